Background: an optimization exercise with open tools, aiming at small area. Do not read the settings as production practice.
At most, simulation tests tie the RTL to the original design; equivalence was not proved.
Order is by start time. A run may have started before the one above it ended, and the first run may already hold edits.
The series may have gaps, and a smaller design here may also do less where the tests do not look.
The RTL of runs 3 and 4 was laid out without a check of its function.

===== flow/design.v =====
module mmult(
    input clk,
    input reset_n,
    input enable,
    input [0:9*8-1] A_mat,
    input [0:9*8-1] B_mat,
    output reg valid,
    output reg [0:9*18-1] C_mat
);
    reg [1:0] cycle;
    reg [53:0] r0, r1, r2;
    wire [0:23] a_row = cycle[1] ? A_mat[48:71] : (cycle[0] ? A_mat[24:47] : A_mat[0:23]);
    wire [7:0] a0 = a_row[0:7];
    wire [7:0] a1 = a_row[8:15];
    wire [7:0] a2 = a_row[16:23];
    wire [17:0] c0 = a0 * B_mat[0:7]   + a1 * B_mat[24:31] + a2 * B_mat[48:55];
    wire [17:0] c1 = a0 * B_mat[8:15]  + a1 * B_mat[32:39] + a2 * B_mat[56:63];
    wire [17:0] c2 = a0 * B_mat[16:23] + a1 * B_mat[40:47] + a2 * B_mat[64:71];
    always @(posedge clk) begin
        if (enable) begin
            r0 <= r1;
            r1 <= r2;
            r2 <= {c0, c1, c2};
        end
    end
    always @(posedge clk or negedge reset_n) begin
        if (!reset_n) begin
            valid <= 1'b0;
            cycle <= 2'd0;
            C_mat <= 162'd0;
        end else if (enable) begin
            cycle <= cycle + 2'd1;
            if (cycle == 2'd3) begin
                C_mat <= {r0, r1, r2};
                valid <= 1'b1;
            end
        end else begin
            valid <= 1'b0;
        end
    end
endmodule

===== flow/run.sh =====
#!/bin/bash
# synth_recipe.tcl (not shown) runs the flow's synth.tcl, then flattens the netlist and writes it again
# the make line also repeats each setting of config.mk as NAME=value (left out here)
make -C /OpenROAD-flow-scripts/flow DESIGN_CONFIG=/design/flow/config.mk WORK_HOME=/design/flow/orfs CLKGATE_MAP_FILE= SYNTH_SCRIPT=/design/flow/synth_recipe.tcl finish

===== flow/config.mk =====
export PLATFORM = sky130hd
export DESIGN_NAME = mmult
export DESIGN_NICKNAME = mmult
export VERILOG_FILES = /design/flow/design.v
export SDC_FILE = /design/flow/constraint.sdc
export NUM_CORES = 4
export LEC_CHECK = 0
export CAP_MARGIN = 20
export CORE_MARGIN = 2
export CORE_UTILIZATION = 40
export SLEW_MARGIN = 20

===== flow/constraint.sdc =====
create_clock -name core_clock -period 10.0 [get_ports {clk}]
set_input_delay 2.0000 -clock core_clock [delete_from_list [all_inputs] [get_ports {clk}]]
set_output_delay 2.0000 -clock core_clock [all_outputs]
set_load 0.01 [all_outputs]

==> metrics.yaml, run 1 <==
cts_tree: "yes"
r2r_end: "r2[49]$_DFFE_PP_"
rsz0062_at_grt: "no"
htreeDepth: 2
synth_top_area_cell: "fa_1"
start_util: 0.4022
fin_tns_setup_ns: 0
clk_pin_slew_worst_paths_ns: 0.07
area_growth_pct: 17.39
crit_start: "A_mat[35]"
wire_per_inst_um: 17.72
drc: 0
grt_first_pass_wirelength_um: 122500
dr.pass1.iters: 5
dieHeight_um: 287.9
ys.flop_type: "dfrtp_1"
hold_buffers: 0
dieArea_mm2: 0.08288
finClkSkew_ns: 0.03057
synth_edf_count: 162
yosys-top-cells-area: "fa_1 30%, edfxtp_1 15%, dfrtp_1 13%, ha_1 12%, inv_1 8.1%"
status: "finished clean"
grtUsageMet1: 0.2601
synthTopCellsByCount: "692 x inv_1, 483 x fa_1, 319 x and2_1, 298 x ha_1, 221 x nand2_1"
final_max_slew_viol_count: 0
grt.total_usage: 0.1917
seq_area_frac_synth: 0.2790
drive_above_1_share: 0.09316
yosys_warnings: 1
num-fill-cells: 7543
period_needed_ns: 8.351
vias: 20270
clk_latency_ns: 0.56
slew_headroom: 0.3605
async_flop_share: 0.5046
fmaxAchievable_mhz: 119.7
core_area_mm2: 0.08016
drv_cap: 0
synth_area_mm2: 0.03224
overflow: 0
nets: 4133
finalNonFillerCells: 4296
die_w_um: 287.9
viasPerCell: 4.718
worst_slew_pin_slew_ns: 0.9593
cts-buffers-inserted: 35
cts_buffer_depth: 3
crit_type: "primary input to flop"
grt_pass1_vias: 21660
num_rows: 104
multi_input_area_mm2: 0.02032
cts_resized: 0
synth_top_cell_area_share: 0.3000
cp-endpoint: "r2[15]$_DFFE_PP_"
synthCells: 2897
seqCellArea_mm2: 0.008996
reg2reg_from: "cycle[1]$_DFFE_PN0P_"
r2r_setup_slack_ns: 2.26
synth-seq-cells: 327
cts_setup_buffers: 0
antenna_found_initial: 12
boundaryPins: 310
end_kind: "flop"
top_usage_layer: "met2"
ant_nets: 0
routabilityCongestion: 0.8466
hold_viol_final: 0
use_met2: 0.3233
setup_violations: 0
yosysMostFrequentCell: "inv_1"
drtIter0Drc: 943
grt_use_met3: 0.03384
min_path_type: "flop to flop"
worstPathMaxFanout: 10
hpwl_um: 61130
port_buffers: 309
min_period_over_period: 0.8351
dpl.cell_count: 4228
grt_max_degree: 104
r2r_cells: 22
required_ns: 10.28
synth_cell_types: 58
clock-root-buffer: "clkbuf_16"
cts.sinks: 327
finalWirelength_um: 76130
critPathLaunchType: "primary input"
syn_area_per_cell_um2: 11.13
critical_path_arrival_ns: 8.64
-- registers in the layout, summed over array words and instances, names as in the netlist --
register  flops
r2           54
valid         1
r1           54
r0           54
C_mat       162
cycle         2
-- stage by stage --
step	util	setup WS [ns]	hold slack [ns]	area, um2
3_5_place_dp	0.4574	1.094	0.4303	36670
3_3_place_gp	0.4574	1.192	0.4287	36670
4_1_cts	0.4719	1.706	0.4408	37830
2_1_floorplan	-	1.996	0.4222	32240
5_1_grt	0.4719	1.305	0.4530	37830
6_report	0.4721	1.649	0.4386	37840
-- cell usage in the layout, fill, tap and decap left out, types with 3 or more instances in the layout --
cell type / instances
clkdlybuf4s50_1: 307
a21oi_1: 25
and2b_1: 17
o21ai_1: 3
o21ai_2: 22
edfxtp_1: 162
buf_4: 40
nand3_1: 6
a21o_1: 14
fa_1: 483
inv_1: 692
o21a_1: 5
nand2b_1: 13
bufinv_16: 4
clkinv_1: 4
nor3_1: 7
diode_2: 5
a211oi_1: 3
and2_1: 319
clkbuf_8: 3
dfrtp_1: 163
nor2b_1: 51
a21oi_2: 4
o21bai_1: 3
clkbuf_16: 36
nor2_1: 28
xor2_1: 10
inv_6: 4
o21ai_0: 16
mux2_2: 163
mux2i_1: 26
ha_1: 298
clkinv_2: 4
nand2_1: 220
clkbuf_1: 7
o211ai_1: 3
xnor2_1: 25
-- metal layers --
layer	vias to the layer above	wire length [um]	part of all wire
li1	9471	-	-
met1	10320	33940	0.45
met5	-	57	0.00075
met4	10	1246	0.016
met2	403	36660	0.48
met3	67	4221	0.055
-- worst min-delay path by stage --
| stage | from | to | depth (start not counted) |
|---|---|---|---|
| detailed placement | r1[44]$_DFFE_PP_ | r0[44]$_DFFE_PP_ | 0 |
| global placement | r1[48]$_DFFE_PP_ | r0[48]$_DFFE_PP_ | 0 |
| floorplan | r1[0]$_DFFE_PP_ | r0[0]$_DFFE_PP_ | 0 |
| finish | r1[9]$_DFFE_PP_ | r0[9]$_DFFE_PP_ | 0 |
| global route | r1[26]$_DFFE_PP_ | r0[26]$_DFFE_PP_ | 0 |
| CTS | r1[9]$_DFFE_PP_ | r0[9]$_DFFE_PP_ | 0 |
-- area by class of cell --
cell class | count | area share
Timing Repair Buffer | 350 | 0.09040
Tap cell | 1060 | 0.03505
Clock inverter | 19 | 0.005885
Antenna cell | 5 | 0.0003306
Multi-Input combinational cell | 1799 | 0.5371
Inverter | 692 | 0.06864
Sequential cell | 327 | 0.2377
Clock buffer | 44 | 0.02486
-- logic make-up after synthesis --
family          after synthesis  share of synthesized area
flops                       327                     0.2790
mux                         189                    0.06501
compound gates              119                    0.02632
simple gates                675                     0.1126
buf+inv                     771                    0.09191
xor+xnor                     35                   0.009509
fa+ha+maj                   781                     0.4156
-- critical path, cell delays in order --
cell and delay (ns):
clkdlybuf4s50_1 0.39, mux2i_1 0.17, nor2_1 0.07, a21oi_2 0.57
buf_4 0.28, nor2b_1 0.07, fa_1 0.50, inv_1 0.05
fa_1 0.53, inv_1 0.05, fa_1 0.45, fa_1 0.51
fa_1 0.46, fa_1 0.50, inv_1 0.05, fa_1 0.49
inv_1 0.05, ha_1 0.33, o21a_1 0.14, o31a_1 0.16
nor2_1 0.09, o31ai_2 0.40, o22ai_1 0.17, xnor2_1 0.15
Power of run 1 is not shown: default switching activity piles up to over one toggle a cycle in this logic, so the estimate is an artifact.
==> run 2: too many edits to list; what changed since run 1 <==
flow/design.v: 41 -> 1746 lines; modules unchanged: 0
  mmult: edited, 41 -> 1728 lines, shown in part
  mmult_sel: new, 8 lines
  mmult_fa: new, 10 lines
==> module mmult, changes in run 2, first 41 of 1733 lines <==
@@ -5,34 +5,1721 @@
     input [0:9*8-1] A_mat,
     input [0:9*8-1] B_mat,
     output reg valid,
-    output reg [0:9*18-1] C_mat
+    output [0:9*18-1] C_mat
 );
     reg [1:0] cycle;
-    reg [53:0] r0, r1, r2;
-    wire [0:23] a_row = cycle[1] ? A_mat[48:71] : (cycle[0] ? A_mat[24:47] : A_mat[0:23]);
+    reg pub;
+    reg [53:0] rn0, rn1, rn2;
+    reg [0:161] cmn;
+    assign C_mat = ~cmn & {162{pub}};
+    wire [0:23] a_row;
+    wire [2:0] row_sel = {cycle[1], ~cycle[1] & cycle[0], ~cycle[1] & ~cycle[0]};
+    mmult_sel sel (.row_sel(row_sel), .A_mat(A_mat), .a_row(a_row));
     wire [7:0] a0 = a_row[0:7];
     wire [7:0] a1 = a_row[8:15];
     wire [7:0] a2 = a_row[16:23];
-    wire [17:0] c0 = a0 * B_mat[0:7]   + a1 * B_mat[24:31] + a2 * B_mat[48:55];
-    wire [17:0] c1 = a0 * B_mat[8:15]  + a1 * B_mat[32:39] + a2 * B_mat[56:63];
-    wire [17:0] c2 = a0 * B_mat[16:23] + a1 * B_mat[40:47] + a2 * B_mat[64:71];
+    wire [7:0] b00 = B_mat[0:7],   b01 = B_mat[8:15],  b02 = B_mat[16:23];
+    wire [7:0] b10 = B_mat[24:31], b11 = B_mat[32:39], b12 = B_mat[40:47];
+    wire [7:0] b20 = B_mat[48:55], b21 = B_mat[56:63], b22 = B_mat[64:71];
+    wire [17:0] cn0, cn1, cn2;
+    wire d0_p0_0_0 = ~(a0[0] & b00[0]);
+    wire d0_p0_0_1 = ~(a0[0] & b00[1]);
+    wire d0_p0_0_2 = ~(a0[0] & b00[2]);
+    wire d0_p0_0_3 = ~(a0[0] & b00[3]);
+    wire d0_p0_0_4 = ~(a0[0] & b00[4]);
+    wire d0_p0_0_5 = ~(a0[0] & b00[5]);
+    wire d0_p0_0_6 = ~(a0[0] & b00[6]);
+    wire d0_p0_0_7 = ~(a0[0] & b00[7]);
+    wire d0_p0_1_0 = ~(a0[1] & b00[0]);
+    wire d0_p0_1_1 = ~(a0[1] & b00[1]);
+    wire d0_p0_1_2 = ~(a0[1] & b00[2]);
+    wire d0_p0_1_3 = ~(a0[1] & b00[3]);
+    wire d0_p0_1_4 = ~(a0[1] & b00[4]);
+    wire d0_p0_1_5 = ~(a0[1] & b00[5]);
==> module mmult_sel as of run 2 <==
module mmult_sel(
    input [2:0] row_sel,
    input [0:71] A_mat,
    output [0:23] a_row
);
    assign a_row = ({24{row_sel[0]}} & A_mat[0:23]) | ({24{row_sel[1]}} & A_mat[24:47]) |
                   ({24{row_sel[2]}} & A_mat[48:71]);
endmodule
==> module mmult_fa as of run 2 <==
module mmult_fa(
    input a,
    input b,
    input c,
    output s,
    output co
);
    assign s = a ^ b ^ c;
    assign co = (a & b) | (c & (a ^ b));
endmodule
--- a/flow/config.mk
+++ b/flow/config.mk
@@ -5,7 +5,9 @@
 export SDC_FILE = /design/flow/constraint.sdc
 export NUM_CORES = 4
 export LEC_CHECK = 0
+export ABC_AREA = 1
 export CAP_MARGIN = 20
 export CORE_MARGIN = 2
 export CORE_UTILIZATION = 40
 export SLEW_MARGIN = 20
+export SYNTH_HIERARCHICAL = 1
==> run 2 against run 1 <==
Against the previous run: still clean on timing, DRC and antenna; cell count is 27% lower; synthesized cell count fell by 35%; sequential share of layout area grew 7.0 points.
==> metrics.yaml, run 2 <==
status: "finished clean"
r2r_cells: 26
synth_edf_count: 324
fmaxAchievable_mhz: 101.9
async_flop_share: 0.01220
viasPerCell: 5.023
worst_slew_pin_slew_ns: 0.8609
critPathMostFrequentCell: "fa_2"
cp_top_family: "adder cells"
synth_cell_types: 16
dr.pass1.iters: 6
start_util: 0.4032
final_cell_mix: "657 x nand2_1, 469 x fa_1, 324 x edfxtp_1"
required_ns: 10.29
antenna_found_initial: 4
finClkSkew_ns: 0.01222
slew_headroom: 0.4261
grt.total_usage: 0.2169
holdPathStages: 0
synth_top_area_cell: "fa_1"
utilization: 0.5203
synth-seq-cells: 328
synthTopCellsByCount: "658 x nand2_1, 549 x fa_1, 324 x edfxtp_1, 162 x nor2_1, 61 x buf_2"
vias: 15820
drive_above_1_share: 0.1615
cts_tree: "yes"
dieHeight_um: 252.9
synthCells: 1873
htreeDepth: 1
seq_area_frac_synth: 0.3965
critical_path_arrival_ns: 10.11
ys.flop_type: "edfxtp_1"
cts_buffer_depth: 3
path_cells: "clkdlybuf4s50_1, nand2_1, nand3_2, buf_12, buf_12, buf_4, nand2_1, fa_2, fa_1, fa_1, fa_1, fa_1, fa_2, fa_1, fa_2, fa_2, fa_2, fa_2, fa_2, fa_2, fa_2, fa_2, fa_2, fa_1"
boundaryPins: 310
fin_tns_setup_ns: 0
drtIter0Drc: 1185
regMostFlops: "cmn"
routabilityCongestion: 0.9219
cp_num_cells: 24
port_buffers: 309
yosysMostFrequentCell: "nand2_1"
wire_per_inst_um: 21.33
yosys_warnings: 7
hp-start: "rn0[45]$_DFFE_PP_"
grt_max_degree: 89
setup_violations: 0
drc: 0
final_max_slew_viol_count: 0
grt_pass1_vias: 17770
cts-buffers-inserted: 30
min_period_over_period: 0.9815
overflow: 0
critPathSlowestCell: "fa_1"
clk_latency_ns: 0.55
ant_nets: 0
num-fill-cells: 5241
period_needed_ns: 9.815
layout_commonest_cell: "nand2_1"
num_rows: 91
crit_type: "primary input to flop"
synth_top_cell_area_share: 0.4434
dieArea_mm2: 0.06398
min_path_type: "flop to flop"
clock-root-buffer: "clkbuf_16"
whs_ns: 0.4135
die_w_um: 252.9
critPathLaunchType: "primary input"
finalWirelength_um: 67200
hold_viol_final: 0
area_growth_pct: 29.06
end_kind: "flop"
max_stage_delay_ns: 0.54
worstPathMaxFanout: 8
crit_start: "A_mat[45]"
synth_area_mm2: 0.02479
grt_first_pass_wirelength_um: 103000
cts.sinks: 328
largest_reg_flops: 162
drv_cap: 0
nets: 3035
cp_num_buf_inv: 4
reg2reg_from: "cycle[0]$_DFFE_PN0P_"
hpwl_um: 56560
core_area_mm2: 0.06148
syn_area_per_cell_um2: 13.23
yosys-top-cells-area: "fa_1 44%, edfxtp_1 39%, nand2_1 10%, nor2_1 2.5%, buf_2 1.2%"
clk_pin_slew_worst_paths_ns: 0.06
## run 2: cell count changes after synthesis, sizes merged, moves of 134 or more
cell    delta
and2     -319
dfrtp    -161
edfxtp   +162
ha       -295
inv      -687
mux2     -163
nand2    +437
nor2     +134
## run 2: cells by family (layout without fill, tap and decap cells)
family | count (synthesis) | count (layout) | synth area share
DFF | 328 | 328 | 0.3965
buffers and inverters | 148 | 608 | 0.02837
and+or+nand+nor | 844 | 844 | 0.1300
adders and majority gates | 552 | 552 | 0.4449
other | 1 | 28 | 0.0001513
## run 2: per-module statistics from Yosys, one instance, submodules excluded
| module | cells inside | flip-flops and latches |
|---|---|---|
| mmult | 1222 | 328 |
| mmult_fa | 1 | 0 |
| mmult_sel | 102 | 0 |
## run 2: layout make-up
type | instances | area (um2) | area share
Multi-Input combinational cell | 1423 | 14610 | 0.4566
Sequential cell | 328 | 9829 | 0.3073
Timing Repair Buffer | 548 | 5585 | 0.1746
Tap cell | 790 | 988.4 | 0.03090
Clock buffer | 35 | 790.8 | 0.02472
Clock inverter | 20 | 160.2 | 0.005006
Inverter | 5 | 26.28 | 0.0008213
Antenna cell | 1 | 2.502 | 0.00007822
## run 2: per-stage QoR
step | cell area, um2 | std cells | setup WS [ns]
6_report | 31990 | 3150 | 0.1845
5_1_grt | 31990 | 3150 | -0.01936
4_1_cts | 31890 | 3149 | 0.002672
3_5_place_dp | 30840 | 3093 | -0.8660
3_3_place_gp | 30840 | 3093 | -0.7795
2_1_floorplan | 25040 | 1899 | 0.0003801
## run 2: per-layer routing
metal | track usage | routed length, um
met5 | 0 | 41
met4 | 0.06340 | 1913
met3 | 0.05942 | 6787
met2 | 0.3407 | 31100
met1 | 0.2972 | 27360
## run 2: worst register-to-register path, delay by kind of cell (launching register included)
kind                     cells  cell delay (ns)
adder cells (fa/ha/maj)     18             7.14
buffers and inverters        5             0.82
flip-flops                   1             0.42
AND/OR/NAND/NOR              3             0.33
## run 2: final timing paths
check | end | slack [ns]
max | rn2[16]$_DFFE_PP_ | 0.18
min | cmn[8]$_DFFE_PP_ | 0.41
max reg2reg | rn2[16]$_DFFE_PP_ | 1.04
min reg2reg | cmn[8]$_DFFE_PP_ | 0.41
max in group asynchronous | cycle[0]$_DFFE_PN0P_ | 8.09
min in group asynchronous | pub$_DFFE_PN0P_ | 1.69
## run 2: repair_timing
action	4_1_cts	5_1_grt
setup buffers	1	0
hold buffers	0	0
endpoints found under the hold margin	0	0
gates resized for setup	29	34
pin swaps	17	30
setup endpoints to repair	6	6
Power of run 2 is left out for the same reason.
==> run 3: too many edits to list; what changed since run 2 <==
flow/design.v: 1746 -> 1579 lines; modules unchanged: 2
  mmult: edited, 1728 -> 1519 lines, shown in part
  mmult_digit: new, 8 lines
  mmult_pick3: new, 7 lines
  mmult_pick2: new, 7 lines
  mmult_x3: new, 6 lines
  mmult_xnor: new, 7 lines
  mmult_or: new, 7 lines
==> module mmult, changes in run 3, first 45 of 2849 lines <==
@@ -8,10 +8,10 @@
     output [0:9*18-1] C_mat
 );
     reg [1:0] cycle;
-    reg pub;
+    reg pubn;
     reg [53:0] rn0, rn1, rn2;
     reg [0:161] cmn;
-    assign C_mat = ~cmn & {162{pub}};
+    assign C_mat = ~(cmn | {162{pubn}});
     wire [0:23] a_row;
     wire [2:0] row_sel = {cycle[1], ~cycle[1] & cycle[0], ~cycle[1] & ~cycle[0]};
     mmult_sel sel (.row_sel(row_sel), .A_mat(A_mat), .a_row(a_row));
@@ -21,1684 +21,1475 @@
     wire [7:0] b00 = B_mat[0:7],   b01 = B_mat[8:15],  b02 = B_mat[16:23];
     wire [7:0] b10 = B_mat[24:31], b11 = B_mat[32:39], b12 = B_mat[40:47];
     wire [7:0] b20 = B_mat[48:55], b21 = B_mat[56:63], b22 = B_mat[64:71];
+    wire [9:0] t0, t1, t2;
+    mmult_x3 x3_0 (.a(a0), .t(t0));
+    mmult_x3 x3_1 (.a(a1), .t(t1));
+    mmult_x3 x3_2 (.a(a2), .t(t2));
     wire [17:0] cn0, cn1, cn2;
-    wire d0_p0_0_0 = ~(a0[0] & b00[0]);
-    wire d0_p0_0_1 = ~(a0[0] & b00[1]);
-    wire d0_p0_0_2 = ~(a0[0] & b00[2]);
-    wire d0_p0_0_3 = ~(a0[0] & b00[3]);
-    wire d0_p0_0_4 = ~(a0[0] & b00[4]);
-    wire d0_p0_0_5 = ~(a0[0] & b00[5]);
-    wire d0_p0_0_6 = ~(a0[0] & b00[6]);
-    wire d0_p0_0_7 = ~(a0[0] & b00[7]);
-    wire d0_p0_1_0 = ~(a0[1] & b00[0]);
-    wire d0_p0_1_1 = ~(a0[1] & b00[1]);
-    wire d0_p0_1_2 = ~(a0[1] & b00[2]);
-    wire d0_p0_1_3 = ~(a0[1] & b00[3]);
-    wire d0_p0_1_4 = ~(a0[1] & b00[4]);
-    wire d0_p0_1_5 = ~(a0[1] & b00[5]);
-    wire d0_p0_1_6 = ~(a0[1] & b00[6]);
-    wire d0_p0_1_7 = ~(a0[1] & b00[7]);
-    wire d0_p0_2_0 = ~(a0[2] & b00[0]);
-    wire d0_p0_2_1 = ~(a0[2] & b00[1]);
-    wire d0_p0_2_2 = ~(a0[2] & b00[2]);
-    wire d0_p0_2_3 = ~(a0[2] & b00[3]);
-    wire d0_p0_2_4 = ~(a0[2] & b00[4]);
-    wire d0_p0_2_5 = ~(a0[2] & b00[5]);
-    wire d0_p0_2_6 = ~(a0[2] & b00[6]);
==> module mmult_digit as of run 3 <==
module mmult_digit(
    input [1:0] b,
    output [3:1] d
);
    assign d[1] = b[0] & ~b[1];
    assign d[2] = ~b[0] & b[1];
    assign d[3] = b[0] & b[1];
endmodule
==> module mmult_pick3 as of run 3 <==
module mmult_pick3(
    input [3:1] d,
    input [3:1] x,
    output y_n
);
    assign y_n = ~((d[1] & x[1]) | (d[2] & x[2]) | (d[3] & x[3]));
endmodule
==> module mmult_pick2 as of run 3 <==
module mmult_pick2(
    input [3:2] d,
    input [3:2] x,
    output y_n
);
    assign y_n = ~((d[2] & x[2]) | (d[3] & x[3]));
endmodule
==> module mmult_x3 as of run 3 <==
module mmult_x3(
    input [7:0] a,
    output [9:0] t
);
    assign t = {1'b0, a, 1'b0} + {2'b0, a};
endmodule
==> module mmult_xnor as of run 3 <==
module mmult_xnor(
    input a,
    input b,
    output y
);
    assign y = ~(a ^ b);
endmodule
==> module mmult_or as of run 3 <==
module mmult_or(
    input a,
    input b,
    output y
);
    assign y = a | b;
endmodule
removed: flow/run.sh
==> flow/flow/run.sh (new file) <==
#!/bin/bash
# The standard layout (standard.sh, unchanged synthesis), with:
#  - the port buffers made of the smallest buffer (buf_1) instead of clkdlybuf4s50_1,
#  - power recovery after global routing (downsizes gates on paths with slack to spare).
set -euo pipefail
export BUFFER_PORTS_ARGS="-buffer_cell sky130_fd_sc_hd__buf_1"
bash standard.sh RECOVER_POWER=100 finish > standard.log 2>&1
==> flow/standard.sh (new file) <==
#!/bin/bash
# synth_recipe.tcl (not shown) runs the flow's synth.tcl, then flattens the netlist and writes it again
# the make line also repeats each setting of config.mk as NAME=value (left out here)
make -C /OpenROAD-flow-scripts/flow DESIGN_CONFIG=/design/flow/config.mk WORK_HOME=/design/flow/orfs CLKGATE_MAP_FILE= SYNTH_SCRIPT=/design/flow/synth_recipe.tcl "${@:-finish}"
--- a/flow/config.mk
+++ b/flow/config.mk
@@ -5,7 +5,6 @@
 export SDC_FILE = /design/flow/constraint.sdc
 export NUM_CORES = 4
 export LEC_CHECK = 0
-export ABC_AREA = 1
 export CAP_MARGIN = 20
 export CORE_MARGIN = 2
 export CORE_UTILIZATION = 40
==> run 3 against run 2 <==
Against the previous run: now fails the layout checks on capacitance limit, slew limit; via count up 9.2%; clock skew up 0.011 ns; synthesized cell count down 16%; global-route usage up 3.4 points; maximum frequency up 2.7%; cell area down 16%.
==> metrics.yaml, run 3 <==
rsz0062_at_grt: "no"
cts_resized: 0
critPathLaunchType: "primary input"
hold_viol_final: 0
hpwl_um: 55310
ant_nets: 0
min_path_type: "flop to flop"
r2r_cells: 25
cts_buffer_depth: 3
setup_violations: 0
regMostFlops: "cmn"
area_growth_pct: 17.33
drive_above_1_share: 0.1386
grt_max_degree: 87
start_util: 0.4052
max_stage_delay_ns: 0.82
clk_latency_ns: 0.53
clk_pin_slew_worst_paths_ns: 0.06
crit_type: "primary input to flop"
dieArea_mm2: 0.05905
grt_first_pass_wirelength_um: 110900
port_buffers: 309
critPathSlowestCell: "xor2_1"
placed_area_mm2: 0.02579
r2r_end: "rn2[53]$_DFFE_PP_"
die_w_um: 243.0
num-fill-cells: 5187
viasPerCell: 6.192
grt.total_usage: 0.2504
min_period_over_period: 0.9557
antenna_found_initial: 3
overflow: 0
whs_ns: 0.4046
nets: 2497
yosys_warnings: 7
cts_setup_buffers: 0
layout_commonest_cell: "edfxtp_1"
final_max_slew_viol_count: 506
routabilityCongestion: 0.9376
reg2reg_from: "cycle[1]$_DFFE_PN0P_"
status: "failed layout checks"
drtIter0Drc: 3621
so_faults: "capacitance limit, slew limit"
drc: 0
crit_start: "A_mat[7]"
slew_headroom: -1.568
boundaryPins: 310
vias: 17290
critical_path_arrival_ns: 9.82
cp-endpoint: "rn2[53]$_DFFE_PP_"
clock-root-buffer: "clkbuf_16"
required_ns: 10.26
wire_per_inst_um: 26.74
htreeDepth: 2
cts_tree: "yes"
synth_area_mm2: 0.02285
synthCells: 1570
final_cell_area_mm2: 0.02681
fmaxAchievable_mhz: 104.6
worst_slew_pin_slew_ns: 3.853
end_kind: "flop"
final_cell_mix: "324 x edfxtp_1, 307 x buf_1, 306 x fa_1"
path_cells: "buf_1, a222oi_1, inv_1, ha_1, fa_1, a21oi_1, o21bai_1, xor2_1, a222oi_1, fa_1, fa_1, fa_1, fa_1, fa_1, fa_1, or2_0, fa_1, fa_1, or2_0, fa_1, or4_1, nor3_1, xor2_1"
num_rows: 87
r2r_setup_slack_ns: 0.70
hold_buffers: 0
period_needed_ns: 9.557
cts-buffers-inserted: 34
finalWirelength_um: 74650
largest_reg_flops: 162
core_area_mm2: 0.05639
critPathMostFrequentCell: "fa_1"
syn_area_per_cell_um2: 14.55
grt_pass1_vias: 17830
drv_cap: 8
cts.sinks: 328
worstPathMaxFanout: 8
dr.pass1.iters: 13
dieHeight_um: 243.0
finClkSkew_ns: 0.02297
[run 3: worst min-delay path by stage]
| stage | startpoint | depth (start not counted) | to |
|---|---|---|---|
| floorplan | rn0[53]$_DFFE_PP_ | 0 | cmn[0]$_DFFE_PP_ |
| global placement | rn0[6]$_DFFE_PP_ | 0 | cmn[47]$_DFFE_PP_ |
| detailed placement | rn0[30]$_DFFE_PP_ | 0 | cmn[23]$_DFFE_PP_ |
| CTS | rn0[46]$_DFFE_PP_ | 0 | cmn[7]$_DFFE_PP_ |
| global route | rn0[1]$_DFFE_PP_ | 0 | cmn[52]$_DFFE_PP_ |
| finish | rn0[46]$_DFFE_PP_ | 0 | cmn[7]$_DFFE_PP_ |
[run 3: layer usage]
layer	routed length, um	track usage	vias to the layer above
met5	0	0	-
met4	2712	0.08860	0
met3	8930	0.06579	203
met2	33740	0.3913	1247
met1	29270	0.3387	8640
li1	-	-	7197
[run 3: area by class of cell]
| type | count | area, um2 | area share |
|---|---|---|---|
| multi-input combinational | 1162 | 12670 | 0.4727 |
| tap | 756 | 945.9 | 0.03528 |
| inverter | 50 | 187.7 | 0.007001 |
| clock inverter | 14 | 148.9 | 0.005554 |
| antenna | 2 | 5.005 | 0.0001867 |
| timing repair buffer | 435 | 2106 | 0.07855 |
| clock buffer | 45 | 913.4 | 0.03407 |
| sequential | 328 | 9831 | 0.3667 |
[run 3: critical path: cells and delay by family]
family,cells,cell delay (ns)
compound gates,4,0.94
xor+xnor,2,0.91
fa+ha+maj,11,4.58
buf+inv,2,0.17
simple gates,4,1.21
[run 3: stage by stage]
stage,setup slack [ns],std cells,setup TNS (ns),utilization
2_1_floorplan,0.4090,1570,0,-
3_3_place_gp,-0.2041,2730,-0.9101,0.4571
3_5_place_dp,0.004717,2731,0,0.4574
4_1_cts,0.5530,2790,0,0.4763
5_1_grt,0.06280,2790,0,0.4754
6_report,0.4431,2792,0,0.4755
Power of run 3 is left out for the same reason.
==> run 4, diff against run 3 <==
==> flow/flow/run.sh (replaced) <==
#!/bin/bash
# The standard layout (standard.sh, unchanged synthesis), with:
#  - the port buffers made of the smallest buffer (buf_1) instead of clkdlybuf4s50_1,
#  - power recovery after global routing (downsizes gates on paths with slack to spare),
#  - a clock tree of smaller buffers and without dummy loads.
set -euo pipefail
export BUFFER_PORTS_ARGS="-buffer_cell sky130_fd_sc_hd__buf_1"
export CTS_ARGS="-sink_clustering_enable -repair_clock_nets -buf_list {sky130_fd_sc_hd__clkbuf_4 sky130_fd_sc_hd__clkbuf_8} -dont_use_dummy_load"
bash standard.sh RECOVER_POWER=100 finish > standard.log 2>&1
==> run 4 against run 3 <==
Against the previous run: still fails the layout checks on capacitance limit, slew limit; die area did not move; cell count decreased by 0.11%; via count decreased by 0.51%; largest cell class unchanged.
==> metrics.yaml, run 4 <==
htreeDepth: 2
finClkSkew_ns: 0.07408
grt.total_usage: 0.2505
status: "failed layout checks"
r2r_cells: 25
placed_area_mm2: 0.02579
nets: 2514
layout_commonest_cell: "edfxtp_1"
clk_pin_slew_worst_paths_ns: 0.05
clock-root-buffer: "clkbuf_8"
antenna_found_initial: 6
worstPathMaxFanout: 8
critical_path_arrival_ns: 9.85
port_buffers: 309
grt_first_pass_wirelength_um: 110900
regMostFlops: "cmn"
cts_resized: 0
cts_setup_buffers: 0
hpwl_um: 55310
cts_tree: "yes"
fmaxAchievable_mhz: 104.9
yosys_warnings: 7
utilization: 0.4692
holdPathStages: 0
num-fill-cells: 5217
rsz0062_at_grt: "no"
crit_type: "primary input to flop"
seqCellArea_mm2: 0.009831
dieHeight_um: 243.0
min_path_type: "flop to flop"
synth_area_mm2: 0.02285
critPathLaunchType: "primary input"
dieArea_mm2: 0.05905
drv_cap: 8
boundaryPins: 310
finalWirelength_um: 74880
num_rows: 87
cts_buffer_depth: 3
start_util: 0.4052
ant_nets: 0
min_period_over_period: 0.9533
grt_max_degree: 87
setup_violations: 0
overflow: 0
grt_pass1_vias: 17940
final_max_slew_viol_count: 506
syn_area_per_cell_um2: 14.55
dr.pass1.iters: 14
slew_headroom: -1.587
core_area_mm2: 0.05639
fin_tns_setup_ns: 0
routabilityCongestion: 0.9376
cts-buffers-inserted: 51
wire_per_inst_um: 26.85
synthCells: 1570
area_growth_pct: 15.79
period_needed_ns: 9.533
hold_viol_final: 0
clk_latency_ns: 0.61
hold_buffers: 0
largest_reg_flops: 162
drive_above_1_share: 0.1422
multi_input_area_mm2: 0.01267
final_cell_area_mm2: 0.02646
drc: 0
dpl.cell_count: 2731
cts.sinks: 328
die_w_um: 243.0
finalNonFillerCells: 2789
drtIter0Drc: 3632
vias: 17200
so_faults: "capacitance limit, slew limit"
required_ns: 10.32
worst_slew_pin_slew_ns: 3.881
viasPerCell: 6.167
end_kind: "flop"
final_cell_mix: "324 x edfxtp_1, 307 x buf_1, 306 x fa_1"
## run 4: metal layers
metal  vias to the layer above  track usage  wire (um)
met5                         -            0          0
met3                       186      0.07054       8828
met1                      8602       0.3339      29520
met2                      1198       0.3888      33880
met4                         0      0.09798       2647
li1                       7213            -          -
## run 4: per-stage QoR
stage | hold WS, ns | setup slack, ns
floorplan | 0.4003 | 0.4090
global placement | 0.4006 | -0.2041
detailed placement | 0.4045 | 0.004717
CTS | 0.3641 | 0.6185
global route | 0.3824 | 0.08786
finish | 0.3706 | 0.4673
## run 4: final cells by class
cell class | count | area share
clock buffers | 51 | 0.02653
flip-flops and latches | 328 | 0.3716
multi-input cells | 1162 | 0.4788
well taps | 756 | 0.03575
repair buffers | 435 | 0.07959
inverters | 50 | 0.007094
diodes | 7 | 0.0006621
## run 4: final timing paths
check	from	endpoint	slack, ns
max	A_mat[6]	rn2[17]$_DFFE_PP_	0.47
min	rn0[46]$_DFFE_PP_	cmn[7]$_DFFE_PP_	0.37
min reg2reg	rn0[46]$_DFFE_PP_	cmn[7]$_DFFE_PP_	0.37
max in group asynchronous	reset_n	pubn$_DFFE_PN1P_	8.48
min in group asynchronous	reset_n	valid$_DFFE_PN0P_	1.29
max reg2reg	cycle[1]$_DFFE_PN0P_	rn2[17]$_DFFE_PP_	0.69
## run 4: worst max-delay path: stages
cell and delay [ns]:
buf_1 0.07, a222oi_1 0.34, inv_1 0.10, ha_1 0.23
fa_1 0.41, a21oi_1 0.23, o21bai_1 0.11, xor2_1 0.80
a222oi_1 0.26, fa_1 0.58, fa_1 0.44, fa_1 0.47
fa_1 0.43, fa_1 0.40, fa_1 0.45, or2_0 0.23
fa_1 0.41, fa_1 0.39, or2_0 0.24, fa_1 0.39
or4_4 0.58, nor3_1 0.19, xor2_1 0.09
Power of run 4 is left out for the same reason.
==> run 5, diff against run 4 <==
--- a/flow/design.v
+++ b/flow/design.v
@@ -1551,7 +1551,66 @@
     input [7:0] a,
     output [9:0] t
 );
-    assign t = {1'b0, a, 1'b0} + {2'b0, a};
+    wire [7:1] g, p;
+    genvar i;
+    generate
+        for (i = 1; i <= 7; i = i + 1) begin : gp
+            mmult_ha h (.a(a[i]), .b(a[i-1]), .s(p[i]), .co(g[i]));
+        end
+    endgenerate
+    wire g21, g43, g65, g75, g41, g31, g51, g61, g71, p43, p65, p75;
+    mmult_ao21 c21 (.a(g[2]), .b(p[2]), .c(g[1]), .y(g21));
+    mmult_ao21 c43 (.a(g[4]), .b(p[4]), .c(g[3]), .y(g43));
+    mmult_ao21 c65 (.a(g[6]), .b(p[6]), .c(g[5]), .y(g65));
+    mmult_ao21 c75 (.a(g[7]), .b(p[7]), .c(g65), .y(g75));
+    mmult_ao21 c41 (.a(g43), .b(p43), .c(g21), .y(g41));
+    mmult_ao21 c31 (.a(g[3]), .b(p[3]), .c(g21), .y(g31));
+    mmult_ao21 c51 (.a(g[5]), .b(p[5]), .c(g41), .y(g51));
+    mmult_ao21 c61 (.a(g65), .b(p65), .c(g41), .y(g61));
+    mmult_ao21 c71 (.a(g75), .b(p75), .c(g41), .y(g71));
+    mmult_and2 q43 (.a(p[4]), .b(p[3]), .y(p43));
+    mmult_and2 q65 (.a(p[6]), .b(p[5]), .y(p65));
+    mmult_and2 q75 (.a(p[7]), .b(p65), .y(p75));
+    wire [8:2] c = {g71, g61, g51, g41, g31, g21, g[1]};
+    assign t[0] = a[0];
+    assign t[1] = p[1];
+    mmult_ha s8 (.a(a[7]), .b(c[8]), .s(t[8]), .co(t[9]));
+    generate
+        for (i = 2; i <= 7; i = i + 1) begin : sum
+            mmult_xor2 x (.a(p[i]), .b(c[i]), .y(t[i]));
+        end
+    endgenerate
+endmodule
+module mmult_ao21(
+    input a,
+    input b,
+    input c,
+    output y
+);
+    assign y = a | (b & c);
+endmodule
+module mmult_and2(
+    input a,
+    input b,
+    output y
+);
+    assign y = a & b;
+endmodule
+module mmult_xor2(
+    input a,
+    input b,
+    output y
+);
+    assign y = a ^ b;
+endmodule
+module mmult_ha(
+    input a,
+    input b,
+    output s,
+    output co
+);
+    assign s = a ^ b;
+    assign co = a & b;
 endmodule
 module mmult_xnor(
     input a,
==> flow/flow/run.sh (replaced) <==
#!/bin/bash
# The standard layout (standard.sh, unchanged synthesis), with:
#  - the port buffers made of the smallest buffer (buf_1) instead of clkdlybuf4s50_1,
#  - a clock tree of smaller buffers (clkbuf_4/clkbuf_8) and without dummy loads.
set -euo pipefail
export BUFFER_PORTS_ARGS="-buffer_cell sky130_fd_sc_hd__buf_1"
export CTS_ARGS="-sink_clustering_enable -repair_clock_nets -buf_list {sky130_fd_sc_hd__clkbuf_4 sky130_fd_sc_hd__clkbuf_8} -dont_use_dummy_load"
bash standard.sh finish > standard.log 2>&1
==> run 5 against run 4 <==
Against the previous run: now clean on timing, DRC and antenna; die area decreased by 1.3%; setup slack better by 0.35 ns; count of clock-buffer cells in the layout grew 1; clock skew decreased by 0.011 ns; global-route usage is 0.067 points lower; cell count decreased by 3.0%; non-clock buffer count fell by 35; synthesized cell count shrank 2.9%; register-to-register slack better by 0.39 ns; maximum frequency rose by 3.8%; sequential cell count is the same; synthesized area shrank 1.3%; largest cell class unchanged.
==> metrics.yaml, run 5 <==
cts_tree: "yes"
cts-buffers-inserted: 52
status: "finished clean"
cts_setup_buffers: 0
worst_slew_pin_slew_ns: 1.069
critical_path_arrival_ns: 9.54
grt_max_degree: 90
synth_area_mm2: 0.02255
hold_viol_final: 0
layout_commonest_cell: "edfxtp_1"
final_max_slew_viol_count: 0
grt_first_pass_wirelength_um: 106300
synthCells: 1525
clk_pin_slew_worst_paths_ns: 0.06
critPathMostFrequentCell: "fa_1"
die_w_um: 241.5
num_rows: 87
drc: 0
critPathSlowestCell: "xor2_1"
area_growth_pct: 15.18
port_buffers: 309
period_needed_ns: 9.185
min_path_type: "flop to flop"
yosys_warnings: 7
max_stage_delay_ns: 0.77
required_ns: 10.35
finClkSkew_ns: 0.06322
clock-root-buffer: "clkbuf_8"
vias: 16630
hold_buffers: 0
dieArea_mm2: 0.05830
ant_nets: 0
htreeDepth: 2
fmaxAchievable_mhz: 108.9
overflow: 0
viasPerCell: 6.151
critPathLaunchType: "primary input"
grt_pass1_vias: 17110
r2r_setup_slack_ns: 1.08
finalNonFillerCells: 2704
num-fill-cells: 5149
rsz0062_at_grt: "no"
drive_above_1_share: 0.1327
dieHeight_um: 241.5
cts_buffer_depth: 3
setup_violations: 0
largest_reg_flops: 162
final_cell_mix: "324 x edfxtp_1, 308 x buf_1, 303 x fa_1"
drtIter0Drc: 3439
antenna_found_initial: 4
nets: 2426
boundaryPins: 310
path_cells: "buf_1, a222oi_1, inv_1, ha_1, a21o_1, a21o_1, a21o_1, xor2_1, buf_4, a222oi_1, fa_1, fa_1, fa_1, fa_1, fa_1, or2_1, fa_1, fa_1, or2_1, fa_1, nor4_1, nand2_1, xnor2_1, buf_4"
worstPathMaxFanout: 7
dr.pass1.iters: 17
finalWirelength_um: 73020
end_kind: "flop"
regMostFlops: "cmn"
drv_cap: 0
min_period_over_period: 0.9185
cts.sinks: 328
routabilityCongestion: 0.9147
core_area_mm2: 0.05606
syn_area_per_cell_um2: 14.79
slew_headroom: 0.2847
start_util: 0.4023
clk_latency_ns: 0.62
wire_per_inst_um: 27.01
crit_type: "primary input to flop"
fin_tns_setup_ns: 0
hpwl_um: 52490
cts_resized: 0
grt.total_usage: 0.2498
dpl.cell_count: 2648
run 5: path summary, 6_finish.rpt:
kind,start,endpoint,depth (start not counted)
max in group asynchronous,reset_n,pubn$_DFFE_PN1P_,1
hold reg to reg,rn0[7]$_DFFE_PP_,cmn[46]$_DFFE_PP_,0
hold / removal,rn0[7]$_DFFE_PP_,cmn[46]$_DFFE_PP_,0
min in group asynchronous,reset_n,valid$_DFFE_PN0P_,1
setup reg to reg,cycle[1]$_DFFE_PN0P_,rn2[53]$_DFFE_PP_,23
setup / recovery,A_mat[5],rn2[35]$_DFFE_PP_,24
run 5: stage by stage:
step                area, um2  worst slack (ns)  hold slack, ns    util
global route            25970            0.4274          0.3905  0.4633
detailed placement      25250            0.2313          0.4045  0.4504
global placement        25250            0.2738          0.4004  0.4504
floorplan               22550            0.5989          0.4003       -
CTS                     25970            0.8654          0.3828  0.4632
finish                  25980            0.8152          0.3822  0.4634
run 5: area by class of cell:
cell class / instances / area, um2 / area share
antenna: 4 / 10.01 / 0.0003853
clock buffer: 52 / 715.7 / 0.02755
inverter: 35 / 131.4 / 0.005058
multi-input combinational: 1129 / 12420 / 0.4780
sequential: 328 / 9834 / 0.3786
tap: 756 / 945.9 / 0.03641
timing repair buffer: 400 / 1922 / 0.07398
run 5: metal layers:
| metal | wire [um] | share of wire | GRT usage |
|---|---|---|---|
| met5 | 23 | 0.00031 | 0 |
| met4 | 2633 | 0.036 | 0.09371 |
| met3 | 8320 | 0.11 | 0.06518 |
| met2 | 33130 | 0.45 | 0.3862 |
| met1 | 28910 | 0.40 | 0.3399 |
run 5: worst max-delay path, delay by kind of cell:
kind | cells | cell delay, ns
fa+ha+maj | 9 | 3.93
compound gates | 5 | 1.08
simple gates | 4 | 0.98
xor+xnor | 2 | 0.93
buf+inv | 4 | 0.62
Power of run 5 is left out for the same reason.
## Run 6: large edit since run 5, in outline
flow/design.v: 1638 -> 1598 lines; modules unchanged: 6
  mmult: edited, 1519 -> 1510 lines, shown in part
  mmult_digit: edited, 8 -> 11 lines
  mmult_inv: new, 6 lines
  mmult_nor2: new, 7 lines
  mmult_x3: edited, 34 -> 16 lines
  removed: mmult_pick2, mmult_ao21, mmult_and2, mmult_xor2
==> module mmult, changes in run 6, first 35 of 1251 lines <==
@@ -44,7 +44,7 @@
     wire d0_p0_0_7;
     mmult_pick3 d0_p0_0_7_s (.d(d0_d0_0), .x({t0[7], a0[6], a0[7]}), .y_n(d0_p0_0_7));
     wire d0_p0_0_8;
-    mmult_pick2 d0_p0_0_8_s (.d(d0_d0_0[3:2]), .x({t0[8], a0[7]}), .y_n(d0_p0_0_8));
+    mmult_pick3 d0_p0_0_8_s (.d({d0_d0_0[3:2], 1'b0}), .x({t0[8], a0[7], 1'b0}), .y_n(d0_p0_0_8));
     wire d0_p0_0_9 = ~(d0_d0_0[3] & t0[9]);
     wire [3:1] d0_d0_1;
     mmult_digit d0_d0_1_dec (.b(b00[3:2]), .d(d0_d0_1));
@@ -64,7 +64,7 @@
     wire d0_p0_1_7;
     mmult_pick3 d0_p0_1_7_s (.d(d0_d0_1), .x({t0[7], a0[6], a0[7]}), .y_n(d0_p0_1_7));
     wire d0_p0_1_8;
-    mmult_pick2 d0_p0_1_8_s (.d(d0_d0_1[3:2]), .x({t0[8], a0[7]}), .y_n(d0_p0_1_8));
+    mmult_pick3 d0_p0_1_8_s (.d({d0_d0_1[3:2], 1'b0}), .x({t0[8], a0[7], 1'b0}), .y_n(d0_p0_1_8));
     wire d0_p0_1_9 = ~(d0_d0_1[3] & t0[9]);
     wire [3:1] d0_d0_2;
     mmult_digit d0_d0_2_dec (.b(b00[5:4]), .d(d0_d0_2));
@@ -84,7 +84,7 @@
     wire d0_p0_2_7;
     mmult_pick3 d0_p0_2_7_s (.d(d0_d0_2), .x({t0[7], a0[6], a0[7]}), .y_n(d0_p0_2_7));
     wire d0_p0_2_8;
-    mmult_pick2 d0_p0_2_8_s (.d(d0_d0_2[3:2]), .x({t0[8], a0[7]}), .y_n(d0_p0_2_8));
+    mmult_pick3 d0_p0_2_8_s (.d({d0_d0_2[3:2], 1'b0}), .x({t0[8], a0[7], 1'b0}), .y_n(d0_p0_2_8));
     wire d0_p0_2_9 = ~(d0_d0_2[3] & t0[9]);
     wire [3:1] d0_d0_3;
     mmult_digit d0_d0_3_dec (.b(b00[7:6]), .d(d0_d0_3));
@@ -104,7 +104,7 @@
     wire d0_p0_3_7;
     mmult_pick3 d0_p0_3_7_s (.d(d0_d0_3), .x({t0[7], a0[6], a0[7]}), .y_n(d0_p0_3_7));
     wire d0_p0_3_8;
-    mmult_pick2 d0_p0_3_8_s (.d(d0_d0_3[3:2]), .x({t0[8], a0[7]}), .y_n(d0_p0_3_8));
+    mmult_pick3 d0_p0_3_8_s (.d({d0_d0_3[3:2], 1'b0}), .x({t0[8], a0[7], 1'b0}), .y_n(d0_p0_3_8));
     wire d0_p0_3_9 = ~(d0_d0_3[3] & t0[9]);
     wire [3:1] d0_d1_0;
==> module mmult_digit as of run 6 <==
module mmult_digit(
    input [1:0] b,
    output [3:1] d
);
    wire [1:0] b_n;
    mmult_inv i0 (.a(b[0]), .y(b_n[0]));
    mmult_inv i1 (.a(b[1]), .y(b_n[1]));
    mmult_nor2 g1 (.a(b_n[0]), .b(b[1]), .y(d[1]));
    mmult_nor2 g2 (.a(b[0]), .b(b_n[1]), .y(d[2]));
    mmult_nor2 g3 (.a(b_n[0]), .b(b_n[1]), .y(d[3]));
endmodule
==> module mmult_inv as of run 6 <==
module mmult_inv(
    input a,
    output y
);
    assign y = ~a;
endmodule
==> module mmult_nor2 as of run 6 <==
module mmult_nor2(
    input a,
    input b,
    output y
);
    assign y = ~(a | b);
endmodule
==> module mmult_x3 as of run 6 <==
module mmult_x3(
    input [7:0] a,
    output [9:0] t
);
    wire [8:1] c;
    assign t[0] = a[0];
    mmult_ha h1 (.a(a[1]), .b(a[0]), .s(t[1]), .co(c[1]));
    genvar i;
    generate
        for (i = 2; i <= 7; i = i + 1) begin : g
            mmult_fa f (.a(a[i]), .b(a[i-1]), .c(c[i-1]), .s(t[i]), .co(c[i]));
        end
    endgenerate
    mmult_ha h8 (.a(a[7]), .b(c[7]), .s(t[8]), .co(c[8]));
    assign t[9] = c[8];
endmodule
==> run 6 against run 5 <==
Against the previous run: global-route usage rose by 1.3 points; via count rose by 5.6%; die area fell by 2.2%.
==> metrics.yaml, run 6 <==
min_period_over_period: 0.9796
period_needed_ns: 9.796
dpl.cell_count: 2854
grt_max_degree: 134
largest_reg_flops: 162
clk_pin_slew_worst_paths_ns: 0.06
hpwl_um: 55500
status: "finished clean"
overflow: 0
crit_type: "primary input to flop"
port_buffers: 309
setup_violations: 0
drv_cap: 0
regMostFlops: "cmn"
clock-root-buffer: "clkbuf_8"
rsz0062_at_grt: "yes"
synthCells: 1540
slew_headroom: 0.2883
synth_area_mm2: 0.02205
num-fill-cells: 4879
clk_latency_ns: 0.62
worstPathMaxFanout: 8
final_max_slew_viol_count: 0
cts_buffer_depth: 3
drive_above_1_share: 0.1543
hold_buffers: 0
critPathLaunchType: "primary input"
critical_path_arrival_ns: 10.12
area_growth_pct: 22.61
antenna_found_initial: 2
end_kind: "flop"
drtIter0Drc: 4020
nets: 2685
drc: 0
wire_per_inst_um: 25.98
fmaxAchievable_mhz: 102.1
dr.pass1.iters: 14
syn_area_per_cell_um2: 14.32
core_area_mm2: 0.05477
worst_slew_pin_slew_ns: 1.068
min_path_type: "flop to flop"
dieArea_mm2: 0.05702
required_ns: 10.32
start_util: 0.4026
cts_tree: "yes"
r2r_setup_slack_ns: 0.61
grt.total_usage: 0.2624
die_w_um: 238.8
num_rows: 86
routabilityCongestion: 0.9638
finClkSkew_ns: 0.04761
boundaryPins: 310
vias: 17560
grt_first_pass_wirelength_um: 110300
cts.sinks: 328
viasPerCell: 6.036
finalWirelength_um: 75570
yosys_warnings: 7
htreeDepth: 2
finalNonFillerCells: 2909
cts-buffers-inserted: 52
grt_pass1_vias: 18070
layout_commonest_cell: "edfxtp_1"
dieHeight_um: 238.8
hold_viol_final: 0
final_cell_mix: "324 x edfxtp_1, 312 x a222oi_1, 310 x fa_1"
ant_nets: 0
-- run 6: layout make-up --
class / count / area [um2] / area share
multi-input cells: 1140 / 11940 / 0.4415
diodes: 2 / 5.005 / 0.0001851
well taps: 704 / 880.8 / 0.03258
clock buffers: 52 / 715.7 / 0.02647
flip-flops and latches: 328 / 9834 / 0.3638
inverters: 110 / 412.9 / 0.01527
repair buffers: 573 / 3249 / 0.1202
-- run 6: path summary, 6_finish.rpt --
| path | start | depth (start not counted) | to |
|---|---|---|---|
| setup / recovery | A_mat[14] | 24 | rn2[53]$_DFFE_PP_ |
| hold / removal | rn0[51]$_DFFE_PP_ | 0 | cmn[2]$_DFFE_PP_ |
| setup reg to reg | cycle[0]$_DFFE_PN0P_ | 25 | rn2[53]$_DFFE_PP_ |
| hold reg to reg | rn0[51]$_DFFE_PP_ | 0 | cmn[2]$_DFFE_PP_ |
| max in group asynchronous | reset_n | 1 | pubn$_DFFE_PN1P_ |
| min in group asynchronous | reset_n | 1 | cycle[0]$_DFFE_PN0P_ |
-- run 6: stage by stage --
stage	setup slack (ns)	hold WS, ns	cell area [um2]	setup TNS, ns	utilization
2_1_floorplan	0.03259	0.4003	22320	0	-
3_3_place_gp	-0.4446	0.4005	26230	-3.577	0.4790
6_report	0.2037	0.4053	27030	0	0.4936
3_5_place_dp	-0.5427	0.4045	26230	-4.829	0.4790
4_1_cts	0.1173	0.4021	26950	0	0.4921
5_1_grt	-0.04254	0.4102	27030	-0.04254	0.4936
-- run 6: critical path, stage by stage --
cell and delay (ns):
buf_1 0.07, a222oi_1 0.42, inv_2 0.11, ha_4 0.26, buf_12 0.15, buf_4 0.19, a222oi_1 0.60, fa_2 0.34
fa_1 0.42, fa_2 0.38, fa_1 0.58, fa_1 0.46, fa_1 0.56, fa_1 0.45, fa_2 0.40, fa_1 0.50
fa_2 0.36, fa_2 0.34, or2_1 0.25, fa_2 0.35, fa_2 0.44, nor4_4 0.25, nand2_1 0.11, xnor2_1 0.13
-- run 6: what timing repair did --
| item | in CTS | in global routing |
|---|---|---|
| resized for setup | 0 | 17 |
| endpoints found under the setup margin | 0 | 9 |
| hold endpoints to repair | 0 | 0 |
| buffers inserted | 0 | 2 |
-- run 6: metal layers --
metal  global-route usage  routed length [um]  up-vias
met1               0.3528               29100     8701
met3              0.07263                9512      208
met4               0.1034                2883        0
li1                     -                   -     7344
met5                    0                   0        -
met2               0.4050               34080     1306
Power of run 6 is left out for the same reason.
## Run 7: large edit since run 6, in outline
flow/design.v: 1598 -> 1654 lines; modules unchanged: 9
  mmult: edited, 1510 -> 1519 lines, shown in part
  mmult_pick2: new, 7 lines
  mmult_x3: edited, 16 -> 34 lines
  mmult_ao21: new, 8 lines
  mmult_and2: new, 7 lines
  mmult_xor2: new, 7 lines
==> module mmult, changes in run 7, first 35 of 1251 lines <==
@@ -44,7 +44,7 @@
     wire d0_p0_0_7;
     mmult_pick3 d0_p0_0_7_s (.d(d0_d0_0), .x({t0[7], a0[6], a0[7]}), .y_n(d0_p0_0_7));
     wire d0_p0_0_8;
-    mmult_pick3 d0_p0_0_8_s (.d({d0_d0_0[3:2], 1'b0}), .x({t0[8], a0[7], 1'b0}), .y_n(d0_p0_0_8));
+    mmult_pick2 d0_p0_0_8_s (.d(d0_d0_0[3:2]), .x({t0[8], a0[7]}), .y_n(d0_p0_0_8));
     wire d0_p0_0_9 = ~(d0_d0_0[3] & t0[9]);
     wire [3:1] d0_d0_1;
     mmult_digit d0_d0_1_dec (.b(b00[3:2]), .d(d0_d0_1));
@@ -64,7 +64,7 @@
     wire d0_p0_1_7;
     mmult_pick3 d0_p0_1_7_s (.d(d0_d0_1), .x({t0[7], a0[6], a0[7]}), .y_n(d0_p0_1_7));
     wire d0_p0_1_8;
-    mmult_pick3 d0_p0_1_8_s (.d({d0_d0_1[3:2], 1'b0}), .x({t0[8], a0[7], 1'b0}), .y_n(d0_p0_1_8));
+    mmult_pick2 d0_p0_1_8_s (.d(d0_d0_1[3:2]), .x({t0[8], a0[7]}), .y_n(d0_p0_1_8));
     wire d0_p0_1_9 = ~(d0_d0_1[3] & t0[9]);
     wire [3:1] d0_d0_2;
     mmult_digit d0_d0_2_dec (.b(b00[5:4]), .d(d0_d0_2));
@@ -84,7 +84,7 @@
     wire d0_p0_2_7;
     mmult_pick3 d0_p0_2_7_s (.d(d0_d0_2), .x({t0[7], a0[6], a0[7]}), .y_n(d0_p0_2_7));
     wire d0_p0_2_8;
-    mmult_pick3 d0_p0_2_8_s (.d({d0_d0_2[3:2], 1'b0}), .x({t0[8], a0[7], 1'b0}), .y_n(d0_p0_2_8));
+    mmult_pick2 d0_p0_2_8_s (.d(d0_d0_2[3:2]), .x({t0[8], a0[7]}), .y_n(d0_p0_2_8));
     wire d0_p0_2_9 = ~(d0_d0_2[3] & t0[9]);
     wire [3:1] d0_d0_3;
     mmult_digit d0_d0_3_dec (.b(b00[7:6]), .d(d0_d0_3));
@@ -104,7 +104,7 @@
     wire d0_p0_3_7;
     mmult_pick3 d0_p0_3_7_s (.d(d0_d0_3), .x({t0[7], a0[6], a0[7]}), .y_n(d0_p0_3_7));
     wire d0_p0_3_8;
-    mmult_pick3 d0_p0_3_8_s (.d({d0_d0_3[3:2], 1'b0}), .x({t0[8], a0[7], 1'b0}), .y_n(d0_p0_3_8));
+    mmult_pick2 d0_p0_3_8_s (.d(d0_d0_3[3:2]), .x({t0[8], a0[7]}), .y_n(d0_p0_3_8));
     wire d0_p0_3_9 = ~(d0_d0_3[3] & t0[9]);
     wire [3:1] d0_d1_0;
==> module mmult_pick2 as of run 7 <==
module mmult_pick2(
    input [3:2] d,
    input [3:2] x,
    output y_n
);
    assign y_n = ~((d[2] & x[2]) | (d[3] & x[3]));
endmodule
==> module mmult_x3 as of run 7 <==
module mmult_x3(
    input [7:0] a,
    output [9:0] t
);
    wire [7:1] g, p;
    genvar i;
    generate
        for (i = 1; i <= 7; i = i + 1) begin : gp
            mmult_ha h (.a(a[i]), .b(a[i-1]), .s(p[i]), .co(g[i]));
        end
    endgenerate
    wire g21, g43, g65, g75, g41, g31, g51, g61, g71, p43, p65, p75;
    mmult_ao21 c21 (.a(g[2]), .b(p[2]), .c(g[1]), .y(g21));
    mmult_ao21 c43 (.a(g[4]), .b(p[4]), .c(g[3]), .y(g43));
    mmult_ao21 c65 (.a(g[6]), .b(p[6]), .c(g[5]), .y(g65));
    mmult_ao21 c75 (.a(g[7]), .b(p[7]), .c(g65), .y(g75));
    mmult_ao21 c41 (.a(g43), .b(p43), .c(g21), .y(g41));
    mmult_ao21 c31 (.a(g[3]), .b(p[3]), .c(g21), .y(g31));
    mmult_ao21 c51 (.a(g[5]), .b(p[5]), .c(g41), .y(g51));
    mmult_ao21 c61 (.a(g65), .b(p65), .c(g41), .y(g61));
    mmult_ao21 c71 (.a(g75), .b(p75), .c(g41), .y(g71));
    mmult_and2 q43 (.a(p[4]), .b(p[3]), .y(p43));
    mmult_and2 q65 (.a(p[6]), .b(p[5]), .y(p65));
    mmult_and2 q75 (.a(p[7]), .b(p65), .y(p75));
    wire [8:2] c = {g71, g61, g51, g41, g31, g21, g[1]};
    assign t[0] = a[0];
    assign t[1] = p[1];
    mmult_ha s8 (.a(a[7]), .b(c[8]), .s(t[8]), .co(t[9]));
    generate
        for (i = 2; i <= 7; i = i + 1) begin : sum
            mmult_xor2 x (.a(p[i]), .b(c[i]), .y(t[i]));
        end
    endgenerate
endmodule
==> module mmult_ao21 as of run 7 <==
module mmult_ao21(
    input a,
    input b,
    input c,
    output y
);
    assign y = a | (b & c);
endmodule
==> module mmult_and2 as of run 7 <==
module mmult_and2(
    input a,
    input b,
    output y
);
    assign y = a & b;
endmodule
==> module mmult_xor2 as of run 7 <==
module mmult_xor2(
    input a,
    input b,
    output y
);
    assign y = a ^ b;
endmodule
==> flow/flow/run.sh (replaced) <==
#!/bin/bash
# The standard layout (standard.sh, unchanged synthesis), with:
#  - the port buffers made of the smallest buffer (buf_1) instead of clkdlybuf4s50_1,
#  - a clock tree of smaller buffers (clkbuf_4/clkbuf_8), sink clusters of up to 16
#    flip-flops, and no dummy loads.
set -euo pipefail
export BUFFER_PORTS_ARGS="-buffer_cell sky130_fd_sc_hd__buf_1"
export CTS_ARGS="-sink_clustering_enable -repair_clock_nets -buf_list {sky130_fd_sc_hd__clkbuf_4 sky130_fd_sc_hd__clkbuf_8} -sink_clustering_size 16 -sink_clustering_max_diameter 60 -dont_use_dummy_load"
bash standard.sh finish > standard.log 2>&1
==> run 7 against run 6 <==
Against the previous run: register-to-register slack better by 0.46 ns; first-iteration DRC count down 21%; still clean; hold slack worse by 0.016 ns; synthesized cell count up 3.7%; utilization down 2.3 points; critical path type unchanged; cell count down 3.8%.
==> metrics.yaml, run 7 <==
ant_nets: 0
nets: 2531
end_kind: "flop"
hpwl_um: 52980
clock-root-buffer: "clkbuf_8"
cts_buffer_depth: 3
finClkSkew_ns: 0.05571
clk_pin_slew_worst_paths_ns: 0.09
status: "finished clean"
hold_buffers: 0
regMostFlops: "cmn"
synth_area_mm2: 0.02242
period_needed_ns: 9.215
utilization: 0.4704
wire_per_inst_um: 26.33
port_buffers: 309
required_ns: 10.33
crit_start: "A_mat[6]"
routabilityCongestion: 0.9223
area_growth_pct: 15.82
critPathLaunchType: "primary input"
grt_max_degree: 87
crit_type: "primary input to flop"
grt_pass1_vias: 17160
htreeDepth: 1
cts.sinks: 328
worst_slew_pin_slew_ns: 1.088
dieArea_mm2: 0.05795
dpl_worst_slack_ns: 0.1656
boundaryPins: 310
drtIter0Drc: 3172
layout_commonest_cell: "edfxtp_1"
min_period_over_period: 0.9215
r2r_setup_slack_ns: 1.07
grt_first_pass_wirelength_um: 107100
min_path_type: "flop to flop"
cts-buffers-inserted: 28
use_met2: 0.3916
timing.final.ws_setup_ns: 0.7855
drv_cap: 0
core_area_mm2: 0.05520
grt.total_usage: 0.2504
drc: 0
grt_use_met3: 0.06142
clk_latency_ns: 0.60
antenna_found_initial: 6
top_usage_layer: "met2"
cp-endpoint: "rn2[53]$_DFFE_PP_"
start_util: 0.4061
fin_tns_setup_ns: 0
num_rows: 86
synthCells: 1597
hold_viol_final: 0
drive_above_1_share: 0.1079
r2r_end: "rn2[53]$_DFFE_PP_"
final_max_slew_viol_count: 0
finalWirelength_um: 73700
dr.pass1.iters: 12
worstPathMaxFanout: 5
yosys_warnings: 7
fmaxAchievable_mhz: 108.5
syn_area_per_cell_um2: 14.04
grtUsageMet1: 0.3440
critical_path_arrival_ns: 9.55
die_w_um: 240.7
reg2reg_from: "cycle[1]$_DFFE_PN0P_"
setup_violations: 0
slew_headroom: 0.2744
rsz0062_at_grt: "no"
viasPerCell: 6.065
final_cell_mix: "324 x edfxtp_1, 308 x buf_1, 303 x fa_1"
cts_setup_buffers: 0
cts_resized: 0
vias: 16980
dieHeight_um: 240.7
overflow: 0
largest_reg_flops: 162
r2r_cells: 23
cts_tree: "yes"
[run 7: cell count changes in the layout (fill, tap and decap cells not counted), sizes merged, moves of 9 or more]
cell | before | now
a21o | 0 | 27
xor2 | 7 | 28
a222oi | 312 | 276
clkbuf | 53 | 29
and2 | 1 | 10
ha | 12 | 30
a22oi | 0 | 36
fa | 321 | 303
conb | 72 | 0
buf | 572 | 456
[run 7: how the worst min path moves through the flow]
stage	to	slack (ns)	startpoint	cells after the start
after detailed placement	cmn[19]$_DFFE_PP_	0.40	rn0[34]$_DFFE_PP_	0
after floorplan	cmn[0]$_DFFE_PP_	0.40	rn0[53]$_DFFE_PP_	0
after global placement	cmn[46]$_DFFE_PP_	0.40	rn0[7]$_DFFE_PP_	0
after global routing	rn0[9]$_DFFE_PP_	0.40	rn1[9]$_DFFE_PP_	0
final	cmn[152]$_DFFE_PP_	0.39	rn2[9]$_DFFE_PP_	0
after CTS	cmn[152]$_DFFE_PP_	0.39	rn2[9]$_DFFE_PP_	0
[run 7: worst max-delay path, cell delays in order]
cell	delay [ns]
buf_1	0.08
a222oi_1	0.34
inv_1	0.15
ha_1	0.43
buf_4	0.21
a222oi_1	0.58
fa_1	0.55
fa_1	0.51
fa_1	0.57
fa_1	0.44
fa_1	0.41
fa_1	0.38
fa_1	0.47
or2_1	0.24
fa_1	0.38
fa_1	0.41
or2_1	0.26
fa_1	0.43
or4_4	0.47
nor3_2	0.14
xor2_1	0.10
[run 7: layout make-up]
class	count	area (um2)
Tap cell	748	935.9
Multi-Input combinational cell	1129	12030
Antenna cell	2	5.005
Sequential cell	328	9834
Inverter	107	401.6
Timing Repair Buffer	457	2375
Fill cell	4998	29240
Clock buffer	28	385.4
[run 7: layer usage]
metal / share of wire / wire [um]
met1: 0.40 / 29110
met2: 0.46 / 33730
met3: 0.11 / 8216
met4: 0.034 / 2536
met5: 0.0014 / 103
[run 7: stage by stage]
step	cell area [um2]	cells	hold WS [ns]
finish	25960	2799	0.3893
CTS	25960	2797	0.3883
global route	25960	2798	0.3951
detailed placement	25570	2769	0.4045
floorplan	22420	1597	0.4003
global placement	25560	2769	0.4001
Power of run 7 is left out for the same reason.
==> run 8, diff against run 7 <==
==> flow/flow/run.sh (replaced) <==
#!/bin/bash
# The standard layout (standard.sh, unchanged synthesis), with:
#  - the port buffers made of the smallest buffer (buf_1) instead of clkdlybuf4s50_1,
#  - a clock tree of smaller buffers (clkbuf_4/clkbuf_8), sink clusters of up to 20
#    flip-flops, and no dummy loads.
set -euo pipefail
export BUFFER_PORTS_ARGS="-buffer_cell sky130_fd_sc_hd__buf_1"
export CTS_ARGS="-sink_clustering_enable -repair_clock_nets -buf_list {sky130_fd_sc_hd__clkbuf_4 sky130_fd_sc_hd__clkbuf_8} -sink_clustering_size 20 -sink_clustering_max_diameter 80 -dont_use_dummy_load"
bash standard.sh finish > standard.log 2>&1
==> run 8 against run 7 <==
Against the previous run: utilization down 0.15 points; setup slack better by 0.024 ns; cell count down 0.21%; maximum frequency up 0.26%; register-to-register slack better by 0.04 ns; critical path type unchanged; sequential cell count unchanged; largest cell class unchanged; global-route usage about the same.
==> metrics.yaml, run 8 <==
status: "finished clean"
dr.pass1.iters: 13
clk_latency_ns: 0.61
clock-root-buffer: "clkbuf_8"
synth_area_mm2: 0.02242
cts_tree: "yes"
max_stage_delay_ns: 0.58
num_rows: 86
die_w_um: 240.7
dieArea_mm2: 0.05795
yosys_warnings: 7
routabilityCongestion: 0.9223
nets: 2525
htreeDepth: 1
finalNonFillerCells: 2793
cp_top_family: "adder cells"
wl_met1_um: 29380
overflow: 0
cts-buffers-inserted: 22
cp_num_buf_inv: 3
cts_setup_buffers: 0
critPathLaunchType: "primary input"
worst_slew_pin_slew_ns: 1.102
antenna_found_initial: 6
layout_commonest_cell: "edfxtp_1"
core_area_mm2: 0.05520
final_cell_mix: "324 x edfxtp_1, 308 x buf_1, 303 x fa_1"
drtIter0Drc: 3361
boundaryPins: 310
rsz0062_at_grt: "no"
regMostFlops: "cmn"
setup_violations: 0
drive_above_1_share: 0.1052
crit_type: "primary input to flop"
largest_reg_flops: 162
vias: 16920
hold_viol_final: 0
critical_path_arrival_ns: 9.55
worstPathMaxFanout: 5
dr.max_layer_used: "met5"
ant_nets: 0
finalWirelength_um: 73660
end_kind: "flop"
dieHeight_um: 240.7
final_max_slew_viol_count: 0
cts_buffer_depth: 3
min_path_type: "flop to flop"
area_growth_pct: 15.45
path_cells: "buf_1, a222oi_1, inv_1, ha_1, buf_4, a222oi_1, fa_1, fa_1, fa_1, fa_1, fa_1, fa_1, fa_1, or2_1, fa_1, fa_1, or2_1, fa_1, or4_4, nor3_2, xor2_1"
dpl.cell_count: 2769
required_ns: 10.36
wire_per_inst_um: 26.37
cts_resized: 0
drc: 0
cts.sinks: 328
grt.total_usage: 0.2505
port_buffers: 309
finClkSkew_ns: 0.07430
clk_pin_slew_worst_paths_ns: 0.11
met3WireLength_um: 7874
fmaxAchievable_mhz: 108.8
grt_pass1_vias: 17080
route.met2.wl_um: 33640
min_period_over_period: 0.9191
num-fill-cells: 5010
start_util: 0.4061
critPathMostFrequentCell: "fa_1"
critPathSlowestCell: "a222oi_1"
hpwl_um: 52980
hold_buffers: 0
grt_first_pass_wirelength_um: 107100
syn_area_per_cell_um2: 14.04
viasPerCell: 6.057
period_needed_ns: 9.191
grt_max_degree: 87
drv_cap: 0
slew_headroom: 0.2653
synthCells: 1597
## run 8: worst paths after layout
check                                           from                    to  slack [ns]  cells after the start
worst max-delay path                        A_mat[6]     rn2[53]$_DFFE_PP_        0.81                     21
worst min-delay path               rn0[46]$_DFFE_PP_      cmn[7]$_DFFE_PP_        0.41                      0
worst max register to register  cycle[1]$_DFFE_PN0P_     rn2[53]$_DFFE_PP_        1.11                     23
worst min register to register     rn0[46]$_DFFE_PP_      cmn[7]$_DFFE_PP_        0.41                      0
max in group asynchronous                    reset_n  cycle[1]$_DFFE_PN0P_        8.49                      1
min in group asynchronous                    reset_n     valid$_DFFE_PN0P_        1.31                      1
## run 8: layer usage
layer,vias to the layer above,GRT usage
met3,163,0.06142
met4,6,0.08156
met1,8512,0.3451
li1,7129,-
met5,-,0
met2,1106,0.3913
## run 8: cell type report
cell class,instances,area (um2),share of cell area
Antenna cell,2,5.005,0.0001934
Sequential cell,328,9834,0.3800
Timing Repair Buffer,457,2375,0.09176
Clock buffer,22,302.8,0.01170
Multi-Input combinational cell,1129,12030,0.4647
Tap cell,748,935.9,0.03616
Inverter,107,401.6,0.01552
## run 8: through the flow
step / setup TNS (ns) / cell area (um2) / setup slack, ns / utilization / hold slack, ns
2_1_floorplan: 0 / 22420 / 0.5989 / - / 0.4003
3_3_place_gp: -0.06791 / 25560 / -0.03469 / 0.4630 / 0.4001
3_5_place_dp: 0 / 25570 / 0.1656 / 0.4633 / 0.4045
4_1_cts: 0 / 25880 / 0.7996 / 0.4688 / 0.4035
5_1_grt: 0 / 25880 / 0.5789 / 0.4688 / 0.4031
6_report: 0 / 25880 / 0.8093 / 0.4689 / 0.4061
Power of run 8 is left out for the same reason.
==> run 9, diff against run 8 <==
--- a/flow/design.v
+++ b/flow/design.v
@@ -1529,25 +1529,9 @@
     input [1:0] b,
     output [3:1] d
 );
-    wire [1:0] b_n;
-    mmult_inv i0 (.a(b[0]), .y(b_n[0]));
-    mmult_inv i1 (.a(b[1]), .y(b_n[1]));
-    mmult_nor2 g1 (.a(b_n[0]), .b(b[1]), .y(d[1]));
-    mmult_nor2 g2 (.a(b[0]), .b(b_n[1]), .y(d[2]));
-    mmult_nor2 g3 (.a(b_n[0]), .b(b_n[1]), .y(d[3]));
-endmodule
-module mmult_inv(
-    input a,
-    output y
-);
-    assign y = ~a;
-endmodule
-module mmult_nor2(
-    input a,
-    input b,
-    output y
-);
-    assign y = ~(a | b);
+    assign d[1] = b[0] & ~b[1];
+    assign d[2] = ~b[0] & b[1];
+    assign d[3] = b[0] & b[1];
 endmodule
 module mmult_pick3(
     input [3:1] d,
==> flow/flow/run.sh (replaced) <==
#!/bin/bash
# The standard layout (standard.sh, unchanged synthesis), with:
#  - the port buffers made of the smallest buffer (buf_1) instead of clkdlybuf4s50_1,
#  - a clock tree of smaller buffers (clkbuf_4/clkbuf_8), sink clusters of up to 16
#    flip-flops, and no dummy loads.
set -euo pipefail
export BUFFER_PORTS_ARGS="-buffer_cell sky130_fd_sc_hd__buf_1"
export CTS_ARGS="-sink_clustering_enable -repair_clock_nets -buf_list {sky130_fd_sc_hd__clkbuf_4 sky130_fd_sc_hd__clkbuf_8} -sink_clustering_size 16 -sink_clustering_max_diameter 60 -dont_use_dummy_load"
bash standard.sh finish > standard.log 2>&1
==> run 9 against run 8 <==
Against the previous run: synthesized area increased by 0.60%; utilization down 1.1 points; clock skew decreased by 0.015 ns; register-to-register slack worse by 0.07 ns; setup slack worse by 0.030 ns; global-route usage fell by 0.32 points; synthesized cell count shrank 4.5%; non-clock buffer count fell by 57; critical path depth increased by 1; highest routed layer unchanged.
==> metrics.yaml, run 9 <==
cp_num_buf_inv: 2
min_path_type: "flop to flop"
cts.sinks: 328
seqCellArea_mm2: 0.009834
htreeDepth: 1
overflow: 0
fmaxAchievable_mhz: 108.5
cts_buffer_depth: 3
num-fill-cells: 5171
drtIter0Drc: 3445
regMostFlops: "cmn"
worstPathMaxFanout: 7
crit_start: "A_mat[5]"
start_util: 0.4023
finalWirelength_um: 72680
min_period_over_period: 0.9221
clk_latency_ns: 0.62
drv_cap: 0
dieHeight_um: 241.5
fin_tns_setup_ns: 0
clk_pin_slew_worst_paths_ns: 0.09
synth_area_mm2: 0.02255
hold_buffers: 0
hold_viol_final: 0
finClkSkew_ns: 0.05945
rsz0062_at_grt: "no"
critical_path_arrival_ns: 9.58
dr.pass1.iters: 15
period_needed_ns: 9.221
clock-root-buffer: "clkbuf_8"
num_rows: 87
required_ns: 10.36
critPathLaunchType: "primary input"
nets: 2403
multi_input_area_mm2: 0.01242
yosys_warnings: 7
routabilityCongestion: 0.9147
end_kind: "flop"
layout_commonest_cell: "edfxtp_1"
cts_tree: "yes"
cp_top_family: "adder cells"
critPathMostFrequentCell: "fa_1"
final_max_slew_viol_count: 0
drc: 0
area_growth_pct: 13.79
grt_first_pass_wirelength_um: 105700
drive_above_1_share: 0.1223
cts_resized: 0
dieArea_mm2: 0.05830
crit_type: "primary input to flop"
path_cells: "buf_1, a222oi_1, inv_1, ha_1, a21o_1, a21o_1, a21o_1, xor2_1, a222oi_1, fa_1, fa_1, fa_1, fa_1, fa_1, or2_1, fa_1, fa_1, or2_1, fa_1, or4_4, nor3_2, xor2_1"
port_buffers: 309
status: "finished clean"
core_area_mm2: 0.05606
antenna_found_initial: 6
die_w_um: 241.5
critPathSlowestCell: "xor2_1"
grt_max_degree: 90
cts_setup_buffers: 0
largest_reg_flops: 162
viasPerCell: 6.123
hp-start: "rn2[10]$_DFFE_PP_"
final_cell_mix: "324 x edfxtp_1, 308 x buf_1, 303 x fa_1"
syn_area_per_cell_um2: 14.79
hpwl_um: 52490
setup_violations: 0
slew_headroom: 0.2964
vias: 16420
reg2reg_from: "cycle[1]$_DFFE_PN0P_"
ant_nets: 0
synthCells: 1525
boundaryPins: 310
cts-buffers-inserted: 29
wire_per_inst_um: 27.10
worst_slew_pin_slew_ns: 1.052
grt_pass1_vias: 16900
grt.total_usage: 0.2473
max_stage_delay_ns: 0.83
-- run 9: per-layer routing --
metal	track usage	vias up	share of wire
met3	0.05982	163	0.11
li1	-	6896	-
met5	0	-	0.00039
met4	0.08717	4	0.035
met2	0.3844	1061	0.46
met1	0.3400	8297	0.40
-- run 9: worst register-to-register path: cells and delay by family, from the launching register on --
| family | cells | cell delay (ns) |
|---|---|---|
| AOI/OAI and AO/OA | 5 | 1.36 |
| buffers and inverters | 3 | 0.54 |
| DFF | 1 | 0.31 |
| adders and majority gates | 10 | 4.45 |
| and+or+nand+nor | 4 | 1.21 |
| xor gates and xnor gates | 2 | 0.91 |
-- run 9: path summary, 6_finish.rpt --
kind,slack (ns),cells after the start,endpoint
setup / recovery,0.78,22,rn2[17]$_DFFE_PP_
hold / removal,0.39,0,cmn[151]$_DFFE_PP_
setup reg to reg,1.04,24,rn2[17]$_DFFE_PP_
hold reg to reg,0.39,0,cmn[151]$_DFFE_PP_
max in group asynchronous,8.51,1,pubn$_DFFE_PN1P_
min in group asynchronous,1.23,1,valid$_DFFE_PN0P_
-- run 9: per-stage QoR --
step                      cell area, um2  instances  hold WS [ns]  setup WS, ns    util
after global routing               25650       2679        0.3922        0.4464  0.4576
after global placement             25250       2648        0.4004        0.2738  0.4504
final                              25660       2682        0.3857        0.7792  0.4578
after detailed placement           25250       2648        0.4045        0.2313  0.4504
after floorplan                    22550       1525        0.4003        0.5989       -
after CTS                          25650       2677        0.3884        0.8908  0.4575
-- run 9: final cells by class --
type	instances	share of cell area
sequential	328	0.3832
tap	756	0.03686
multi-input combinational	1129	0.4839
clock buffer	29	0.01555
inverter	35	0.005119
antenna	5	0.0004876
timing repair buffer	400	0.07489
Power of run 9 is left out for the same reason.
==> run 10, diff against run 9 <==
--- a/flow/config.mk
+++ b/flow/config.mk
@@ -7,6 +7,6 @@
 export LEC_CHECK = 0
 export CAP_MARGIN = 20
 export CORE_MARGIN = 2
-export CORE_UTILIZATION = 40
+export CORE_UTILIZATION = 50
 export SLEW_MARGIN = 20
 export SYNTH_HIERARCHICAL = 1
==> run 10 against run 9 <==
Against the previous run: via count increased by 1.3%; global-route usage increased by 5.2 points; register-to-register slack got worse by 0.10 ns; largest cell class unchanged.
==> metrics.yaml, run 10 <==
holdPathStages: 0
min_period_over_period: 0.9489
yosys_warnings: 7
synth_area_mm2: 0.02255
drtIter0Drc: 3261
cts-buffers-inserted: 25
min_path_type: "flop to flop"
dr.pass1.iters: 15
cts_tree: "yes"
critPathLaunchType: "primary input"
required_ns: 10.33
regMostFlops: "cmn"
die_w_um: 216.4
clk_pin_slew_worst_paths_ns: 0.10
cts_resized: 0
drive_above_1_share: 0.1351
seqCellArea_mm2: 0.009834
crit_type: "primary input to flop"
r2r_cells: 24
vias: 16630
final_max_slew_viol_count: 0
synthCells: 1525
dieArea_mm2: 0.04682
r2r_setup_slack_ns: 0.94
boundaryPins: 310
rsz0062_at_grt: "no"
multi_input_area_mm2: 0.01243
critical_path_arrival_ns: 9.82
syn_area_per_cell_um2: 14.79
grt_pass1_vias: 17430
drv_cap: 0
layout_commonest_cell: "edfxtp_1"
viasPerCell: 6.549
finClkSkew_ns: 0.02669
grt_first_pass_wirelength_um: 104500
fin_tns_setup_ns: 0
dpl.cell_count: 2514
start_util: 0.5078
hp-start: "rn0[50]$_DFFE_PP_"
core_area_mm2: 0.04441
fmaxAchievable_mhz: 105.4
grt_max_degree: 128
routabilityCongestion: 0.9659
worstPathMaxFanout: 8
slew_headroom: 0.2060
wire_per_inst_um: 27.79
cts_setup_buffers: 0
hpwl_um: 51500
final_cell_mix: "324 x edfxtp_1, 308 x buf_1, 303 x fa_1"
setup_violations: 0
grt.total_usage: 0.2990
port_buffers: 309
end_kind: "flop"
holdPathEnd: "cmn[3]$_DFFE_PP_"
hold_viol_final: 0
area_growth_pct: 13.65
ant_nets: 0
htreeDepth: 1
largest_reg_flops: 162
finalNonFillerCells: 2540
num-fill-cells: 3685
drc: 0
r2r_end: "rn2[35]$_DFFE_PP_"
num_rows: 77
worst_slew_pin_slew_ns: 1.187
final_cell_area_mm2: 0.02563
nets: 2429
cts_buffer_depth: 3
finalWirelength_um: 70590
placed_area_mm2: 0.02528
status: "finished clean"
clock-root-buffer: "clkbuf_8"
dieHeight_um: 216.4
cts.sinks: 328
antenna_found_initial: 1
overflow: 0
period_needed_ns: 9.489
clk_latency_ns: 0.58
hold_buffers: 0
reg2reg_from: "cycle[0]$_DFFE_PN0P_"
-- run 10: changes by cell type in the layout (fill, tap and decap cells not counted), sizes merged --
cell    change
buf        +30
clkbuf      -4
diode       -4
-- run 10: metal layers --
| layer | share of wire | vias to the layer above | global-route usage |
|---|---|---|---|
| li1 | - | 6943 | - |
| met1 | 0.38 | 8296 | 0.4071 |
| met2 | 0.46 | 1205 | 0.4754 |
| met3 | 0.12 | 190 | 0.06821 |
| met4 | 0.039 | 0 | 0.1071 |
| met5 | 0 | - | 0 |
-- run 10: cell type report --
class / count / share of cell area
Antenna cell: 1 / 0.00009763
Clock buffer: 25 / 0.01342
Inverter: 35 / 0.005125
Multi-Input combinational cell: 1129 / 0.4850
Sequential cell: 328 / 0.3837
Tap cell: 592 / 0.02890
Timing Repair Buffer: 430 / 0.08376
-- run 10: worst max path at each step --
stage / startpoint / to / cells past startpoint
2_1_floorplan: A_mat[5] / rn2[17]$_DFFE_PP_ / 21
3_3_place_gp: A_mat[6] / rn2[16]$_DFFE_PP_ / 22
3_5_place_dp: A_mat[14] / rn2[35]$_DFFE_PP_ / 21
4_1_cts: A_mat[14] / rn2[35]$_DFFE_PP_ / 21
5_1_grt: A_mat[14] / rn2[35]$_DFFE_PP_ / 21
6_report: A_mat[21] / rn2[35]$_DFFE_PP_ / 23
-- run 10: critical path, stage by stage --
cell	delay, ns
buf_1	0.08
a222oi_1	0.35
buf_4	0.18
inv_1	0.08
ha_1	0.33
a21o_1	0.24
xor2_1	0.94
a222oi_1	0.26
fa_1	0.60
fa_1	0.43
fa_1	0.48
fa_1	0.42
fa_1	0.41
fa_1	0.47
or2_1	0.24
fa_1	0.37
fa_1	0.40
or2_1	0.27
fa_1	0.42
nor4_1	0.43
nand2_1	0.13
xnor2_1	0.15
buf_4	0.13
-- run 10: per-stage QoR --
stage	util	hold slack (ns)	setup WS (ns)
after floorplan	-	0.4003	0.5989
after global placement	0.5690	0.4014	-0.01284
after detailed placement	0.5691	0.4045	0.02818
after CTS	0.5769	0.4036	0.6246
after global routing	0.5771	0.4025	0.2638
final	0.5771	0.4002	0.5109
Power of run 10 is left out for the same reason.
==> run 11, diff against run 10 <==
==> flow/flow/run.sh (replaced) <==
#!/bin/bash
# The standard layout (standard.sh, unchanged synthesis), with:
#  - the port buffers made of the smallest buffer (buf_1) instead of clkdlybuf4s50_1,
#  - a clock tree of smaller buffers (clkbuf_4/clkbuf_8), sink clusters of up to 18
#    flip-flops, and no dummy loads.
set -euo pipefail
export BUFFER_PORTS_ARGS="-buffer_cell sky130_fd_sc_hd__buf_1"
export CTS_ARGS="-sink_clustering_enable -repair_clock_nets -buf_list {sky130_fd_sc_hd__clkbuf_4 sky130_fd_sc_hd__clkbuf_8} -sink_clustering_size 18 -sink_clustering_max_diameter 70 -dont_use_dummy_load"
bash standard.sh finish > standard.log 2>&1
==> run 11 against run 10 <==
Against the previous run: synthesized cell count did not move; die area stayed put; cell count is 0.12% lower; critical endpoint unchanged; utilization down 0.093 points; hold slack worse by 0.0056 ns; wire length barely moved; sequential share of layout area increased by 0.062 points; via count grew 0.29%; sequential cell count stayed put.
==> metrics.yaml, run 11 <==
cts.sinks: 328
largest_reg_flops: 162
syn_area_per_cell_um2: 14.79
ant_nets: 0
clk_pin_slew_worst_paths_ns: 0.10
critical_path_arrival_ns: 9.86
drive_above_1_share: 0.1337
num-fill-cells: 3685
area_growth_pct: 13.47
layout_commonest_cell: "edfxtp_1"
wire_per_inst_um: 27.85
cp_top_family: "adder cells"
boundaryPins: 310
core_area_mm2: 0.04441
min_period_over_period: 0.9541
end_kind: "flop"
num_rows: 77
fmaxAchievable_mhz: 104.8
period_needed_ns: 9.541
synthCells: 1525
antenna_found_initial: 1
drtIter0Drc: 3557
finalWirelength_um: 70640
critPathLaunchType: "primary input"
clk_latency_ns: 0.59
viasPerCell: 6.576
path_cells: "buf_1, a222oi_1, buf_4, inv_1, ha_1, a21o_1, xor2_1, a222oi_1, fa_1, fa_1, fa_1, fa_1, fa_1, fa_1, or2_1, fa_1, fa_1, or2_1, fa_1, nor4_1, nand2_1, xnor2_1, buf_4"
status: "finished clean"
setup_violations: 0
overflow: 0
rsz0062_at_grt: "no"
max_stage_delay_ns: 0.97
grt.total_usage: 0.2989
cts_setup_buffers: 0
cts_tree: "yes"
critPathSlowestCell: "xor2_1"
cp_num_buf_inv: 4
worst_slew_pin_slew_ns: 1.226
final_cell_area_mm2: 0.02559
cts-buffers-inserted: 22
vias: 16680
hold_viol_final: 0
dr.pass1.iters: 15
regMostFlops: "cmn"
yosys_warnings: 7
critPathMostFrequentCell: "fa_1"
min_path_type: "flop to flop"
final_max_slew_viol_count: 0
hold_buffers: 0
final_cell_mix: "324 x edfxtp_1, 308 x buf_1, 303 x fa_1"
finClkSkew_ns: 0.05384
grt_first_pass_wirelength_um: 104400
placed_area_mm2: 0.02528
crit_type: "primary input to flop"
routabilityCongestion: 0.9659
dieArea_mm2: 0.04682
drc: 0
required_ns: 10.32
port_buffers: 309
synth_area_mm2: 0.02255
cts_buffer_depth: 3
die_w_um: 216.4
dieHeight_um: 216.4
htreeDepth: 1
cts_resized: 0
worstPathMaxFanout: 8
clock-root-buffer: "clkbuf_8"
hpwl_um: 51500
grt_pass1_vias: 17400
drv_cap: 0
grt_max_degree: 128
nets: 2426
start_util: 0.5078
slew_headroom: 0.1800
run 11: per-stage QoR:
step / hold WS (ns) / std cells / util / TNS (ns) / setup slack, ns
2_1_floorplan: 0.4003 / 1525 / - / 0 / 0.5989
3_5_place_dp: 0.4045 / 2514 / 0.5691 / 0 / 0.02818
4_1_cts: 0.3935 / 2536 / 0.5760 / 0 / 0.6236
3_3_place_gp: 0.4014 / 2514 / 0.5690 / -0.02523 / -0.01284
5_1_grt: 0.4137 / 2537 / 0.5762 / 0 / 0.2507
6_report: 0.3947 / 2537 / 0.5762 / 0 / 0.4590
run 11: layout make-up:
| cell class | instances | area [um2] | share of cell area |
|---|---|---|---|
| Tap cell | 592 | 740.7 | 0.02894 |
| Antenna cell | 1 | 2.502 | 0.00009779 |
| Sequential cell | 328 | 9834 | 0.3843 |
| Multi-Input combinational cell | 1129 | 12430 | 0.4858 |
| Clock buffer | 22 | 302.8 | 0.01183 |
| Inverter | 35 | 131.4 | 0.005134 |
| Timing Repair Buffer | 430 | 2147 | 0.08390 |
run 11: path summary, 6_finish.rpt:
check | depth (start not counted) | from | slack (ns) | to
worst min register to register | 0 | rn2[52]$_DFFE_PP_ | 0.39 | rn1[52]$_DFFE_PP_
worst min-delay path | 0 | rn2[52]$_DFFE_PP_ | 0.39 | rn1[52]$_DFFE_PP_
worst max-delay path | 23 | A_mat[21] | 0.46 | rn2[35]$_DFFE_PP_
min in group asynchronous | 1 | reset_n | 1.23 | cycle[1]$_DFFE_PN0P_
max in group asynchronous | 1 | reset_n | 8.51 | valid$_DFFE_PN0P_
worst max register to register | 24 | cycle[1]$_DFFE_PN0P_ | 0.87 | rn2[35]$_DFFE_PP_
run 11: metal layers:
layer,global-route usage,vias up,share of wire
li1,-,6942,-
met1,0.4079,8385,0.39
met2,0.4740,1164,0.46
met3,0.06709,192,0.11
met4,0.1091,0,0.039
met5,0,-,0
Power of run 11 is left out for the same reason.
==> run 12, diff against run 11 <==
==> flow/flow/run.sh (replaced) <==
#!/bin/bash
# The standard layout (standard.sh, unchanged synthesis), with:
#  - the port buffers made of the smallest buffer (buf_1) instead of clkdlybuf4s50_1,
#  - a clock tree of smaller buffers (clkbuf_4/clkbuf_8), sink clusters of up to 16
#    flip-flops, and no dummy loads.
set -euo pipefail
export BUFFER_PORTS_ARGS="-buffer_cell sky130_fd_sc_hd__buf_1"
export CTS_ARGS="-sink_clustering_enable -repair_clock_nets -buf_list {sky130_fd_sc_hd__clkbuf_4} -sink_clustering_size 12 -sink_clustering_max_diameter 50 -dont_use_dummy_load"
bash standard.sh finish > standard.log 2>&1
--- a/flow/config.mk
+++ b/flow/config.mk
@@ -7,6 +7,6 @@
 export LEC_CHECK = 0
 export CAP_MARGIN = 20
 export CORE_MARGIN = 2
-export CORE_UTILIZATION = 50
+export CORE_UTILIZATION = 40
 export SLEW_MARGIN = 20
 export SYNTH_HIERARCHICAL = 1
==> run 12 against run 11 <==
Against the previous run: cell area is 0.20% lower; critical path depth did not move; clock skew up 0.040 ns; count of clock-buffer cells in the layout increased by 15; cell count is 6.0% higher; hold slack lost 0.035 ns; die area increased by 25%; critical endpoint is now rn2[34]$_DFFE_PP_; highest routed layer is now met5.
==> metrics.yaml, run 12 <==
status: "finished clean"
drc: 0
synthCells: 1525
dieHeight_um: 241.5
reg2reg_from: "cycle[1]$_DFFE_PN0P_"
start_util: 0.4023
layout_commonest_cell: "edfxtp_1"
fin_tns_setup_ns: 0
crit_start: "A_mat[21]"
grt.total_usage: 0.2491
worst_slew_pin_slew_ns: 1.083
antenna_found_initial: 6
period_needed_ns: 9.074
min_period_over_period: 0.9074
grt_max_degree: 90
routabilityCongestion: 0.9147
vias: 16570
clk_latency_ns: 0.73
worstPathMaxFanout: 7
regMostFlops: "cmn"
r2r_cells: 25
viasPerCell: 6.160
port_buffers: 309
fmaxAchievable_mhz: 110.2
num-fill-cells: 5192
nets: 2411
syn_area_per_cell_um2: 14.79
crit_type: "primary input to flop"
overflow: 0
route.met2.wl_um: 33090
min_path_type: "flop to flop"
final_max_slew_viol_count: 0
die_w_um: 241.5
wl_met1_um: 28330
hpwl_um: 52490
hold_viol_final: 0
met3WireLength_um: 8427
end_kind: "flop"
cts_buffer_depth: 3
dieArea_mm2: 0.05830
critical_path_arrival_ns: 9.47
drv_cap: 0
cts.sinks: 328
drtIter0Drc: 3439
grt_first_pass_wirelength_um: 105900
finalWirelength_um: 72830
dr.pass1.iters: 17
finClkSkew_ns: 0.09383
rsz0062_at_grt: "no"
hold_buffers: 0
clock-root-buffer: "clkbuf_4"
final_cell_mix: "324 x edfxtp_1, 308 x buf_1, 303 x fa_1"
slew_headroom: 0.2754
r2r_end: "rn2[34]$_DFFE_PP_"
wire_per_inst_um: 27.07
htreeDepth: 2
r2r_setup_slack_ns: 1.10
synth_area_mm2: 0.02255
ant_nets: 0
setup_violations: 0
core_area_mm2: 0.05606
yosys_warnings: 7
dr.max_layer_used: "met5"
cts-buffers-inserted: 37
cts_tree: "yes"
num_rows: 87
cts_resized: 0
area_growth_pct: 13.25
cts_setup_buffers: 0
largest_reg_flops: 162
grt_pass1_vias: 16980
drive_above_1_share: 0.1260
boundaryPins: 310
critPathLaunchType: "primary input"
clk_pin_slew_worst_paths_ns: 0.11
cp-endpoint: "rn2[34]$_DFFE_PP_"
required_ns: 10.40
run 12: cell type report:
class,count,area [um2],share of cell area
repair buffers,400,1922,0.07525
well taps,756,945.9,0.03704
clock buffers,37,277.8,0.01088
flip-flops and latches,328,9834,0.3850
diodes,5,12.51,0.0004899
multi-input cells,1129,12420,0.4862
inverters,35,131.4,0.005144
run 12: per-stage QoR:
stage | utilization | cell area (um2) | cells | hold WS, ns | worst slack, ns
after CTS | 0.4554 | 25530 | 2685 | 0.3626 | 0.9719
after global routing | 0.4555 | 25540 | 2688 | 0.3651 | 0.5140
after detailed placement | 0.4504 | 25250 | 2648 | 0.4045 | 0.2313
final | 0.4556 | 25540 | 2690 | 0.3592 | 0.9256
after floorplan | - | 22550 | 1525 | 0.4003 | 0.5989
after global placement | 0.4504 | 25250 | 2648 | 0.4004 | 0.2738
run 12: how the worst min path moves through the flow:
stage	start	endpoint	slack (ns)	cells past startpoint
floorplan	rn0[53]$_DFFE_PP_	cmn[0]$_DFFE_PP_	0.40	0
global placement	rn0[9]$_DFFE_PP_	cmn[44]$_DFFE_PP_	0.40	0
detailed placement	rn0[0]$_DFFE_PP_	cmn[53]$_DFFE_PP_	0.40	0
CTS	rn2[36]$_DFFE_PP_	cmn[125]$_DFFE_PP_	0.36	0
global route	rn0[7]$_DFFE_PP_	cmn[46]$_DFFE_PP_	0.37	0
finish	rn2[36]$_DFFE_PP_	cmn[125]$_DFFE_PP_	0.36	0
run 12: metal layers:
layer  global-route usage  vias up
met5                    0        -
met4              0.09596        4
met3              0.06313      176
met2               0.3847     1139
met1               0.3395     8330
li1                     -     6922
run 12: critical path, cell delays in order:
cell      delay (ns)
buf_1           0.07
a222oi_1        0.34
inv_1           0.13
ha_1            0.34
a21o_1          0.22
a21o_1          0.21
xor2_1          0.87
buf_4           0.36
a222oi_1        0.14
fa_1            0.45
fa_1            0.53
fa_1            0.44
fa_1            0.42
fa_1            0.50
or2_1           0.25
fa_1            0.38
fa_1            0.40
or2_1           0.25
fa_1            0.42
nor4_1          0.37
buf_4           0.18
nand2b_1        0.06
xnor2_1         0.13
Power of run 12 is left out for the same reason.
==> run 13, diff against run 12 <==
==> flow/flow/run.sh (replaced) <==
#!/bin/bash
# The standard layout (standard.sh, unchanged synthesis), with:
#  - the port buffers made of the smallest buffer (buf_1) instead of clkdlybuf4s50_1,
#  - a clock tree of clkbuf_4 only, sink clusters of up to 10 flip-flops, and no dummy loads.
set -euo pipefail
export BUFFER_PORTS_ARGS="-buffer_cell sky130_fd_sc_hd__buf_1"
export CTS_ARGS="-sink_clustering_enable -repair_clock_nets -buf_list {sky130_fd_sc_hd__clkbuf_4} -sink_clustering_size 10 -sink_clustering_max_diameter 45 -dont_use_dummy_load"
bash standard.sh finish > standard.log 2>&1
==> run 13 against run 12 <==
Against the previous run: still clean on timing, DRC and antenna; first-iteration DRC count increased by 1.4%; hold slack improved by 0.019 ns; critical path depth increased by 1; maximum frequency about the same; cell count increased by 0.26%; critical endpoint unchanged; highest routed layer unchanged.
==> metrics.yaml, run 13 <==
ant_nets: 0
fin_tns_setup_ns: 0
cts_buffer_depth: 3
regMostFlops: "cmn"
use_met2: 0.3853
boundaryPins: 310
grt_use_met3: 0.06404
drtIter0Drc: 3487
final_cell_mix: "324 x edfxtp_1, 308 x buf_1, 303 x fa_1"
drv_cap: 0
rsz0062_at_grt: "no"
dr.pass1.iters: 11
r2r_setup_slack_ns: 1.08
port_buffers: 309
dieArea_mm2: 0.05830
min_path_type: "flop to flop"
required_ns: 10.44
path_cells: "buf_1, a222oi_1, inv_1, ha_1, a21o_1, a21o_1, a21o_1, xor2_1, buf_4, a222oi_1, fa_1, fa_1, fa_1, fa_1, fa_1, or2_1, fa_1, fa_1, or2_1, fa_1, nor4_1, buf_4, nand2b_1, xnor2_1"
hold_buffers: 0
drc: 0
end_kind: "flop"
slew_headroom: 0.2766
clk_pin_slew_worst_paths_ns: 0.11
cts-buffers-inserted: 42
num_rows: 87
top_usage_layer: "met2"
cts_setup_buffers: 0
synth_area_mm2: 0.02255
cp_top_family: "adder cells"
htreeDepth: 2
overflow: 0
hpwl_um: 52490
dieHeight_um: 241.5
start_util: 0.4023
multi_input_area_mm2: 0.01242
max_stage_delay_ns: 0.78
worstPathMaxFanout: 7
finClkSkew_ns: 0.06604
crit_type: "primary input to flop"
grtUsageMet1: 0.3403
cts_tree: "yes"
layout_commonest_cell: "edfxtp_1"
critPathMostFrequentCell: "fa_1"
wire_per_inst_um: 27.02
clock-root-buffer: "clkbuf_4"
critPathLaunchType: "primary input"
clk_latency_ns: 0.72
finalWirelength_um: 72880
grt_pass1_vias: 17020
nets: 2416
vias: 16530
die_w_um: 241.5
viasPerCell: 6.130
critical_path_arrival_ns: 9.52
cp_num_buf_inv: 4
grt.total_usage: 0.2496
grt_max_degree: 90
status: "finished clean"
syn_area_per_cell_um2: 14.79
largest_reg_flops: 162
worst_slew_pin_slew_ns: 1.081
cts_resized: 0
seqCellArea_mm2: 0.009834
final_max_slew_viol_count: 0
routabilityCongestion: 0.9147
drive_above_1_share: 0.1282
period_needed_ns: 9.083
antenna_found_initial: 5
synthCells: 1525
yosys_warnings: 7
num-fill-cells: 5182
area_growth_pct: 13.44
min_period_over_period: 0.9083
grt_first_pass_wirelength_um: 106100
core_area_mm2: 0.05606
setup_violations: 0
critPathSlowestCell: "xor2_1"
cts.sinks: 328
fmaxAchievable_mhz: 110.1
hold_viol_final: 0
==> run 13: cell type report <==
cell class / instances / area share
tap: 756 / 0.03697
timing repair buffer: 400 / 0.07512
clock buffer: 42 / 0.01232
antenna: 7 / 0.0006847
multi-input combinational: 1129 / 0.4854
inverter: 35 / 0.005135
sequential: 328 / 0.3844
==> run 13: final timing paths <==
check	from	to	cells past startpoint
setup reg to reg	cycle[1]$_DFFE_PN0P_	rn2[34]$_DFFE_PP_	26
min in group asynchronous	reset_n	valid$_DFFE_PN0P_	1
hold reg to reg	rn2[36]$_DFFE_PP_	cmn[125]$_DFFE_PP_	0
setup / recovery	A_mat[5]	rn2[34]$_DFFE_PP_	24
max in group asynchronous	reset_n	cycle[0]$_DFFE_PN0P_	1
hold / removal	rn2[36]$_DFFE_PP_	cmn[125]$_DFFE_PP_	0
==> run 13: routing by layer <==
metal  vias up  part of all wire
met5         -           0.00019
met4         2             0.035
met3       160              0.11
met2      1123              0.46
met1      8311              0.39
li1       6936                 -
==> run 13: stage by stage <==
stage | hold slack (ns) | instance area [um2] | setup slack, ns | util | std cells
after detailed placement | 0.4045 | 25250 | 0.2313 | 0.4504 | 2648
after CTS | 0.3965 | 25570 | 1.004 | 0.4560 | 2690
after global placement | 0.4004 | 25250 | 0.2738 | 0.4504 | 2648
after floorplan | 0.4003 | 22550 | 0.5989 | - | 1525
final | 0.3777 | 25580 | 0.9174 | 0.4564 | 2697
after global routing | 0.4073 | 25580 | 0.5259 | 0.4562 | 2694
Power of run 13 is left out for the same reason.
==> run 14, diff against run 13 <==
==> flow/flow/run.sh (replaced) <==
#!/bin/bash
# The standard layout (standard.sh, unchanged synthesis), with:
#  - cell sizes in the synthesized netlist adjusted before placement (same functions, pins
#    and registers): the 36 a22oi_2 gates, each driving one adder input, downsized to
#    a22oi_1; every inv_1 and or2_1 upsized to inv_2 and or2_2, which take the same area
#    (the inverters drive the selected row of A, which fans out to about 26 gates),
#  - the port buffers made of the smallest buffer (buf_1) instead of clkdlybuf4s50_1,
#  - a clock tree of clkbuf_4 only, sink clusters of up to 10 flip-flops, and no dummy loads.
set -euo pipefail
export BUFFER_PORTS_ARGS="-buffer_cell sky130_fd_sc_hd__buf_1"
export CTS_ARGS="-sink_clustering_enable -repair_clock_nets -buf_list {sky130_fd_sc_hd__clkbuf_4} -sink_clustering_size 10 -sink_clustering_max_diameter 45 -dont_use_dummy_load"
netlist=$PWD/orfs/results/sky130hd/mmult/base/1_2_yosys.v
bash standard.sh "$netlist" > synth.log 2>&1
sed -i -e 's/\bsky130_fd_sc_hd__a22oi_2\b/sky130_fd_sc_hd__a22oi_1/' \
       -e 's/\bsky130_fd_sc_hd__inv_1\b/sky130_fd_sc_hd__inv_2/' \
       -e 's/\bsky130_fd_sc_hd__or2_1\b/sky130_fd_sc_hd__or2_2/' "$netlist"
bash standard.sh finish > standard.log 2>&1
==> run 14 against run 13 <==
Against the previous run: utilization increased by 0.72 points; setup slack got worse by 0.38 ns; cell area about the same; via count increased by 1.5%; clock skew increased by 0.047 ns; global-route usage increased by 0.083 points; critical path type unchanged.
==> metrics.yaml, run 14 <==
worstPathMaxFanout: 7
dpl.cell_count: 2669
rsz0062_at_grt: "no"
crit_type: "primary input to flop"
vias: 16770
grt_max_degree: 86
routabilityCongestion: 0.9246
min_path_type: "flop to flop"
syn_area_per_cell_um2: 14.67
port_buffers: 309
r2r_setup_slack_ns: 0.77
regMostFlops: "cmn"
hold_buffers: 0
grt_pass1_vias: 17230
cts_buffer_depth: 3
grt_use_met3: 0.06395
clk_latency_ns: 0.74
crit_start: "A_mat[5]"
finalWirelength_um: 72900
end_kind: "flop"
hpwl_um: 53530
slew_headroom: 0.2100
timing.final.ws_setup_ns: 0.5420
cts-buffers-inserted: 44
dr.pass1.iters: 13
setup_violations: 0
cp-endpoint: "rn2[52]$_DFFE_PP_"
layout_commonest_cell: "edfxtp_1"
core_area_mm2: 0.05520
cts.sinks: 328
status: "finished clean"
cts_resized: 0
largest_reg_flops: 162
ant_nets: 0
fmaxAchievable_mhz: 105.7
dieArea_mm2: 0.05784
finalNonFillerCells: 2716
boundaryPins: 310
antenna_found_initial: 5
min_period_over_period: 0.9458
grt_first_pass_wirelength_um: 106800
hold_viol_final: 0
final_max_slew_viol_count: 0
top_usage_layer: "met2"
worst_slew_pin_slew_ns: 1.181
wire_per_inst_um: 26.84
num-fill-cells: 5053
start_util: 0.4053
drive_above_1_share: 0.1552
critical_path_arrival_ns: 9.84
grtUsageMet1: 0.3434
finClkSkew_ns: 0.1133
die_w_um: 240.5
final_cell_mix: "324 x edfxtp_1, 308 x buf_1, 303 x fa_1"
use_met2: 0.3845
cts_setup_buffers: 0
required_ns: 10.38
overflow: 0
viasPerCell: 6.175
nets: 2447
htreeDepth: 2
critPathLaunchType: "primary input"
cts_tree: "yes"
synth_area_mm2: 0.02237
r2r_end: "rn2[52]$_DFFE_PP_"
dieHeight_um: 240.5
drtIter0Drc: 3696
num_rows: 86
area_growth_pct: 14.38
clk_pin_slew_worst_paths_ns: 0.09
period_needed_ns: 9.458
reg2reg_from: "cycle[1]$_DFFE_PN0P_"
drv_cap: 0
yosys_warnings: 7
r2r_cells: 25
synthCells: 1525
dpl_worst_slack_ns: -0.09465
drc: 0
clock-root-buffer: "clkbuf_4"
grt.total_usage: 0.2505
## run 14: critical path, cell delays in order
cell	delay, ns
buf_1	0.07
a222oi_1	0.40
inv_2	0.10
ha_1	0.34
a21o_1	0.23
a21o_1	0.23
xor2_1	0.87
buf_4	0.29
a222oi_1	0.12
fa_1	0.55
fa_1	0.44
fa_1	0.48
fa_1	0.41
fa_1	0.38
fa_1	0.45
or2_2	0.29
fa_1	0.38
fa_1	0.39
or2_2	0.32
fa_1	0.40
or4_4	0.47
nor2_1	0.13
xor2_1	0.07
## run 14: final cells by class
class	instances	area, um2	share of cell area
Sequential cell	328	9834	0.3843
Clock buffer	44	330.3	0.01291
Multi-Input combinational cell	1129	12240	0.4782
Antenna cell	3	7.507	0.0002934
Timing Repair Buffer	429	2115	0.08263
Tap cell	748	935.9	0.03657
Inverter	35	131.4	0.005134
## run 14: per-stage QoR
stage,utilization,TNS [ns],cell area [um2],hold WS [ns]
2_1_floorplan,-,0,22370,0.4003
3_3_place_gp,0.4575,0,25250,0.4003
3_5_place_dp,0.4575,-0.2302,25250,0.4045
4_1_cts,0.4635,0,25580,0.3634
5_1_grt,0.4636,0,25590,0.3846
6_report,0.4636,0,25590,0.3782
## run 14: routing by layer
metal | vias up | share of wire
li1 | 7000 | -
met1 | 8362 | 0.39
met2 | 1209 | 0.45
met3 | 197 | 0.12
met4 | 4 | 0.037
met5 | - | 0.00036
## run 14: worst min-delay path by stage
stage                                  from           endpoint  cells after the start
after floorplan           rn0[53]$_DFFE_PP_   cmn[0]$_DFFE_PP_                      0
after global placement    rn0[21]$_DFFE_PP_  cmn[32]$_DFFE_PP_                      0
after detailed placement  rn0[41]$_DFFE_PP_  cmn[12]$_DFFE_PP_                      0
after CTS                 rn0[46]$_DFFE_PP_   cmn[7]$_DFFE_PP_                      0
after global routing      rn0[46]$_DFFE_PP_   cmn[7]$_DFFE_PP_                      0
final                     rn0[46]$_DFFE_PP_   cmn[7]$_DFFE_PP_                      0
Power of run 14 is left out for the same reason.
==> run 15, diff against run 14 <==
==> flow/flow/run.sh (replaced) <==
#!/bin/bash
# The standard layout (standard.sh, unchanged synthesis), with:
#  - the port buffers made of the smallest buffer (buf_1) instead of clkdlybuf4s50_1,
#  - a clock tree of clkbuf_4 only, sink clusters of up to 10 flip-flops, and no dummy loads.
set -euo pipefail
export BUFFER_PORTS_ARGS="-buffer_cell sky130_fd_sc_hd__buf_1"
export CTS_ARGS="-sink_clustering_enable -repair_clock_nets -buf_list {sky130_fd_sc_hd__clkbuf_4} -sink_clustering_size 10 -sink_clustering_max_diameter 45 -dont_use_dummy_load"
netlist=$PWD/orfs/results/sky130hd/mmult/base/1_2_yosys.v
bash standard.sh "$netlist" > synth.log 2>&1
sed -i 's/\bsky130_fd_sc_hd__a22oi_2\b/sky130_fd_sc_hd__a22oi_1/' "$netlist"
bash standard.sh finish > standard.log 2>&1
==> run 15 against run 14 <==
Against the previous run: sequential cell count unchanged; utilization down 0.34 points; non-clock buffer count down 24; cell area down 0.74%; global-route usage up 0.16 points; highest routed layer unchanged.
==> metrics.yaml, run 15 <==
port_buffers: 309
antenna_found_initial: 5
r2r_end: "rn2[17]$_DFFE_PP_"
worstPathMaxFanout: 10
period_needed_ns: 9.267
layout_commonest_cell: "edfxtp_1"
critPathMostFrequentCell: "fa_1"
multi_input_area_mm2: 0.01225
num_rows: 86
cts-buffers-inserted: 43
whs_ns: 0.3850
drtIter0Drc: 3583
wire_per_inst_um: 27.25
cts_resized: 0
top_usage_layer: "met2"
critPathLaunchType: "primary input"
final_cell_mix: "324 x edfxtp_1, 308 x buf_1, 303 x fa_1"
yosys_warnings: 7
grt.total_usage: 0.2521
final_max_slew_viol_count: 0
worst_slew_pin_slew_ns: 1.070
clock-root-buffer: "clkbuf_4"
fmaxAchievable_mhz: 107.9
end_kind: "flop"
clk_pin_slew_worst_paths_ns: 0.10
r2r_setup_slack_ns: 1.12
htreeDepth: 2
core_area_mm2: 0.05520
cts_buffer_depth: 3
cp_top_family: "adder cells"
area_growth_pct: 13.53
crit_start: "A_mat[6]"
dieArea_mm2: 0.05784
vias: 16680
path_cells: "buf_1, a222oi_1, inv_1, ha_1, a21o_1, a21o_1, xor2_2, a222oi_1, fa_1, fa_1, fa_1, fa_1, fa_1, fa_1, or2_1, fa_1, fa_1, or2_1, fa_1, or4_4, nor3_2, xor2_1"
rsz0062_at_grt: "no"
boundaryPins: 310
synth_area_mm2: 0.02237
hold_viol_final: 0
drive_above_1_share: 0.1134
drc: 0
use_met2: 0.3748
grt_use_met3: 0.06361
dieHeight_um: 240.5
critPathSlowestCell: "xor2_2"
grt_max_degree: 79
largest_reg_flops: 162
status: "finished clean"
min_period_over_period: 0.9267
grt_first_pass_wirelength_um: 107000
num-fill-cells: 5014
required_ns: 10.47
syn_area_per_cell_um2: 14.67
cp_num_buf_inv: 2
r2r_cells: 23
critical_path_arrival_ns: 9.73
cp-endpoint: "rn2[17]$_DFFE_PP_"
utilization: 0.4602
grtUsageMet1: 0.3480
holdPathStages: 0
drv_cap: 0
final_cell_area_mm2: 0.02540
synthCells: 1525
seqCellArea_mm2: 0.009834
grt_pass1_vias: 17280
hpwl_um: 52590
reg2reg_from: "cycle[0]$_DFFE_PN0P_"
cts_tree: "yes"
min_path_type: "flop to flop"
regMostFlops: "cmn"
slew_headroom: 0.2843
overflow: 0
placed_area_mm2: 0.02506
crit_type: "primary input to flop"
viasPerCell: 6.192
clk_latency_ns: 0.73
finClkSkew_ns: 0.08250
routabilityCongestion: 0.9198
die_w_um: 240.5
hold_buffers: 0
cp_num_cells: 22
start_util: 0.4053
ant_nets: 0
cts_setup_buffers: 0
cts.sinks: 328
finalWirelength_um: 73410
dr.pass1.iters: 17
max_stage_delay_ns: 0.80
nets: 2422
setup_violations: 0
-- run 15: worst register-to-register path, delay by kind of cell (launching register included) --
| family | cells | cell delay (ns) |
|---|---|---|
| AOI/OAI and AO/OA | 4 | 1.17 |
| xor gates and xnor gates | 2 | 0.88 |
| adders and majority gates | 11 | 4.81 |
| buffers and inverters | 2 | 0.21 |
| DFF | 1 | 0.40 |
| and+or+nand+nor | 4 | 1.23 |
-- run 15: cell type report --
class / count / area share
timing repair buffer: 405 / 0.07517
inverter: 35 / 0.005172
sequential: 328 / 0.3872
multi-input combinational: 1129 / 0.4823
tap: 748 / 0.03685
clock buffer: 43 / 0.01271
antenna: 6 / 0.0005911
-- run 15: stage by stage --
| step | cells | TNS [ns] | worst slack [ns] |
|---|---|---|---|
| after floorplan | 1525 | 0 | 0.5989 |
| after global placement | 2645 | -0.6213 | -0.1653 |
| after detailed placement | 2645 | 0 | 0.09391 |
| after CTS | 2688 | 0 | 0.8391 |
| after global routing | 2692 | 0 | 0.4787 |
| final | 2694 | 0 | 0.7332 |
-- run 15: metal layers --
| metal | vias to the layer above | part of all wire | wire (um) |
|---|---|---|---|
| met5 | - | 0.00012 | 9 |
| met4 | 2 | 0.045 | 3318 |
| met3 | 193 | 0.12 | 8815 |
| met2 | 1162 | 0.45 | 32830 |
| met1 | 8365 | 0.39 | 28440 |
| li1 | 6959 | - | - |
-- run 15: how the worst min path moves through the flow --
stage | start | to
floorplan | rn0[53]$_DFFE_PP_ | cmn[0]$_DFFE_PP_
global placement | rn0[3]$_DFFE_PP_ | cmn[50]$_DFFE_PP_
detailed placement | rn0[37]$_DFFE_PP_ | cmn[16]$_DFFE_PP_
CTS | rn2[42]$_DFFE_PP_ | rn1[42]$_DFFE_PP_
global route | rn2[42]$_DFFE_PP_ | cmn[119]$_DFFE_PP_
finish | rn2[36]$_DFFE_PP_ | cmn[125]$_DFFE_PP_
Power of run 15 is left out for the same reason.
==> run 16, diff against run 15 <==
==> flow/flow/run.sh (replaced) <==
#!/bin/bash
# The standard layout (standard.sh, unchanged synthesis), with:
#  - cell sizes in the synthesized netlist reduced before placement (same functions, pins
#    and registers): the 36 a22oi_2 gates that drive one adder input each, and the and2_2
#    and and2b_2 gates of the digit decoders, to their _1 sizes,
#  - the port buffers made of the smallest buffer (buf_1) instead of clkdlybuf4s50_1,
#  - a clock tree of clkbuf_4 only, sink clusters of up to 10 flip-flops, and no dummy loads.
set -euo pipefail
export BUFFER_PORTS_ARGS="-buffer_cell sky130_fd_sc_hd__buf_1"
export CTS_ARGS="-sink_clustering_enable -repair_clock_nets -buf_list {sky130_fd_sc_hd__clkbuf_4} -sink_clustering_size 10 -sink_clustering_max_diameter 45 -dont_use_dummy_load"
netlist=$PWD/orfs/results/sky130hd/mmult/base/1_2_yosys.v
bash standard.sh "$netlist" > synth.log 2>&1
sed -i -e 's/\bsky130_fd_sc_hd__a22oi_2\b/sky130_fd_sc_hd__a22oi_1/' \
       -e 's/\bsky130_fd_sc_hd__and2_2\b/sky130_fd_sc_hd__and2_1/' \
       -e 's/\bsky130_fd_sc_hd__and2b_2\b/sky130_fd_sc_hd__and2b_1/' "$netlist"
bash standard.sh finish > standard.log 2>&1
==> run 16 against run 15 <==
Against the previous run: sequential cell count did not move; first-iteration DRC count grew 6.1%; hold slack lost 0.010 ns; register-to-register slack gained 0.12 ns; die area shrank 0.40%; synthesized cell count did not move; cell count increased by 0.15%; synthesized area down 0.40%; setup slack improved by 0.099 ns; utilization barely moved; critical path depth is the same.
==> metrics.yaml, run 16 <==
use_met2: 0.3783
grt_first_pass_wirelength_um: 106300
cts_resized: 0
holdPathStages: 0
hold_buffers: 0
rsz0062_at_grt: "no"
largest_reg_flops: 162
layout_commonest_cell: "edfxtp_1"
yosys_warnings: 7
core_area_mm2: 0.05509
drc: 0
boundaryPins: 310
cts_buffer_depth: 3
drtIter0Drc: 3803
final_cell_mix: "324 x edfxtp_1, 308 x buf_1, 303 x fa_1"
wire_per_inst_um: 26.88
required_ns: 10.45
die_w_um: 240.0
slew_headroom: 0.3150
finalNonFillerCells: 2698
grt_use_met3: 0.06785
dpl.cell_count: 2648
drive_above_1_share: 0.07767
r2r_cells: 23
min_path_type: "flop to flop"
cts_setup_buffers: 0
nets: 2426
synthCells: 1525
fmaxAchievable_mhz: 109.1
ant_nets: 0
finClkSkew_ns: 0.1192
area_growth_pct: 13.80
hp-start: "rn2[10]$_DFFE_PP_"
r2r_end: "rn2[53]$_DFFE_PP_"
reg2reg_from: "cycle[0]$_DFFE_PN0P_"
routabilityCongestion: 0.9147
start_util: 0.4045
clk_latency_ns: 0.75
fin_tns_setup_ns: 0
grt_max_degree: 86
worstPathMaxFanout: 10
dieArea_mm2: 0.05761
hpwl_um: 52260
regMostFlops: "cmn"
clock-root-buffer: "clkbuf_4"
synth_area_mm2: 0.02228
drv_cap: 0
cts.sinks: 328
end_kind: "flop"
r2r_setup_slack_ns: 1.24
vias: 16680
grt.total_usage: 0.2499
setup_violations: 0
dieHeight_um: 240.0
hold_viol_final: 0
period_needed_ns: 9.168
finalWirelength_um: 72510
status: "finished clean"
worst_slew_pin_slew_ns: 1.024
min_period_over_period: 0.9168
port_buffers: 309
clk_pin_slew_worst_paths_ns: 0.10
grtUsageMet1: 0.3386
holdPathEnd: "rn1[10]$_DFFE_PP_"
viasPerCell: 6.183
overflow: 0
critPathLaunchType: "primary input"
critical_path_arrival_ns: 9.62
final_max_slew_viol_count: 0
antenna_found_initial: 9
crit_type: "primary input to flop"
grt_pass1_vias: 17050
cts-buffers-inserted: 44
top_usage_layer: "met2"
htreeDepth: 2
num_rows: 86
cts_tree: "yes"
dr.pass1.iters: 14
syn_area_per_cell_um2: 14.61
## run 16: worst max-delay path by stage
stage / start / end / slack [ns] / depth (start not counted)
6_report: A_mat[6] / rn2[53]$_DFFE_PP_ / 0.83 / 22
5_1_grt: A_mat[6] / rn2[35]$_DFFE_PP_ / 0.61 / 25
4_1_cts: A_mat[6] / rn2[53]$_DFFE_PP_ / 0.93 / 22
3_5_place_dp: A_mat[6] / rn2[53]$_DFFE_PP_ / 0.17 / 22
3_3_place_gp: A_mat[13] / rn2[16]$_DFFE_PP_ / 0.02 / 21
2_1_floorplan: A_mat[5] / rn2[17]$_DFFE_PP_ / 0.60 / 21
## run 16: layout make-up
type	count	area [um2]
fillers	5135	29730
inverters	35	131.4
multi-input cells	1129	12150
repair buffers	408	1957
clock buffers	44	330.3
diodes	6	15.01
flip-flops and latches	328	9834
well taps	748	935.9
## run 16: metal layers
layer  up-vias  wire, um
met5         -        38
met3       193      8954
met2      1209     32470
met1      8307     28110
met4         6      2938
li1       6966         -
## run 16: worst max-delay path, cell delays in order
cell,delay (ns)
buf_1,0.07
a222oi_1,0.35
inv_1,0.16
ha_1,0.56
buf_4,0.25
buf_4,0.14
a222oi_1,0.49
fa_1,0.52
fa_1,0.43
fa_1,0.41
fa_1,0.53
fa_1,0.42
fa_1,0.38
fa_1,0.47
or2_1,0.24
fa_1,0.39
fa_1,0.41
or2_1,0.27
fa_1,0.43
or4_4,0.47
nor3_2,0.14
xor2_1,0.08
## run 16: per-stage QoR
| step | area [um2] | hold slack (ns) | setup slack (ns) | util |
|---|---|---|---|---|
| after floorplan | 22280 | 0.4003 | 0.5989 | - |
| after global placement | 25010 | 0.4002 | 0.01662 | 0.4539 |
| after detailed placement | 25010 | 0.4045 | 0.1670 | 0.4540 |
| after CTS | 25340 | 0.3767 | 0.9346 | 0.4600 |
| after global routing | 25360 | 0.3758 | 0.6121 | 0.4602 |
| final | 25360 | 0.3750 | 0.8323 | 0.4603 |
Power of run 16 is left out for the same reason.

## what the ideal ports hide
In the flow no input, the clock included, has a driving cell. The finished layouts below were timed again as built, in two steps.
Step 1: set_driving_cell puts a clkbuf_16 on clk and a buf_2 on each other input, an assumption about the parent block.
Step 2 also shifts input and output timing later by t, the mid clock arrival at the registers, as if the neighbouring blocks saw the same clock.
Three values: ideal, step 1, step 2; two values: the first two.
run | t, ns | slack for setup (ns) | worst setup path after step 2 | worst slew at a driven data input, ns | cell pins on the clock port's net
run 1 | 0.605 | 1.649 / 1.689 / 1.084 | input to register | 0.15 | 1
run 2 | 0.599 | 0.185 / 0.213 / -0.386 | input to register | 0.10 | 1
run 3 | 0.575 | 0.443 / 0.473 / -0.103 | input to register | 0.11 | 1
run 4 | 0.630 | 0.467 / 0.497 / -0.133 | input to register | 0.10 | 1
run 5 | 0.645 | 0.815 / 0.849 / 0.204 | input to register | 0.11 | 1
run 6 | 0.639 | 0.204 / 0.236 / -0.403 | input to register | 0.11 | 1
run 7 | 0.631 | 0.785 / 0.819 / 0.188 | input to register | 0.12 | 1
run 8 | 0.630 | 0.809 / 0.843 / 0.213 | input to register | 0.12 | 1
run 9 | 0.643 | 0.779 / 0.814 / 0.171 | input to register | 0.12 | 1
run 10 | 0.619 | 0.511 / 0.540 / -0.080 | input to register | 0.10 | 1
run 11 | 0.609 | 0.459 / 0.484 / -0.125 | input to register | 0.09 | 1
run 12 | 0.743 | 0.926 / 0.961 / 0.218 | input to register | 0.12 | 1
run 13 | 0.742 | 0.917 / 0.951 / 0.208 | input to register | 0.12 | 1
run 14 | 0.742 | 0.542 / 0.577 / -0.165 | input to register | 0.14 | 1
run 15 | 0.740 | 0.733 / 0.763 / 0.024 | input to register | 0.14 | 1
run 16 | 0.747 | 0.832 / 0.868 / 0.121 | input to register | 0.13 | 1
For run 16, which loses most, drivers alone change the setup slack by +0.036 ns; drivers and shift together by -0.711 ns.
